Background: an optimization exercise with open tools, aiming at small area, a short achievable clock period and few clock cycles. Do not read the settings as production practice. In this exercise RTL edits were held to simulation tests only and were not proved equivalent to the original. Runs are listed by start time; runs that overlapped did not see each other's results, and the first one shown may already differ from the original design. The series may have gaps, and a smaller design here may also do less where the tests do not look. Power is estimated from default activity; no workload was simulated.

[flow/run.sh]
#!/bin/bash
# synth_recipe.tcl (not shown) runs the flow's synth.tcl, then flattens the netlist and writes it again
# the make line also repeats each setting of config.mk as NAME=value (left out here)
make -C /OpenROAD-flow-scripts/flow DESIGN_CONFIG=/design/flow/config.mk WORK_HOME=/design/flow/orfs CLKGATE_MAP_FILE= SYNTH_SCRIPT=/design/flow/synth_recipe.tcl finish
[flow/config.mk]
export PLATFORM = sky130hd
export DESIGN_NAME = Processor
export DESIGN_NICKNAME = Processor
export VERILOG_FILES = /design/flow/design.v
export SDC_FILE = /design/flow/constraint.sdc
export NUM_CORES = 4
export LEC_CHECK = 0
export CAP_MARGIN = 20
export CORE_MARGIN = 2
export CORE_UTILIZATION = 40
export SLEW_MARGIN = 20
[flow/constraint.sdc]
create_clock -name core_clock -period 17.0 [get_ports {CLK}]
set_input_delay 3.4000 -clock core_clock [delete_from_list [all_inputs] [get_ports {CLK}]]
set_output_delay 3.4000 -clock core_clock [all_outputs]
set_load 0.01 [all_outputs]
[flow/design.v]
`default_nettype none
module fadd_pipe
   ( input wire [31:0] x1,
     input wire [31:0] x2,
     output wire [31:0] y,
     input wire clk);
   wire s1, s2;
   wire [7:0] e1, e2;
   wire [22:0] m1, m2;
   assign {s1, e1, m1} = x1;
   assign {s2, e2, m2} = x2;
   wire [24:0] m1a, m2a;
   assign m1a = (e1 == 8'd0) ? {2'b0, m1} : {2'b1, m1};
   assign m2a = (e2 == 8'd0) ? {2'b0, m2} : {2'b1, m2};
   wire [7:0] e1a, e2a;
   assign e1a = (e1 == 8'd0) ? 8'd1 : e1;
   assign e2a = (e2 == 8'd0) ? 8'd1 : e2;
   wire [7:0] e2ai;
   assign e2ai = ~e2a;
   wire [8:0] te;
   assign te = {1'b0, e1a} + {1'b0, e2ai};
   wire ce;
   wire [7:0] tde;
   assign ce = (te[8] == 1'b1) ? 1'b0 : 1'b1;
   wire [8:0] tmp1;
   wire [7:0] tmp2;
   assign tmp1 = te + 9'd1;
   assign tmp2 = ~te[7:0];
   assign tde = (te[8] == 1'b1) ? tmp1[7:0] : tmp2[7:0];
   wire [4:0] de;
   assign de = (|(tde[7:5])) ? 5'd31 : tde[4:0];
   wire sel;
   assign sel = (de == 5'b0) ? ((m1a > m2a) ? 1'b0 : 1'b1) : ce;
   wire [24:0] ms, mi;
   wire [7:0] es;
   wire ss;
   assign ms = (sel == 1'b0) ? m1a : m2a;
   assign mi = (sel == 1'b0) ? m2a : m1a;
   assign es = (sel == 1'b0) ? e1a : e2a;
   assign ss = (sel == 1'b0) ? s1 : s2;
   wire [55:0] mie;
   assign mie = {mi, 31'b0};
   wire [55:0] mia;
   assign mia = mie >> de;
   wire tstck;
   assign tstck = |(mia[28:0]);
   reg [24:0] ms_1;
   reg [26:0] mia_1;
   reg tstck_1;
   reg [7:0] es_1;
   reg ss_1;
   wire [26:0] mye;
   assign mye = (s1 == s2) ? {ms_1, 2'b0} + mia_1 : {ms_1, 2'b0} - mia_1;
   wire [7:0] esi;
   assign esi = es_1 + 8'd1;
   wire [7:0] eyd;
   wire [26:0] myd;
   wire stck;
   assign eyd = (mye[26] == 1'b1) ? ((esi == 8'd255) ? 8'd255 : esi) : es_1;
   assign myd = (mye[26] == 1'b1) ? ((esi == 8'd255) ? {2'b01, 25'b0} : mye >> 1) : mye;
   assign stck = (mye[26] == 1'b1) ? tstck_1 || mye[0] : tstck_1;
   wire [4:0] se;
   assign se = (myd[25] == 1) ? 5'b00000 :
               (myd[24] == 1) ? 5'b00001 :
               (myd[23] == 1) ? 5'b00010 :
               (myd[22] == 1) ? 5'b00011 :
               (myd[21] == 1) ? 5'b00100 :
               (myd[20] == 1) ? 5'b00101 :
               (myd[19] == 1) ? 5'b00110 :
               (myd[18] == 1) ? 5'b00111 :
               (myd[17] == 1) ? 5'b01000 :
               (myd[16] == 1) ? 5'b01001 :
               (myd[15] == 1) ? 5'b01010 :
               (myd[14] == 1) ? 5'b01011 :
               (myd[13] == 1) ? 5'b01100 :
               (myd[12] == 1) ? 5'b01101 :
               (myd[11] == 1) ? 5'b01110 :
               (myd[10] == 1) ? 5'b01111 :
               (myd[9] == 1) ? 5'b10000 :
               (myd[8] == 1) ? 5'b10001 :
               (myd[7] == 1) ? 5'b10010 :
               (myd[6] == 1) ? 5'b10011 :
               (myd[5] == 1) ? 5'b10100 :
               (myd[4] == 1) ? 5'b10101 :
               (myd[3] == 1) ? 5'b10110 :
               (myd[2] == 1) ? 5'b10111 :
               (myd[1] == 1) ? 5'b11000 :
               (myd[0] == 1) ? 5'b11001 : 5'b11010;
   reg [7:0] eyd_2;
   reg [26:0] myd_2;
   reg stck_2;
   reg [4:0] se_2;
   reg ss_2;
   wire signed [8:0] eyf;
   assign eyf = $signed({1'b0,eyd_2}) - $signed({4'b0,se_2});
   wire [7:0] eyr;
   wire [26:0] myf;
   assign myf = ($signed(eyf) > $signed(8'b0)) ? myd_2 << se_2 : myd_2 << (eyd_2[4:0]-1);
   assign eyr = ($signed(eyf) > $signed(8'b0)) ? eyf[7:0] : 8'b0;
   reg [26:0] myf_3;
   reg [7:0] eyr_3;
   reg stck_3;
   reg ss_3;
   wire [24:0] myr;
   assign myr = ((myf_3[1] == 1 && myf_3[0] == 0 & stck_3 == 0 && myf_3[2] == 1) || (myf_3[1] == 1 && myf_3[0] == 0 && s1 == s2 && stck_3 == 1) || myf_3[1] == 1 && myf_3[0] == 1) ? myf_3[26:2] + 25'b1 : myf_3[26:2];
   wire [7:0] eyri;
   assign eyri = eyr_3 + 8'b1;
   wire [7:0] ey;
   wire [22:0] my;
   assign ey = (myr[24] == 1) ? eyri : ((myr[23:0] == 24'b0) ? 8'd0 : eyr_3);
   assign my = (myr[24] == 1) ? 23'b0 : ((myr[23:0] == 24'b0) ? 23'b0 : myr[22:0]);
   wire sy;
   assign sy = (ey == 0 && my == 0) ? s1 && s2 : ss_3;
   wire nzm1, nzm2;
   assign nzm1 = |(m1[22:0]);
   assign nzm2 = |(m2[22:0]);
   assign y = (e1 == 255 && e2 != 255) ? {s1,8'd255,nzm1,m1[21:0]} : ((e2 == 255 && e1 != 255) ? {s2,8'd255,nzm2,m2[21:0]} : ((e1 == 255 && e2 == 255 && nzm2) ? {s2,8'd255,1'b1,m2[21:0]} : ((e1 == 255 && e2 == 255 && nzm1) ? {s1,8'd255,1'b1,m1[21:0]} : ((e1 == 255 && e2 == 255 && s1==s2) ? {s1,8'd255,23'b0} : ((e1 == 255 && e2 == 255) ? {1'b1,8'd255,1'b1,22'b0} : {sy,ey,my})))));
   always @(posedge clk) begin
      ms_1 <= ms;
      mia_1 <= mia[55:29];
      tstck_1 <= tstck;
      es_1 <= es;
      ss_1 <= ss;
      eyd_2 <= eyd;
      myd_2 <= myd;
      stck_2 <= stck;
      se_2 <= se;
      ss_2 <= ss_1;
      myf_3 <= myf;
      eyr_3 <= eyr;
      stck_3 <= stck_2;
      ss_3 <= ss_2;
   end
endmodule
`default_nettype wire
`default_nettype none
module fmul_pipe
   ( input wire [31:0] x1,
     input wire [31:0] x2,
     output wire [31:0] y,
     input wire clk);
   wire s1, s2;
   wire [7:0] e1, e2;
   wire [22:0] m1, m2;
   assign {s1, e1, m1} = x1;
   assign {s2, e2, m2} = x2;
   wire [23:0] ma, mb;
   assign ma = {1'b1, m1};
   assign mb = {1'b1, m2};
   reg [35:0] p_lo, p_hi;
   always @(posedge clk) begin
     p_lo <= ma * mb[11:0];
     p_hi <= ma * mb[23:12];
   end
   wire s;
   assign s = s1 ^ s2;
   wire [47:0] tmp_m;
   assign tmp_m = {p_hi, 12'd0} + {12'd0, p_lo};
   wire [22:0] m;
   assign m = (tmp_m[47] == 1'b0) ? tmp_m[45:23] : tmp_m[46:24];
   wire [8:0] tmp_e;
   assign tmp_e = (tmp_m[47] == 1'b0) ? {1'b0, e1} + {1'b0, e2} : {1'b0, e1} + {1'b0, e2} + 9'd1;
   wire [8:0] tmp_tmp_e;
   wire [7:0] e;
   assign tmp_tmp_e = tmp_e - 9'd127;
   assign e = tmp_tmp_e[7:0];
   wire unf, ovf;
   assign unf = (tmp_e <= 9'd127) || (e1 == 8'd0 || e2 == 8'd0);
   assign ovf = (tmp_e >= 9'd382);
   assign y = (unf) ? 32'd0 :
              (ovf) ? {s, 31'b1111111100000000000000000000000} : {s, e, m};
endmodule
`default_nettype wire
`default_nettype none
module itof
   ( input wire [31:0] x,
     output wire [31:0] y);
   wire s;
   wire [30:0] i;
   assign {s, i} = x;
   wire [30:0] i_abs;
   assign i_abs = (s == 1'b0) ? i : ~(i - 31'b1);
   wire [4:0] l;
   function [4:0] SE (
     input [30:0] M
   );
     begin
     casex(M)
       31'b1xxxxxxxxxxxxxxxxxxxxxxxxxxxxxx: SE = 5'd0;
       31'b01xxxxxxxxxxxxxxxxxxxxxxxxxxxxx: SE = 5'd1;
       31'b001xxxxxxxxxxxxxxxxxxxxxxxxxxxx: SE = 5'd2;
       31'b0001xxxxxxxxxxxxxxxxxxxxxxxxxxx: SE = 5'd3;
       31'b00001xxxxxxxxxxxxxxxxxxxxxxxxxx: SE = 5'd4;
       31'b000001xxxxxxxxxxxxxxxxxxxxxxxxx: SE = 5'd5;
       31'b0000001xxxxxxxxxxxxxxxxxxxxxxxx: SE = 5'd6;
       31'b00000001xxxxxxxxxxxxxxxxxxxxxxx: SE = 5'd7;
       31'b000000001xxxxxxxxxxxxxxxxxxxxxx: SE = 5'd8;
       31'b0000000001xxxxxxxxxxxxxxxxxxxxx: SE = 5'd9;
       31'b00000000001xxxxxxxxxxxxxxxxxxxx: SE = 5'd10;
       31'b000000000001xxxxxxxxxxxxxxxxxxx: SE = 5'd11;
       31'b0000000000001xxxxxxxxxxxxxxxxxx: SE = 5'd12;
       31'b00000000000001xxxxxxxxxxxxxxxxx: SE = 5'd13;
       31'b000000000000001xxxxxxxxxxxxxxxx: SE = 5'd14;
       31'b0000000000000001xxxxxxxxxxxxxxx: SE = 5'd15;
       31'b00000000000000001xxxxxxxxxxxxxx: SE = 5'd16;
       31'b000000000000000001xxxxxxxxxxxxx: SE = 5'd17;
       31'b0000000000000000001xxxxxxxxxxxx: SE = 5'd18;
       31'b00000000000000000001xxxxxxxxxxx: SE = 5'd19;
       31'b000000000000000000001xxxxxxxxxx: SE = 5'd20;
       31'b0000000000000000000001xxxxxxxxx: SE = 5'd21;
       31'b00000000000000000000001xxxxxxxx: SE = 5'd22;
       31'b000000000000000000000001xxxxxxx: SE = 5'd23;
       31'b0000000000000000000000001xxxxxx: SE = 5'd24;
       31'b00000000000000000000000001xxxxx: SE = 5'd25;
       31'b000000000000000000000000001xxxx: SE = 5'd26;
       31'b0000000000000000000000000001xxx: SE = 5'd27;
       31'b00000000000000000000000000001xx: SE = 5'd28;
       31'b000000000000000000000000000001x: SE = 5'd29;
       31'b0000000000000000000000000000001: SE = 5'd30;
       31'b0000000000000000000000000000000: SE = 5'd31;
     endcase
     end
   endfunction
   assign l = SE(i_abs);
   wire [7:0] e;
   wire [22:0] m;
   wire [30:0] tmp_i;
   assign tmp_i = i_abs << (l + 5'd1);
   assign m = tmp_i[30:8];
   assign e = 8'd157 - {3'd0, l};
   assign y = (i == 0) ? 32'd0 :
              (x == 32'd4294967295) ? {1'b1, 8'd0, 23'd158} : {s, e, m};
endmodule
`default_nettype wire
`default_nettype none
module ftoi
   ( input wire [31:0] x,
     output wire [31:0] y,
     output wire ovf);
   wire s;
   wire [7:0] e;
   wire [22:0] m;
   assign {s, e, m} = x;
   wire [23:0] m1;
   assign m1 = {1'b1, m};
   wire [53:0] shift_m1;
   assign shift_m1 = m1 << (e - 8'd127);
   wire [30:0] i;
   assign i = (e == 8'd126) ? 31'd1 :
              (e <= 8'd125) ? 31'd0 :
              (e >= 8'd150) ? shift_m1[53:23] : shift_m1[53:23] + {30'b0, shift_m1[22]};
   assign ovf = (e >= 8'd158);
   assign y = (s == 0) ? {s, i} : {1'b1, ~i} + 32'd1;
endmodule
`default_nettype wire
module RegisterFile (
    input  wire        CLK,
    input  wire [4:0]  ra1,
    input  wire [4:0]  ra2,
    output wire [31:0] rd1,
    output wire [31:0] rd2,
    input  wire        we,
    input  wire [4:0]  wa,
    input  wire [31:0] wd);
    reg [31:0] RF [1:31];
    assign rd1 = (ra1 == 5'd0) ? 32'd0 : RF[ra1];
    assign rd2 = (ra2 == 5'd0) ? 32'd0 : RF[ra2];
    always @(posedge CLK) begin
        if (we && wa != 5'd0) RF[wa] <= wd;
    end
endmodule
module Processor(
  output wire [31:0] inst_addr,
  output wire [31:0] inst_wdata,
  input wire [31:0]  inst_rdata,
  output wire [3:0]  inst_we,
  output wire        inst_en,
  input wire [31:0] mem_rdata,
  output wire [31:0] mem_wdata,
  output wire [31:0] mem_addr,
  output wire [3:0] mem_wenable,
  output wire mem_enable,
  output wire io_read_req,
  output wire io_write_req,
  input wire io_ready,
  input wire io_done,
  output wire [7:0] io_wdata,
  input wire [7:0] io_rdata,
  output wire boot_ready,
  output wire [7:0] err,
  input wire CLK,
  input wire RSTN
);
  reg        booted;
  reg        b_start;
  reg        b_req;
  reg [16:0] b_nacc;      
  reg [16:0] b_nrec;      
  reg [15:0] b_len;
  reg [31:0] b_buf;
  reg [3:0]  b_mask;
  reg        b_wr;
  reg        b_last;
  reg [31:0] b_waddr;
  reg [31:0] b_wdata;
  reg [3:0]  b_we;
  wire [16:0] b_j = b_nrec - 17'd2;             
  wire        b_islast = (b_nrec == {1'b0, b_len} + 17'd1);
  reg  [31:0] b_bufn;
  reg  [3:0]  b_lane;
  always @(*) begin
    b_bufn = b_buf;
    case (b_j[1:0])
      2'd0: begin b_bufn[31:24] = io_rdata; b_lane = 4'b1000; end
      2'd1: begin b_bufn[23:16] = io_rdata; b_lane = 4'b0100; end
      2'd2: begin b_bufn[15:8]  = io_rdata; b_lane = 4'b0010; end
      default: begin b_bufn[7:0] = io_rdata; b_lane = 4'b0001; end
    endcase
  end
  always @(posedge CLK) begin
    if (~RSTN) begin
      booted <= 1'b0;
      b_start <= 1'b0;
      b_req <= 1'b0;
      b_nacc <= 17'd0;
      b_nrec <= 17'd0;
      b_len <= 16'd0;
      b_mask <= 4'd0;
      b_wr <= 1'b0;
      b_last <= 1'b0;
      b_we <= 4'd0;
    end else if (!booted) begin
      if (!b_start) begin
        b_start <= 1'b1;
        b_req <= 1'b1;
      end
      if (b_req & io_ready) begin
        b_nacc <= b_nacc + 17'd1;
        if (b_nacc >= 17'd2 && b_nacc == {1'b0, b_len} + 17'd1) b_req <= 1'b0;
      end
      b_wr <= 1'b0;
      b_we <= 4'd0;
      if (io_done) begin
        b_nrec <= b_nrec + 17'd1;
        if (b_nrec == 17'd0) b_len[15:8] <= io_rdata;
        else if (b_nrec == 17'd1) b_len[7:0] <= io_rdata;
        else begin
          b_buf <= b_bufn;
          if (b_j[1:0] == 2'd3 || b_islast) begin
            b_wr <= 1'b1;
            b_we <= b_mask | b_lane;
            b_wdata <= b_bufn;
            b_waddr <= {13'd0, b_j[16:2], 2'b00};
            b_mask <= 4'd0;
            b_last <= b_islast;
          end else begin
            b_mask <= b_mask | b_lane;
          end
        end
      end
      if (b_wr && b_last) booted <= 1'b1;
    end
  end
  reg [31:0] fpc;         
  reg [31:0] dpc;         
  reg        d_valid;
  reg        e_valid;
  reg        ebusy;
  reg [1:0]  ecnt;
  reg        e_fix;       
  reg [4:0]  erd;
  reg [31:0] opA, opB, e_imm, e_lr1;
  reg        e_useimm;
  reg        e_wi, e_wf, e_win;
  reg        k_add, k_sub, k_shl, k_shr, k_li, k_mr, k_mflr, k_ld, k_st, k_cvt, k_itof;
  reg        k_fadd, k_fflip, k_fmul, k_in, k_out, k_halt, k_ba, k_lrw, k_mtlr, k_cmp, k_fcmp;
  reg [31:0] linkreg;
  reg        c_lt, c_eq;
  reg        c_rreq, c_wreq, c_rdout;
  reg [7:0]  c_wdata;
  reg        halted;
  reg [31:0] cvt_q;
  wire [31:0] inst = inst_rdata;
  wire [5:0]  op = inst[31:26];
  wire [4:0]  f_rd = inst[25:21];
  wire [4:0]  f_ra = inst[20:16];
  wire [4:0]  f_rb = inst[15:11];
  wire o_li = op == 6'd0, o_mr = op == 6'd1, o_addi = op == 6'd2, o_add = op == 6'd3;
  wire o_sub = op == 6'd4, o_slwi = op == 6'd5, o_srwi = op == 6'd6, o_fadd = op == 6'd7;
  wire o_fsub = op == 6'd8, o_fmul = op == 6'd10, o_fmr = op == 6'd13, o_b = op == 6'd14;
  wire o_beq = op == 6'd15, o_bne = op == 6'd16, o_blt = op == 6'd17, o_bl = op == 6'd18;
  wire o_blr = op == 6'd19, o_mflr = op == 6'd20, o_mtlr = op == 6'd21, o_cmpwi = op == 6'd22;
  wire o_cmpw = op == 6'd23, o_fcmpw = op == 6'd24, o_ld = op == 6'd25, o_st = op == 6'd26;
  wire o_fld = op == 6'd27, o_fst = op == 6'd28, o_slw = op == 6'd29, o_srw = op == 6'd30;
  wire o_itof = op == 6'd32, o_ftoi = op == 6'd33, o_ba = op == 6'd34, o_bal = op == 6'd35;
  wire o_in = op == 6'd62, o_out = op == 6'd63;
  wire o_halt = (op == 6'd9) | (op == 6'd11) | (op == 6'd12) | (op == 6'd31) |
                ((op >= 6'd36) & (op <= 6'd61));
  wire a_f  = o_fadd | o_fsub | o_fmul | o_fcmpw | o_ftoi;      
  wire b_f  = o_fadd | o_fsub | o_fmul | o_fcmpw | o_fst;       
  wire b_di = o_st | o_mtlr | o_ba | o_bal | o_out;             
  wire [4:0] ia2 = b_di ? f_rd : f_rb;
  wire [4:0] fa2 = o_fst ? f_rd : f_rb;
  wire [31:0] ip1, ip2, fp1, fp2;
  wire [31:0] eres;
  wire        iw_en, fw_en;
  RegisterFile iregs(.CLK(CLK), .ra1(f_ra), .ra2(ia2), .rd1(ip1), .rd2(ip2),
                     .we(iw_en), .wa(erd), .wd(eres));
  RegisterFile fregs(.CLK(CLK), .ra1(f_ra), .ra2(fa2), .rd1(fp1), .rd2(fp2),
                     .we(fw_en), .wa(erd), .wd(eres));
  wire fw_i = e_valid & e_wi;
  wire fw_f = e_valid & e_wf;
  wire a_fwd = a_f ? (fw_f & (erd == f_ra)) : (fw_i & (erd == f_ra));
  wire b_fwd = b_f ? (fw_f & (erd == fa2)) : (fw_i & (erd == ia2));
  wire [31:0] opA_n = a_fwd ? eres : (a_f ? fp1 : ip1);
  wire [31:0] opB_n = b_fwd ? eres : (b_f ? fp2 : ip2);
  wire [31:0] b2 = e_useimm ? e_imm : opB;
  wire [31:0] addsub = k_sub ? (opA - b2) : (opA + b2);
  wire        shbig = |b2[31:5];
  wire [31:0] shl = shbig ? 32'd0 : (opA << b2[4:0]);
  wire [31:0] shr = shbig ? 32'd0 : (opA >> b2[4:0]);
  wire [31:0] fx2 = {opB[31] ^ k_fflip, opB[30:0]};
  wire [31:0] fadd_y, fmul_y, itof_y, ftoi_y;
  wire        ftoi_ovf;
  fadd_pipe u_fadd(.x1(opA), .x2(fx2), .y(fadd_y), .clk(CLK));
  fmul_pipe u_fmul(.x1(opA), .x2(opB), .y(fmul_y), .clk(CLK));
  itof u_itof(opA, itof_y);
  ftoi u_ftoi(opA, ftoi_y, ftoi_ovf);
  always @(posedge CLK) cvt_q <= k_itof ? itof_y : ftoi_y;
  assign eres = ({32{k_add | k_sub}} & addsub) |
                ({32{k_shl}} & shl) |
                ({32{k_shr}} & shr) |
                ({32{k_li}} & e_imm) |
                ({32{k_mr}} & opA) |
                ({32{k_mflr}} & linkreg) |
                ({32{k_ld}} & mem_rdata) |
                ({32{k_cvt}} & cvt_q) |
                ({32{k_fadd}} & fadd_y) |
                ({32{k_fmul}} & fmul_y) |
                ({32{k_in}} & {24'd0, io_rdata});
  wire in_done = k_in & c_rdout & io_done;
  assign iw_en = e_valid & ((e_wi & ~ebusy) | (e_win & in_done));
  assign fw_en = e_valid & e_wf & ~ebusy;
  wire e_ccw = e_valid & (k_cmp | k_fcmp);
  wire e_lt = k_fcmp ? fadd_y[31] : addsub[31];
  wire e_eq = k_fcmp ? (fadd_y[30:23] != 8'd0) : (addsub == 32'd0);
  wire cc_lt = e_ccw ? e_lt : c_lt;
  wire cc_eq = e_ccw ? e_eq : c_eq;
  wire e_lrw = e_valid & k_lrw;
  wire [31:0] e_lrv = k_mtlr ? opB : e_lr1;
  wire [31:0] lr_f = e_lrw ? e_lrv : linkreg;
  wire e_redir = e_valid & k_ba;
  wire [31:0] d_rel = dpc + {{6{inst[25]}}, inst[25:0]};
  wire d_taken = o_b | o_bl | o_blr | (o_beq & cc_eq) | (o_bne & ~cc_eq) | (o_blt & cc_lt);
  wire [31:0] d_tgt = o_blr ? lr_f : d_rel;
  wire d_ok = d_valid & ~e_redir;
  wire go = booted & ~ebusy;
  assign inst_addr  = booted ? {fpc[29:0], 2'b00} : b_waddr;
  assign inst_en    = booted ? ~ebusy : b_wr;
  assign inst_we    = b_we;
  assign inst_wdata = b_wdata;
  assign mem_addr    = opA + e_imm;
  assign mem_wdata   = opB;
  assign mem_enable  = e_valid & ((k_ld & ebusy) | k_st);
  assign mem_wenable = {4{e_valid & k_st}};
  assign io_read_req  = booted ? c_rreq : b_req;
  assign io_write_req = c_wreq;
  assign io_wdata     = c_wdata;
  assign boot_ready = booted;
  assign err = {3'b000, halted, 4'b0000};
  always @(posedge CLK) begin
    if (~RSTN) begin
      fpc <= 32'd0;
      dpc <= 32'd0;
      d_valid <= 1'b0;
      e_valid <= 1'b0;
      ebusy <= 1'b0;
      ecnt <= 2'd0;
      e_fix <= 1'b0;
      c_rreq <= 1'b0;
      c_wreq <= 1'b0;
      c_rdout <= 1'b0;
      c_wdata <= 8'd0;
      halted <= 1'b0;
      c_lt <= 1'b0;
      c_eq <= 1'b0;
      linkreg <= 32'd0;
    end else begin
      if (c_wreq & io_ready) c_wreq <= 1'b0;
      if (c_rreq & io_ready) begin
        c_rreq <= 1'b0;
        c_rdout <= 1'b1;
      end
      if (ebusy) begin
        if (e_fix) begin
          if (ecnt == 2'd0) ebusy <= 1'b0;
          else ecnt <= ecnt - 2'd1;
        end
        if (k_in) begin
          if (~c_rreq & ~c_rdout & ~c_wreq) c_rreq <= 1'b1;
          if (c_rdout & io_done) begin
            c_rdout <= 1'b0;
            ebusy <= 1'b0;
          end
        end
        if (k_out) begin
          if (~c_wreq & ~c_rreq & ~c_rdout) begin
            c_wreq <= 1'b1;
            c_wdata <= opB[7:0];
            ebusy <= 1'b0;
          end
        end
        if (k_halt) begin
          if (~c_wreq & ~c_rreq & ~c_rdout) halted <= 1'b1;
        end
      end else if (booted) begin
        if (e_valid & (k_cmp | k_fcmp)) begin
          c_lt <= e_lt;
          c_eq <= e_eq;
        end
        if (e_lrw) linkreg <= e_lrv;
        dpc <= fpc;
        if (e_redir) begin
          fpc <= opB;
          d_valid <= 1'b0;
        end else if (d_ok & d_taken) begin
          fpc <= d_tgt;
          d_valid <= 1'b0;
        end else begin
          fpc <= fpc + 32'd1;
          d_valid <= 1'b1;
        end
        e_valid <= d_ok;
        if (d_ok) begin
          ebusy <= o_ld | o_fld | o_itof | o_ftoi | o_fmul | o_fadd | o_fsub | o_fcmpw |
                   o_in | o_out | o_halt;
          e_fix <= o_ld | o_fld | o_itof | o_ftoi | o_fmul | o_fadd | o_fsub | o_fcmpw;
          ecnt <= (o_fadd | o_fsub | o_fcmpw) ? 2'd2 : 2'd0;
        end
      end
    end
  end
  always @(posedge CLK) begin
    if (go & d_ok) begin
      opA <= opA_n;
      opB <= opB_n;
      e_imm <= (o_slwi | o_srwi) ? {27'd0, f_rb} : {{16{inst[15]}}, inst[15:0]};
      e_lr1 <= dpc + 32'd1;
      erd <= f_rd;
      e_useimm <= o_addi | o_cmpwi | o_slwi | o_srwi;
      e_wi <= (o_li | o_mr | o_addi | o_add | o_sub | o_slwi | o_srwi | o_slw | o_srw |
               o_mflr | o_ld | o_ftoi) & (f_rd != 5'd0);
      e_wf <= (o_fadd | o_fsub | o_fmul | o_fmr | o_fld | o_itof) & (f_rd != 5'd0);
      e_win <= o_in & (f_rd != 5'd0);
      k_add <= o_add | o_addi;
      k_sub <= o_sub | o_cmpw | o_cmpwi;
      k_shl <= o_slwi | o_slw;
      k_shr <= o_srwi | o_srw;
      k_li <= o_li;
      k_mr <= o_mr | o_fmr;
      k_mflr <= o_mflr;
      k_ld <= o_ld | o_fld;
      k_st <= o_st | o_fst;
      k_cvt <= o_itof | o_ftoi;
      k_itof <= o_itof;
      k_fadd <= o_fadd | o_fsub | o_fcmpw;
      k_fflip <= o_fsub | o_fcmpw;
      k_fmul <= o_fmul;
      k_in <= o_in;
      k_out <= o_out;
      k_halt <= o_halt;
      k_ba <= o_ba | o_bal;
      k_lrw <= o_bl | o_bal | o_mtlr;
      k_mtlr <= o_mtlr;
      k_cmp <= o_cmpw | o_cmpwi;
      k_fcmp <= o_fcmpw;
    end
  end
endmodule
==> results.ini, run 1 <==
[setup_path]
crit_arrival_ns=6.34
reg2regPathDepth=26
startpoint=opA[1]$_DFFE_PP_
cp-endpoint=mem_addr[31]
r2r-end=fpc[24]$_SDFFE_PN0P_
cp-end-kind=primary output
cpPeakStageDelay_ns=0.62
crit_fanout=21
required_ns=13.60
path_cells=buf_4 > buf_4 > ha_1 > a21oi_1 > nor2_1 > o2111ai_1 > nand3_1 > a211oi_1 > o31ai_1 > a41o_1 > a31oi_1 > nor2b_1 > o21a_1 > o41a_1 > and2_1 > o21ai_0 > o21ai_0 > xnor2_1 > clkdlybuf4s50_1
start_kind=flop
r2r_start=e_useimm$_DFFE_PP_
cp_slowest_cell=clkdlybuf4s50_1
crit_type=flop to primary output
rrSetupSlack_ns=8.10

[global_routing]
grt_pass1_vias=121000
grt.total_usage_pct=27.7
grt_start_max_net_pins=164
grt_overflow_total=0
antenna_found_initial=37
grt_pass1_wl_microns=853000

[synth]
yosysUniqueCellTypes=111
ys_seq_area_share_pct=45.3
syn-cell-area_sq_um=164000
synthArstFlopShare_pct=0
synth_cells=14700
synth-edff-count=2206
ys.flop_type=edfxtp_1
ys_ff_latch=2615
ys_warn_count=5
syn_area_per_cell_sq_um=11.2

[power_and_ir_drop]
p_int_mw=11.1
switchingPower_mw=3.41
switching_share_pct=23.6
p_seq_share_pct=47.6
p_leak_nw=64.4
peakVddDrop_v=0.0000935
power_density_nw_per_um2=79.2
p_clk_share_pct=45.4
p_total_mw=14.5
power_frac_comb_pct=7.1

[floorplan]
rows=235
dieArea_sq_um=416000
core_sq_um=409000
die_w_microns=645
io_pins=233
initial_core_util_pct=40.1
fp.dieH_microns=645

[timing]
finalCriticalPeriod_ns=9.74
slew_headroom_pct=18.3
rsz0062_at_grt=false
slew_violations=0
fin_crit_sh_pct=57.3
worst_pin_slew_ns=1.21
setup_ws_ns=7.26
hold_violations=0
timing.setup.tns_ns=0
skew_ns=0.0770
setup_viol=0
maxClockFrequency_ghz=0.103

[clock_network]
cts_hold_buf=0
cts_tree=yes
clock_sinks=2615
cts_resized=0
cts_setup_buffers=0
clockBufferDepth=4
cts_buffers=293
root_buffer=clkbuf_16
clk_pin_slew_worst_paths_ns=0.06
h-tree-depth=5
clock_latency_ns=0.96

[placed_design]
io_buffers=223
dp_slack_ns=6.70
placed_cells=19700
finalWeightedCongestion=0.997
hpwl_microns=385000

[layout]
syn_to_final_growth_pct=11.4
layout_common_cells=edfxtp_1, nand2_1, mux4_2
instances_no_fill=20200
nNetsFinal=15500
drive_above_1_share_pct=13.8
final_common_cell=edfxtp_1
final_core_util_pct=44.7

[route]
drt-pass1-iter-count=8
ant_nets=0
drc_errors=0
num_vias=126000
vias_per_cell=6.25
wl_per_cell_microns=29.2
drt_iter0_drc=16800
wl_microns=590000

[run_status]
status=finished clean

[min_path]
hold_path.class=flop to flop

[run]
drv_cap=0

-- cells by family after synthesis --
logic type | count (synthesis) | share of synthesized area (%)
buffers and inverters | 1809 | 4.23
adder cells (fa/ha/maj) | 860 | 8.59
AND/OR/NAND/NOR | 4829 | 13.3
flip-flops | 2615 | 45.3
XOR/XNOR | 521 | 2.80
multiplexers | 1394 | 15.2
AO/OA/AOI/OAI | 2681 | 10.6
other | 1 | 0.00228
-- critical path: cells and delay by family (launching register included) --
kind | cells | cell delay [ns]
compound gates | 10 | 2.41
buf+inv | 3 | 1.44
simple gates | 4 | 0.53
xor+xnor | 1 | 0.39
flops | 1 | 0.34
fa+ha+maj | 1 | 0.28
-- how the worst min path moves through the flow --
stage / start / end / slack [ns] / depth (start not counted)
after floorplan: u_fadd.ss_1$_DFF_P_ / u_fadd.ss_2$_DFF_P_ / 0.31 / 0
after global placement: u_fadd.ss_2$_DFF_P_ / u_fadd.ss_3$_DFF_P_ / 0.31 / 0
after detailed placement: u_fadd.ss_2$_DFF_P_ / u_fadd.ss_3$_DFF_P_ / 0.31 / 0
after CTS: u_fadd.ss_2$_DFF_P_ / u_fadd.ss_3$_DFF_P_ / 0.33 / 0
after global routing: u_fadd.ss_2$_DFF_P_ / u_fadd.ss_3$_DFF_P_ / 0.34 / 0
final: u_fadd.ss_2$_DFF_P_ / u_fadd.ss_3$_DFF_P_ / 0.33 / 0
-- sequential cells by signal, indices dropped and copies added, names as in the netlist, 24 cells and up --
signal,cells
u_fadd.myd_2,26
iregs.RF,992
fregs.RF,992
b_buf,32
u_fadd.myf_3,27
opA,32
cvt_q,32
u_fadd.ms_1,24
b_wdata,32
u_fmul.p_lo,24
opB,32
u_fmul.p_hi,36
e_lr1,32
linkreg,32
u_fadd.mia_1,26
fpc,32
dpc,32
-- power by group through the flow --
stage	Sequential [mW]	Combinational, mW	Clock [mW]
global route	6.89	1.09	6.90
CTS	6.89	1.01	6.65
global placement	7.03	1.00	0
detailed placement	7.03	1.01	0
finish	6.89	1.02	6.58
floorplan	7.03	0.677	0
-- synthesized netlist by cell type (all sizes together), types with 58 or more instances --
cell type,instances,area [sq um]
nand2b,96,601
nor4,63,415
buf,224,992
a311oi,236,2070
mux2i,404,4040
mux2,129,1450
fa,446,8930
o21a,65,488
inv,704,2640
o22ai,71,444
edfxtp,2206,66200
dfxtp,409,8190
nand4,92,591
a21o,58,435
or3,63,394
nor3,185,936
xnor2,330,2900
nor2b,69,432
a31oi,133,845
o211ai,91,688
a22oi,98,736
nand2,2174,8160
mux4,861,19400
o21ai,546,2730
clkbuf,871,3270
nor2,895,3360
and2,262,1640
xor2,191,1690
a21oi,802,4030
ha,414,5180
a211oi,119,893
nand3,638,3200
and3,142,893
-- stage by stage --
stage               hold WS (ns)  instance area [sq um]
finish                     0.327                 183000
CTS                        0.328                 183000
global placement           0.311                 173000
floorplan                  0.310                 164000
detailed placement         0.314                 173000
global route               0.338                 183000
-- cell type report --
class,count,area [sq um]
flip-flops and latches,2615,74400
multi-input cells,10300,83800
inverters,714,2690
fillers,37600,226000
well taps,5451,6820
diodes,13,32.5
clock buffers,349,7640
repair buffers,597,5280
clock inverters,183,2230
-- metal layers --
layer	vias to the layer above	part of all wire, %	track usage (%)
li1	54100	-	-
met1	63800	40	37.7
met2	7137	45	42.8
met3	1362	11	6.02
met4	20	4.9	11.9
met5	-	0.021	0
Testbench counts, summed over its fixed seeds: cycles 269,459.
==> inputs of run 2 (changes only) <==
--- a/flow/design.v
+++ b/flow/design.v
@@ -42,13 +42,21 @@
    assign mie = {mi, 31'b0};
    wire [55:0] mia;
    assign mia = mie >> de;
-   wire tstck;
-   assign tstck = |(mia[28:0]);
    reg [24:0] ms_1;
    reg [26:0] mia_1;
-   reg tstck_1;
+   reg [24:0] mi_1;
+   reg [4:0] de_1;
    reg [7:0] es_1;
    reg ss_1;
+   wire [24:0] tmask;
+   genvar j;
+   generate
+     for (j = 0; j < 25; j = j + 1) begin : g_tm
+       assign tmask[j] = ({1'b0, de_1} >= j + 3);
+     end
+   endgenerate
+   wire tstck_1;
+   assign tstck_1 = |(mi_1 & tmask);
    wire [26:0] mye;
    assign mye = (s1 == s2) ? {ms_1, 2'b0} + mia_1 : {ms_1, 2'b0} - mia_1;
    wire [7:0] esi;
@@ -118,7 +126,8 @@
    always @(posedge clk) begin
       ms_1 <= ms;
       mia_1 <= mia[55:29];
-      tstck_1 <= tstck;
+      mi_1 <= mi;
+      de_1 <= de;
       es_1 <= es;
       ss_1 <= ss;
       eyd_2 <= eyd;
@@ -147,15 +156,36 @@
    wire [23:0] ma, mb;
    assign ma = {1'b1, m1};
    assign mb = {1'b1, m2};
-   reg [35:0] p_lo, p_hi;
+   wire [24*48-1:0] pp;
+   genvar i;
+   generate
+     for (i = 0; i < 24; i = i + 1) begin : g_pp
+       assign pp[i*48 +: 48] = {24'd0, ma & {24{mb[i]}}} << i;
+     end
+   endgenerate
+   wire [16*48-1:0] r1;
+   wire [11*48-1:0] r2;
+   wire [8*48-1:0]  r3;
+   wire [6*48-1:0]  r4;
+   wire [4*48-1:0]  r5;
+   wire [3*48-1:0]  r6;
+   wire [2*48-1:0]  r7;
+   csa_level #(.N(24)) l1 (.in(pp), .out(r1));
+   csa_level #(.N(16)) l2 (.in(r1), .out(r2));
+   csa_level #(.N(11)) l3 (.in(r2), .out(r3));
+   csa_level #(.N(8))  l4 (.in(r3), .out(r4));
+   csa_level #(.N(6))  l5 (.in(r4), .out(r5));
+   csa_level #(.N(4))  l6 (.in(r5), .out(r6));
+   csa_level #(.N(3))  l7 (.in(r6), .out(r7));
+   reg [47:0] row_s, row_c;
+   reg [47:0] tmp_m;
    always @(posedge clk) begin
-     p_lo <= ma * mb[11:0];
-     p_hi <= ma * mb[23:12];
+     row_s <= r7[47:0];
+     row_c <= r7[95:48];
+     tmp_m <= row_s + row_c;
    end
    wire s;
    assign s = s1 ^ s2;
-   wire [47:0] tmp_m;
-   assign tmp_m = {p_hi, 12'd0} + {12'd0, p_lo};
    wire [22:0] m;
    assign m = (tmp_m[47] == 1'b0) ? tmp_m[45:23] : tmp_m[46:24];
    wire [8:0] tmp_e;
@@ -170,6 +200,23 @@
    assign y = (unf) ? 32'd0 :
               (ovf) ? {s, 31'b1111111100000000000000000000000} : {s, e, m};
 endmodule
+module csa_level #(parameter N = 3)
+   ( input wire [N*48-1:0] in,
+     output wire [(2*(N/3)+(N%3))*48-1:0] out);
+   genvar g;
+   generate
+     for (g = 0; g < N/3; g = g + 1) begin : g_fa
+       wire [47:0] a = in[(3*g)*48 +: 48];
+       wire [47:0] b = in[(3*g+1)*48 +: 48];
+       wire [47:0] c = in[(3*g+2)*48 +: 48];
+       assign out[(2*g)*48 +: 48] = a ^ b ^ c;
+       assign out[(2*g+1)*48 +: 48] = ((a & b) | (a & c) | (b & c)) << 1;
+     end
+     for (g = 0; g < N%3; g = g + 1) begin : g_pass
+       assign out[(2*(N/3)+g)*48 +: 48] = in[(3*(N/3)+g)*48 +: 48];
+     end
+   endgenerate
+endmodule
 `default_nettype wire
 `default_nettype none
 module itof
@@ -269,6 +316,113 @@
         if (we && wa != 5'd0) RF[wa] <= wd;
     end
 endmodule
+module KSAdd32 (
+    input  wire [31:0] a,
+    input  wire [31:0] b,
+    input  wire        cin,
+    output wire [31:0] s);
+    wire [31:0] p0 = a ^ b;
+    wire [31:0] g0 = (a & b) | {31'd0, p0[0] & cin};
+    wire [31:0] g1, p1, g2, p2, g3, p3, g4, p4, g5;
+    genvar i;
+    generate
+      for (i = 0; i < 32; i = i + 1) begin : g_pref
+        if (i >= 1) begin : l1
+          assign g1[i] = g0[i] | (p0[i] & g0[i-1]);
+          assign p1[i] = p0[i] & p0[i-1];
+        end else begin : l1n
+          assign g1[i] = g0[i];
+          assign p1[i] = p0[i];
+        end
+        if (i >= 2) begin : l2
+          assign g2[i] = g1[i] | (p1[i] & g1[i-2]);
+          assign p2[i] = p1[i] & p1[i-2];
+        end else begin : l2n
+          assign g2[i] = g1[i];
+          assign p2[i] = p1[i];
+        end
+        if (i >= 4) begin : l3
+          assign g3[i] = g2[i] | (p2[i] & g2[i-4]);
+          assign p3[i] = p2[i] & p2[i-4];
+        end else begin : l3n
+          assign g3[i] = g2[i];
+          assign p3[i] = p2[i];
+        end
+        if (i >= 8) begin : l4
+          assign g4[i] = g3[i] | (p3[i] & g3[i-8]);
+          assign p4[i] = p3[i] & p3[i-8];
+        end else begin : l4n
+          assign g4[i] = g3[i];
+          assign p4[i] = p3[i];
+        end
+        if (i >= 16) begin : l5
+          assign g5[i] = g4[i] | (p4[i] & g4[i-16]);
+        end else begin : l5n
+          assign g5[i] = g4[i];
+        end
+      end
+    endgenerate
+    assign s = p0 ^ {g5[30:0], cin};
+endmodule
+module KSAdd10 (
+    input  wire [9:0]  a,
+    input  wire [9:0]  b,
+    output wire [10:0] s);
+    wire [9:0] p0 = a ^ b;
+    wire [9:0] g0 = a & b;
+    wire [9:0] g1, p1, g2, p2, g3, p3, g4;
+    genvar i;
+    generate
+      for (i = 0; i < 10; i = i + 1) begin : g_pref
+        if (i >= 1) begin : l1
+          assign g1[i] = g0[i] | (p0[i] & g0[i-1]);
+          assign p1[i] = p0[i] & p0[i-1];
+        end else begin : l1n
+          assign g1[i] = g0[i];
+          assign p1[i] = p0[i];
+        end
+        if (i >= 2) begin : l2
+          assign g2[i] = g1[i] | (p1[i] & g1[i-2]);
+          assign p2[i] = p1[i] & p1[i-2];
+        end else begin : l2n
+          assign g2[i] = g1[i];
+          assign p2[i] = p1[i];
+        end
+        if (i >= 4) begin : l3
+          assign g3[i] = g2[i] | (p2[i] & g2[i-4]);
+          assign p3[i] = p2[i] & p2[i-4];
+        end else begin : l3n
+          assign g3[i] = g2[i];
+          assign p3[i] = p2[i];
+        end
+        if (i >= 8) begin : l4
+          assign g4[i] = g3[i] | (p3[i] & g3[i-8]);
+        end else begin : l4n
+          assign g4[i] = g3[i];
+        end
+      end
+    endgenerate
+    assign s = {g4[9], p0 ^ {g4[8:0], 1'b0}};
+endmodule
+module RegisterFile3 (
+    input  wire        CLK,
+    input  wire [4:0]  ra1,
+    input  wire [4:0]  ra2,
+    input  wire [4:0]  ra3,
+    output wire [31:0] rd1,
+    output wire [31:0] rd2,
+    output wire [31:0] rd3,
+    input  wire        we,
+    input  wire [4:0]  wa,
+    input  wire [31:0] wd);
+    reg [31:0] RF [1:31];
+    assign rd1 = (ra1 == 5'd0) ? 32'd0 : RF[ra1];
+    assign rd2 = (ra2 == 5'd0) ? 32'd0 : RF[ra2];
+    assign rd3 = (ra3 == 5'd0) ? 32'd0 : RF[ra3];
+    always @(posedge CLK) begin
+        if (we && wa != 5'd0) RF[wa] <= wd;
+    end
+endmodule
 module Processor(
   output wire [31:0] inst_addr,
   output wire [31:0] inst_wdata,
@@ -293,93 +447,56 @@
 );
   reg        booted;
   reg        b_start;
-  reg        b_req;
   reg [16:0] b_nacc;      
   reg [16:0] b_nrec;      
   reg [15:0] b_len;
   reg [31:0] b_buf;
   reg [3:0]  b_mask;
-  reg        b_wr;
   reg        b_last;
-  reg [31:0] b_waddr;
   reg [31:0] b_wdata;
   reg [3:0]  b_we;
-  wire [16:0] b_j = b_nrec - 17'd2;             
-  wire        b_islast = (b_nrec == {1'b0, b_len} + 17'd1);
-  reg  [31:0] b_bufn;
-  reg  [3:0]  b_lane;
-  always @(*) begin
-    b_bufn = b_buf;
-    case (b_j[1:0])
-      2'd0: begin b_bufn[31:24] = io_rdata; b_lane = 4'b1000; end
-      2'd1: begin b_bufn[23:16] = io_rdata; b_lane = 4'b0100; end
-      2'd2: begin b_bufn[15:8]  = io_rdata; b_lane = 4'b0010; end
-      default: begin b_bufn[7:0] = io_rdata; b_lane = 4'b0001; end
-    endcase
-  end
-  always @(posedge CLK) begin
-    if (~RSTN) begin
-      booted <= 1'b0;
-      b_start <= 1'b0;
-      b_req <= 1'b0;
-      b_nacc <= 17'd0;
-      b_nrec <= 17'd0;
-      b_len <= 16'd0;
-      b_mask <= 4'd0;
-      b_wr <= 1'b0;
-      b_last <= 1'b0;
-      b_we <= 4'd0;
-    end else if (!booted) begin
-      if (!b_start) begin
-        b_start <= 1'b1;
-        b_req <= 1'b1;
-      end
-      if (b_req & io_ready) begin
-        b_nacc <= b_nacc + 17'd1;
-        if (b_nacc >= 17'd2 && b_nacc == {1'b0, b_len} + 17'd1) b_req <= 1'b0;
-      end
-      b_wr <= 1'b0;
-      b_we <= 4'd0;
-      if (io_done) begin
-        b_nrec <= b_nrec + 17'd1;
-        if (b_nrec == 17'd0) b_len[15:8] <= io_rdata;
-        else if (b_nrec == 17'd1) b_len[7:0] <= io_rdata;
-        else begin
-          b_buf <= b_bufn;
-          if (b_j[1:0] == 2'd3 || b_islast) begin
-            b_wr <= 1'b1;
-            b_we <= b_mask | b_lane;
-            b_wdata <= b_bufn;
-            b_waddr <= {13'd0, b_j[16:2], 2'b00};
-            b_mask <= 4'd0;
-            b_last <= b_islast;
-          end else begin
-            b_mask <= b_mask | b_lane;
-          end
-        end
-      end
-      if (b_wr && b_last) booted <= 1'b1;
-    end
-  end
   reg [31:0] fpc;         
   reg [31:0] dpc;         
+  reg [21:0] dhp1, dhm1;   
   reg        d_valid;
   reg        e_valid;
-  reg        ebusy;
-  reg [1:0]  ecnt;
-  reg        e_fix;       
+  reg        ebusy;       
+  reg        e_long;      
+  reg        pbusy;       
   reg [4:0]  erd;
-  reg [31:0] opA, opB, e_imm, e_lr1;
+  reg [31:0] opA, opB, e_imm, e_pc;
+  reg [31:0] xA, xB;      
   reg        e_useimm;
   reg        e_wi, e_wf, e_win;
   reg        k_add, k_sub, k_shl, k_shr, k_li, k_mr, k_mflr, k_ld, k_st, k_cvt, k_itof;
   reg        k_fadd, k_fflip, k_fmul, k_in, k_out, k_halt, k_ba, k_lrw, k_mtlr, k_cmp, k_fcmp;
+  reg        k_lbr;       
+  reg        e_outpost;   
+  reg        lu_valid;
+  reg [1:0]  lu_cnt;      
+  reg [4:0]  lu_rd;
+  reg        lu_wi, lu_wf, lu_ld, lu_fadd, lu_fmul, lu_cvt, lu_fcmp;
   reg [31:0] linkreg;
   reg        c_lt, c_eq;
   reg        c_rreq, c_wreq, c_rdout;
   reg [7:0]  c_wdata;
   reg        halted;
   reg [31:0] cvt_q;
+  reg [31:0] m_addr, m_wdata;
+  reg        m_en, m_we;
+  wire [16:0] b_j = b_nrec - 17'd2;             
+  wire        b_islast = (b_nrec == {1'b0, b_len} + 17'd1);
+  reg  [31:0] b_bufn;
+  reg  [3:0]  b_lane;
+  always @(*) begin
+    b_bufn = b_buf;
+    case (b_j[1:0])
+      2'd0: begin b_bufn[31:24] = io_rdata; b_lane = 4'b1000; end
+      2'd1: begin b_bufn[23:16] = io_rdata; b_lane = 4'b0100; end
+      2'd2: begin b_bufn[15:8]  = io_rdata; b_lane = 4'b0010; end
+      default: begin b_bufn[7:0] = io_rdata; b_lane = 4'b0001; end
+    endcase
+  end
   wire [31:0] inst = inst_rdata;
   wire [5:0]  op = inst[31:26];
   wire [4:0]  f_rd = inst[25:21];
@@ -399,84 +516,155 @@
   wire a_f  = o_fadd | o_fsub | o_fmul | o_fcmpw | o_ftoi;      
   wire b_f  = o_fadd | o_fsub | o_fmul | o_fcmpw | o_fst;       
   wire b_di = o_st | o_mtlr | o_ba | o_bal | o_out;             
-  wire [4:0] ia2 = b_di ? f_rd : f_rb;
   wire [4:0] fa2 = o_fst ? f_rd : f_rb;
-  wire [31:0] ip1, ip2, fp1, fp2;
-  wire [31:0] eres;
-  wire        iw_en, fw_en;
-  RegisterFile iregs(.CLK(CLK), .ra1(f_ra), .ra2(ia2), .rd1(ip1), .rd2(ip2),
-                     .we(iw_en), .wa(erd), .wd(eres));
+  wire x_fp   = o_fadd | o_fsub | o_fmul | o_fcmpw | o_itof | o_ftoi;
+  wire x_long = o_ld | o_fld | x_fp;
+  wire x_wi   = o_li | o_mr | o_addi | o_add | o_sub | o_slwi | o_srwi | o_slw | o_srw |
+                o_mflr | o_ld | o_ftoi;
+  wire x_wf   = o_fadd | o_fsub | o_fmul | o_fmr | o_fld | o_itof;
+  wire a_used = o_mr | o_addi | o_add | o_sub | o_slwi | o_srwi | o_slw | o_srw | o_fmr |
+                o_cmpwi | o_cmpw | o_ld | o_st | o_fld | o_fst | x_fp;
+  wire b_used = o_add | o_sub | o_slw | o_srw | o_cmpw | o_st | o_fst | o_mtlr | o_ba |
+                o_bal | o_out | o_fadd | o_fsub | o_fmul | o_fcmpw;
+  wire x_shadow = ~x_long & ~o_in & ~o_out & ~o_halt & ~o_ba & ~o_bal;
+  wire [31:0] ip1, ip2, ip3, fp1, fp2;
+  wire [31:0] eres, lu_res;
+  wire lu_fin = lu_valid & (lu_cnt == 2'd0);    
+  wire in_done = k_in & c_rdout & io_done;
+  wire e_wr_i = e_valid & ~e_long & e_wi & ~ebusy;
+  wire e_wr_f = e_valid & ~e_long & e_wf;
+  wire l_wr_i = lu_fin & lu_wi;
+  wire l_wr_f = lu_fin & lu_wf;
+  wire iw_en = e_wr_i | l_wr_i | (e_valid & e_win & in_done);
+  wire fw_en = e_wr_f | l_wr_f;
+  wire [4:0]  iw_a = l_wr_i ? lu_rd : erd;
+  wire [4:0]  fw_a = l_wr_f ? lu_rd : erd;
+  wire [31:0] iw_d = l_wr_i ? lu_res : eres;
+  wire [31:0] fw_d = l_wr_f ? lu_res : eres;
+  RegisterFile3 iregs(.CLK(CLK), .ra1(f_ra), .ra2(f_rb), .ra3(f_rd),
+                      .rd1(ip1), .rd2(ip2), .rd3(ip3),
+                      .we(iw_en), .wa(iw_a), .wd(iw_d));
   RegisterFile fregs(.CLK(CLK), .ra1(f_ra), .ra2(fa2), .rd1(fp1), .rd2(fp2),
-                     .we(fw_en), .wa(erd), .wd(eres));
-  wire fw_i = e_valid & e_wi;
-  wire fw_f = e_valid & e_wf;
-  wire a_fwd = a_f ? (fw_f & (erd == f_ra)) : (fw_i & (erd == f_ra));
-  wire b_fwd = b_f ? (fw_f & (erd == fa2)) : (fw_i & (erd == ia2));
-  wire [31:0] opA_n = a_fwd ? eres : (a_f ? fp1 : ip1);
-  wire [31:0] opB_n = b_fwd ? eres : (b_f ? fp2 : ip2);
+                     .we(fw_en), .wa(fw_a), .wd(fw_d));
+  wire fwi = e_wr_i | l_wr_i;
+  wire fwf = e_wr_f | l_wr_f;
+  wire a_fwd = a_f ? (fwf & (fw_a == f_ra)) : (fwi & (iw_a == f_ra));
+  wire bi_rb = fwi & (iw_a == f_rb);
+  wire bi_rd = fwi & (iw_a == f_rd);
+  wire bf_rb = fwf & (fw_a == f_rb);
+  wire bf_rd = fwf & (fw_a == f_rd);
+  wire b_fwd = b_f ? (o_fst ? bf_rd : bf_rb) : (b_di ? bi_rd : bi_rb);
+  wire [31:0] opA_n = a_fwd ? (a_f ? fw_d : iw_d) : (a_f ? fp1 : ip1);
+  wire [31:0] opB_n = b_fwd ? (b_f ? fw_d : iw_d) : (b_f ? fp2 : (b_di ? ip3 : ip2));
   wire [31:0] b2 = e_useimm ? e_imm : opB;
-  wire [31:0] addsub = k_sub ? (opA - b2) : (opA + b2);
+  wire [31:0] addsub;
+  KSAdd32 u_alu_add(.a(opA), .b(k_sub ? ~b2 : b2), .cin(k_sub), .s(addsub));
   wire        shbig = |b2[31:5];
   wire [31:0] shl = shbig ? 32'd0 : (opA << b2[4:0]);
   wire [31:0] shr = shbig ? 32'd0 : (opA >> b2[4:0]);
-  wire [31:0] fx2 = {opB[31] ^ k_fflip, opB[30:0]};
-  wire [31:0] fadd_y, fmul_y, itof_y, ftoi_y;
-  wire        ftoi_ovf;
-  fadd_pipe u_fadd(.x1(opA), .x2(fx2), .y(fadd_y), .clk(CLK));
-  fmul_pipe u_fmul(.x1(opA), .x2(opB), .y(fmul_y), .clk(CLK));
-  itof u_itof(opA, itof_y);
-  ftoi u_ftoi(opA, ftoi_y, ftoi_ovf);
-  always @(posedge CLK) cvt_q <= k_itof ? itof_y : ftoi_y;
   assign eres = ({32{k_add | k_sub}} & addsub) |
                 ({32{k_shl}} & shl) |
                 ({32{k_shr}} & shr) |
                 ({32{k_li}} & e_imm) |
                 ({32{k_mr}} & opA) |
                 ({32{k_mflr}} & linkreg) |
-                ({32{k_ld}} & mem_rdata) |
-                ({32{k_cvt}} & cvt_q) |
-                ({32{k_fadd}} & fadd_y) |
-                ({32{k_fmul}} & fmul_y) |
                 ({32{k_in}} & {24'd0, io_rdata});
-  wire in_done = k_in & c_rdout & io_done;
-  assign iw_en = e_valid & ((e_wi & ~ebusy) | (e_win & in_done));
-  assign fw_en = e_valid & e_wf & ~ebusy;
-  wire e_ccw = e_valid & (k_cmp | k_fcmp);
-  wire e_lt = k_fcmp ? fadd_y[31] : addsub[31];
-  wire e_eq = k_fcmp ? (fadd_y[30:23] != 8'd0) : (addsub == 32'd0);
-  wire cc_lt = e_ccw ? e_lt : c_lt;
-  wire cc_eq = e_ccw ? e_eq : c_eq;
+  wire [31:0] fx2 = {xB[31] ^ k_fflip, xB[30:0]};
+  reg         fflip_q;
+  wire [31:0] fadd_y, fmul_y, itof_y, ftoi_y;
+  wire        ftoi_ovf;
+  fadd_pipe u_fadd(.x1(xA), .x2({xB[31] ^ fflip_q, xB[30:0]}), .y(fadd_y), .clk(CLK));
+  fmul_pipe u_fmul(.x1(xA), .x2(xB), .y(fmul_y), .clk(CLK));
+  itof u_itof(xA, itof_y);
+  ftoi u_ftoi(xA, ftoi_y, ftoi_ovf);
+  reg         itof_q;
+  always @(posedge CLK) cvt_q <= itof_q ? itof_y : ftoi_y;
+  assign lu_res = ({32{lu_ld}} & mem_rdata) |
+                  ({32{lu_cvt}} & cvt_q) |
+                  ({32{lu_fadd}} & fadd_y) |
+                  ({32{lu_fmul}} & fmul_y);
+  wire [31:0] maddr;
+  KSAdd32 u_maddr(.a(opA), .b(e_imm), .cin(1'b0), .s(maddr));
+  wire m_go_st = e_valid & k_st;
+  wire m_go_ld = e_valid & k_ld;
+  wire m_go = m_go_st | m_go_ld;
+  wire e_ccw = e_valid & k_cmp;
+  wire l_ccw = lu_fin & lu_fcmp;
+  wire e_lt = addsub[31];
+  wire e_eq = (addsub == 32'd0);
+  wire l_lt = fadd_y[31];
+  wire l_eq = (fadd_y[30:23] != 8'd0);
+  wire cc_lt = e_ccw ? e_lt : (l_ccw ? l_lt : c_lt);
+  wire cc_eq = e_ccw ? e_eq : (l_ccw ? l_eq : c_eq);
   wire e_lrw = e_valid & k_lrw;
+  wire [31:0] e_lr1 = e_pc + 32'd1;
   wire [31:0] e_lrv = k_mtlr ? opB : e_lr1;
   wire [31:0] lr_f = e_lrw ? e_lrv : linkreg;
-  wire e_redir = e_valid & k_ba;
-  wire [31:0] d_rel = dpc + {{6{inst[25]}}, inst[25:0]};
-  wire d_taken = o_b | o_bl | o_blr | (o_beq & cc_eq) | (o_bne & ~cc_eq) | (o_blt & cc_lt);
+  wire e_redir = e_valid & (k_ba | k_lbr);
+  wire [31:0] e_btgt;
+  KSAdd32 u_ebr(.a(e_pc), .b(e_imm), .cin(1'b0), .s(e_btgt));
+  wire [31:0] e_rtgt = k_ba ? opB : e_btgt;
+  wire e_lp = e_valid & e_long;
+  wire [4:0] p_rd = e_lp ? erd : lu_rd;
+  wire p_wi = e_lp ? e_wi : lu_wi;
+  wire p_wf = e_lp ? e_wf : lu_wf;
+  wire p_fcmp = e_lp ? k_fcmp : lu_fcmp;
+  wire p_rem1 = e_lp ? k_cvt : (lu_cnt == 2'd1);    
+  wire hz_raw_a = a_used & (a_f ? p_wf : p_wi) & (p_rd == f_ra);
+  wire p_hit_rb = (p_rd == f_rb);
+  wire p_hit_rd = (p_rd == f_rd);
+  wire hz_raw_b = b_used & (b_f ? (p_wf & (o_fst ? p_hit_rd : p_hit_rb))
+                               : (p_wi & (b_di ? p_hit_rd : p_hit_rb)));
+  wire hz_waw = ((x_wi & p_wi) | (x_wf & p_wf)) & p_hit_rd;
+  wire hz_port = p_rem1 & ((x_wi & p_wi) | (x_wf & p_wf));
+  wire hz_flag = p_fcmp & (o_beq | o_bne | o_blt | o_cmpw | o_cmpwi);
+  wire hz = pbusy & (~x_shadow | hz_raw_a | hz_raw_b | hz_waw | hz_port | hz_flag);
+  wire [10:0] d_lo;
+  KSAdd10 u_dlo(.a(dpc[9:0]), .b(inst[9:0]), .s(d_lo));
+  wire        d_short = (inst[25:10] == 16'h0000) | (inst[25:10] == 16'hffff);
+  wire [21:0] d_hi = (inst[25] == d_lo[10]) ? dpc[31:10] : (d_lo[10] ? dhp1 : dhm1);
+  wire [31:0] d_rel = {d_hi, d_lo[9:0]};
+  wire d_rtaken = o_b | o_bl | (o_beq & cc_eq) | (o_bne & ~cc_eq) | (o_blt & cc_lt);
+  wire d_taken = (d_rtaken & d_short) | o_blr;
   wire [31:0] d_tgt = o_blr ? lr_f : d_rel;
-  wire d_ok = d_valid & ~e_redir;
-  wire go = booted & ~ebusy;
-  assign inst_addr  = booted ? {fpc[29:0], 2'b00} : b_waddr;
-  assign inst_en    = booted ? ~ebusy : b_wr;
+  wire fetch = ~d_valid | (~ebusy & ~pbusy);
+  wire d_adv = booted & d_valid & ~ebusy & ~e_redir & ~hz;
+  wire d_redir = booted & d_valid & ~ebusy & ~e_redir & d_taken &
+                 ~(pbusy & p_fcmp & (o_beq | o_bne | o_blt));
+  wire io_idle = ~(c_wreq & ~io_ready) & ~(e_valid & k_out & e_outpost) &
+                 ~c_rreq & ~c_rdout;
+  assign inst_addr  = {fpc[29:0], 2'b00};
+  assign inst_en    = fetch;
   assign inst_we    = b_we;
   assign inst_wdata = b_wdata;
-  assign mem_addr    = opA + e_imm;
-  assign mem_wdata   = opB;
-  assign mem_enable  = e_valid & ((k_ld & ebusy) | k_st);
-  assign mem_wenable = {4{e_valid & k_st}};
-  assign io_read_req  = booted ? c_rreq : b_req;
+  assign mem_addr    = m_addr;
+  assign mem_wdata   = m_wdata;
+  assign mem_enable  = m_en;
+  assign mem_wenable = {4{m_we}};
+  assign io_read_req  = c_rreq;
   assign io_write_req = c_wreq;
   assign io_wdata     = c_wdata;
   assign boot_ready = booted;
   assign err = {3'b000, halted, 4'b0000};
   always @(posedge CLK) begin
     if (~RSTN) begin
+      booted <= 1'b0;
+      b_start <= 1'b0;
+      b_nacc <= 17'd0;
+      b_nrec <= 17'd0;
+      b_len <= 16'd0;
+      b_mask <= 4'd0;
+      b_last <= 1'b0;
+      b_we <= 4'd0;
       fpc <= 32'd0;
       dpc <= 32'd0;
       d_valid <= 1'b0;
       e_valid <= 1'b0;
       ebusy <= 1'b0;
-      ecnt <= 2'd0;
-      e_fix <= 1'b0;
+      e_long <= 1'b0;
+      pbusy <= 1'b0;
+      lu_valid <= 1'b0;
+      lu_cnt <= 2'd0;
       c_rreq <= 1'b0;
       c_wreq <= 1'b0;
       c_rdout <= 1'b0;
@@ -485,17 +673,72 @@
       c_lt <= 1'b0;
       c_eq <= 1'b0;
       linkreg <= 32'd0;
+      m_en <= 1'b0;
+      m_we <= 1'b0;
+    end else if (!booted) begin
+      if (!b_start) begin
+        b_start <= 1'b1;
+        c_rreq <= 1'b1;
+      end
+      if (c_rreq & io_ready) begin
+        b_nacc <= b_nacc + 17'd1;
+        if (b_nacc >= 17'd2 && b_nacc == {1'b0, b_len} + 17'd1) c_rreq <= 1'b0;
+      end
+      b_we <= 4'd0;
+      if (io_done) begin
+        b_nrec <= b_nrec + 17'd1;
+        if (b_nrec == 17'd0) b_len[15:8] <= io_rdata;
+        else if (b_nrec == 17'd1) b_len[7:0] <= io_rdata;
+        else begin
+          b_buf <= b_bufn;
+          if (b_j[1:0] == 2'd3 || b_islast) begin
+            b_we <= b_mask | b_lane;
+            b_wdata <= b_bufn;
+            fpc <= {17'd0, b_j[16:2]};
+            b_mask <= 4'd0;
+            b_last <= b_islast;
+          end else begin
+            b_mask <= b_mask | b_lane;
+          end
+        end
+      end
+      if (b_we != 4'd0 && b_last) begin
+        booted <= 1'b1;
+        fpc <= 32'd0;
+      end
     end else begin
       if (c_wreq & io_ready) c_wreq <= 1'b0;
       if (c_rreq & io_ready) begin
         c_rreq <= 1'b0;
         c_rdout <= 1'b1;
       end
+      m_en <= m_go;
+      m_we <= m_go_st;
+      if (m_go) begin
+        m_addr <= maddr;
+        m_wdata <= opB;
+      end
+      if (e_lp) begin
+        lu_valid <= 1'b1;
+        lu_cnt <= k_cvt ? 2'd0 : (k_fadd ? 2'd2 : 2'd1);
+        lu_rd <= erd;
+        lu_wi <= e_wi;
+        lu_wf <= e_wf;
+        lu_ld <= k_ld;
+        lu_fadd <= k_fadd;
+        lu_fmul <= k_fmul;
+        lu_cvt <= k_cvt;
+        lu_fcmp <= k_fcmp;
+      end else if (lu_valid) begin
+        if (lu_cnt == 2'd0) lu_valid <= 1'b0;
+        else lu_cnt <= lu_cnt - 2'd1;
+      end
+      pbusy <= (d_adv & x_long) | (e_lp & ~k_cvt) | (lu_valid & lu_cnt[1]);
+      if (l_ccw) begin
+        c_lt <= l_lt;
+        c_eq <= l_eq;
+      end
       if (ebusy) begin
-        if (e_fix) begin
-          if (ecnt == 2'd0) ebusy <= 1'b0;
-          else ecnt <= ecnt - 2'd1;
-        end
         if (k_in) begin
           if (~c_rreq & ~c_rdout & ~c_wreq) c_rreq <= 1'b1;
           if (c_rdout & io_done) begin
@@ -513,44 +756,55 @@
         if (k_halt) begin
           if (~c_wreq & ~c_rreq & ~c_rdout) halted <= 1'b1;
         end
-      end else if (booted) begin
-        if (e_valid & (k_cmp | k_fcmp)) begin
+      end else begin
+        if (e_ccw) begin
           c_lt <= e_lt;
           c_eq <= e_eq;
         end
         if (e_lrw) linkreg <= e_lrv;
-        dpc <= fpc;
-        if (e_redir) begin
-          fpc <= opB;
-          d_valid <= 1'b0;
-        end else if (d_ok & d_taken) begin
-          fpc <= d_tgt;
-          d_valid <= 1'b0;
-        end else begin
-          fpc <= fpc + 32'd1;
-          d_valid <= 1'b1;
-        end
-        e_valid <= d_ok;
-        if (d_ok) begin
-          ebusy <= o_ld | o_fld | o_itof | o_ftoi | o_fmul | o_fadd | o_fsub | o_fcmpw |
-                   o_in | o_out | o_halt;
-          e_fix <= o_ld | o_fld | o_itof | o_ftoi | o_fmul | o_fadd | o_fsub | o_fcmpw;
-          ecnt <= (o_fadd | o_fsub | o_fcmpw) ? 2'd2 : 2'd0;
+        if (e_valid & k_out & e_outpost) begin
+          c_wreq <= 1'b1;
+          c_wdata <= opB[7:0];
         end
+        e_valid <= d_adv;
+        e_long <= d_adv & x_long;
+        if (d_adv) begin
+          ebusy <= o_in | (o_out & ~io_idle) | o_halt;
+          e_outpost <= o_out & io_idle;
+          if (o_in & io_idle) c_rreq <= 1'b1;
+        end
+      end
+      if (fetch) begin
+        dpc <= fpc;
+        dhp1 <= fpc[31:10] + 22'd1;
+        dhm1 <= fpc[31:10] - 22'd1;
       end
+      if (e_redir) fpc <= e_rtgt;
+      else if (d_redir) fpc <= d_tgt;
+      else if (fetch) fpc <= fpc + 32'd1;
+      d_valid <= fetch ? ~(e_redir | d_redir) : (d_valid & ~d_adv & ~e_redir);
     end
   end
+  wire e_take = booted & ~ebusy;
+  wire fp_hold = (e_lp & (k_fadd | k_fmul)) | (lu_valid & (lu_fadd | lu_fmul) & (lu_cnt != 2'd0));
   always @(posedge CLK) begin
-    if (go & d_ok) begin
+    if (e_take & x_fp & ~fp_hold) begin
+      xA <= opA_n;
+      xB <= opB_n;
+      fflip_q <= o_fsub | o_fcmpw;
+      itof_q <= o_itof;
+    end
+    if (e_take) begin
       opA <= opA_n;
       opB <= opB_n;
-      e_imm <= (o_slwi | o_srwi) ? {27'd0, f_rb} : {{16{inst[15]}}, inst[15:0]};
-      e_lr1 <= dpc + 32'd1;
+      e_imm <= (o_slwi | o_srwi) ? {27'd0, f_rb} :
+               (o_b | o_bl | o_beq | o_bne | o_blt) ? {{6{inst[25]}}, inst[25:0]} :
+               {{16{inst[15]}}, inst[15:0]};
+      e_pc <= dpc;
       erd <= f_rd;
       e_useimm <= o_addi | o_cmpwi | o_slwi | o_srwi;
-      e_wi <= (o_li | o_mr | o_addi | o_add | o_sub | o_slwi | o_srwi | o_slw | o_srw |
-               o_mflr | o_ld | o_ftoi) & (f_rd != 5'd0);
-      e_wf <= (o_fadd | o_fsub | o_fmul | o_fmr | o_fld | o_itof) & (f_rd != 5'd0);
+      e_wi <= x_wi & (f_rd != 5'd0);
+      e_wf <= x_wf & (f_rd != 5'd0);
       e_win <= o_in & (f_rd != 5'd0);
       k_add <= o_add | o_addi;
       k_sub <= o_sub | o_cmpw | o_cmpwi;
@@ -574,6 +828,7 @@
       k_mtlr <= o_mtlr;
       k_cmp <= o_cmpw | o_cmpwi;
       k_fcmp <= o_fcmpw;
+      k_lbr <= d_rtaken & ~d_short;
     end
   end
 endmodule
==> flow/flow/run.sh (new file) <==
#!/bin/bash
# Standard synthesis, then the standard layout with repair_timing asked for a
# larger setup margin, so that it sizes and buffers the design's real critical
# paths (the design's clock and constraints are unchanged). Only the worst
# fifth of the failing endpoints are repaired, to keep the added area down.
set -euo pipefail
bash standard.sh synth > synth.log 2>&1
bash standard.sh SETUP_SLACK_MARGIN=11.5 TNS_END_PERCENT=20 finish > layout.log 2>&1
==> flow/standard.sh (new file) <==
#!/bin/bash
# synth_recipe.tcl (not shown) runs the flow's synth.tcl, then flattens the netlist and writes it again
# the make line also repeats each setting of config.mk as NAME=value (left out here)
make -C /OpenROAD-flow-scripts/flow DESIGN_CONFIG=/design/flow/config.mk WORK_HOME=/design/flow/orfs CLKGATE_MAP_FILE= SYNTH_SCRIPT=/design/flow/synth_recipe.tcl "${@:-finish}"
removed: flow/run.sh
==> results.ini, run 2 <==
[global_routing]
grt_pass1_wl_microns=1070000  ; was 853000 microns
grt_start_max_net_pins=81  ; was 164
grt_pass1_vias=139000  ; was 121000
grt.total_usage_pct=32.2  ; was 27.7%
grt_overflow_total=0  ; unchanged
antenna_found_initial=63  ; was 37

[power_and_ir_drop]
p_total_mw=16.2  ; was 14.5 mW
power_density_nw_per_um2=74.9  ; was 79.2 nW/um^2
p_leak_nw=77.7  ; was 64.4 nW
peakVddDrop_v=0.0000762  ; was 0.0000935 V

[setup_path]
crit_arrival_ns=6.81  ; was 6.34 ns
start_kind=flop  ; unchanged
cp-end-kind=flop  ; was primary output
required_ns=17.81  ; was 13.60 ns
crit_type=flop to flop  ; was flop to primary output
crit_fanout=19  ; was 21

[layout]
layout_common_cells=edfxtp_1, nand2_1, nor2_1  ; was edfxtp_1, nand2_1, mux4_2
instances_no_fill=22500  ; was 20200
final_core_util_pct=47.8  ; was 44.7%
final_common_cell=edfxtp_1  ; unchanged
reg.largest.list=fregs.RF: 992 flops, iregs.RF: 992 flops  ; was fregs.RF: 992 flops, iregs.RF: 992 flops, u_fmul.p_hi: 36 flops
drive_above_1_share_pct=22.0  ; was 13.8%
nNetsFinal=17200  ; was 15500
final_area_sq_um=216000  ; was 183000 sq um
syn_to_final_growth_pct=19.0  ; was 11.4%

[placed_design]
placed_area_sq_um=192000  ; was 173000 sq um
io_buffers=223  ; unchanged
finalWeightedCongestion=0.981  ; was 0.997
dp_slack_ns=7.91  ; was 6.70 ns
placed_cells=21200  ; was 19700
hpwl_microns=471000  ; was 385000 microns

[synth]
synth_top_area_share_pct=39.4  ; was 40.3%
ys.flop_type=edfxtp_1  ; unchanged
syn-cell-area_sq_um=182000  ; was 164000 sq um
ys_seq_area_share_pct=44.8  ; was 45.3%
yosysUniqueCellTypes=119  ; was 111
synthArstFlopShare_pct=0  ; unchanged
synth_cells=15800  ; was 14700
synthTopCellsByArea=edfxtp_1, mux4_2, fa_1  ; unchanged
yosysTopAreaCell=edfxtp_1  ; unchanged
synth_common_cells=edfxtp_1, nand2_1, nor2_1  ; unchanged
synth-edff-count=2386  ; was 2206
post-synth-top-count-cell=edfxtp_1  ; unchanged
ys_warn_count=6  ; was 5
syn_area_per_cell_sq_um=11.5  ; was 11.2 sq um
ys_ff_latch=2870  ; was 2615

[clock_network]
clk_pin_slew_worst_paths_ns=0.06  ; about the same
clockBufferDepth=4  ; unchanged
cts_buffers=320  ; was 293
clock_latency_ns=1.02  ; was 0.96 ns
root_buffer=clkbuf_16  ; unchanged
cts_tree=yes  ; unchanged
clock_sinks=2870  ; was 2615
h-tree-depth=5  ; unchanged
cts_hold_buf=0  ; unchanged

[timing]
hold_violations=0  ; unchanged
slew_headroom_pct=12.3  ; was 18.3%
timing.setup.tns_ns=0  ; unchanged
rsz0062_at_grt=true  ; was false
skew_ns=0.106  ; was 0.0770 ns
slew_violations=0  ; unchanged
finalCriticalPeriod_ns=6.00  ; was 9.74 ns
setup_ws_ns=11.00  ; was 7.26 ns
setup_viol=0  ; unchanged
fin_crit_sh_pct=35.3  ; was 57.3%
worst_pin_slew_ns=1.31  ; was 1.21 ns
maxClockFrequency_ghz=0.167  ; was 0.103 GHz
whs_ns=0.331  ; was 0.327 ns

[min_path]
hold_path.class=flop to flop  ; unchanged

[floorplan]
rows=247  ; was 235
core_sq_um=452000  ; was 409000 sq um
die_w_microns=678  ; was 645 microns
fp.dieH_microns=678  ; was 645 microns
dieArea_sq_um=460000  ; was 416000 sq um
initial_core_util_pct=40.2  ; was 40.1%
io_pins=233  ; unchanged

[route]
ant_nets=0  ; unchanged
wl_per_cell_microns=34.2  ; was 29.2 microns
drt_iter0_drc=21600  ; was 16800
num_vias=148000  ; was 126000
vias_per_cell=6.60  ; was 6.25
wl_microns=769000  ; was 590000 microns
drc_errors=0  ; unchanged
drt-pass1-iter-count=12  ; was 8

[run]
drv_cap=0  ; unchanged

[run_status]
status=finished clean  ; unchanged

run 2: final cells by class:
| type | count | area, sq um |
|---|---|---|
| Antenna cell | 36 | 90.1 |
| Clock buffer | 392 | 8590 |
| Clock inverter | 194 | 1820 |
| Fill cell | 39900 | 236000 |
| Inverter | 773 | 3080 |
| Multi-Input combinational cell | 11000 | 98100 |
| Sequential cell | 2870 | 81300 |
| Tap cell | 5976 | 7480 |
| Timing Repair Buffer | 1236 | 15600 |
| Timing Repair inverter | 23 | 168 |
run 2: final timing paths:
path	end	slack (ns)	start	depth (start not counted)
max	u_fadd.mia_1[4]$_DFF_P_	11.00	xA[30]$_DFFE_PP_	24
min	u_fadd.stck_3$_DFF_P_	0.33	u_fadd.stck_2$_DFF_P_	0
max reg2reg	u_fadd.mia_1[4]$_DFF_P_	11.00	xA[30]$_DFFE_PP_	24
min reg2reg	u_fadd.stck_3$_DFF_P_	0.33	u_fadd.stck_2$_DFF_P_	0
run 2: logic make-up after synthesis:
| group | Yosys count | share of synthesized area, % |
|---|---|---|
| AO/OA/AOI/OAI | 2899 | 10.7 |
| XOR/XNOR | 533 | 2.59 |
| adder cells (fa/ha/maj) | 887 | 8.16 |
| buffers and inverters | 2004 | 4.29 |
| flip-flops | 2870 | 44.8 |
| multiplexers | 1925 | 18.1 |
| other | 1 | 0.00206 |
| AND/OR/NAND/NOR | 4692 | 11.4 |
run 2: metal layers:
| metal | track usage (%) | vias to the layer above | part of all wire (%) |
|---|---|---|---|
| li1 | - | 60300 | - |
| met1 | 42.0 | 74300 | 36 |
| met2 | 46.3 | 11100 | 42 |
| met3 | 10.6 | 2450 | 14 |
| met4 | 19.9 | 50 | 7.7 |
| met5 | 1.37 | - | 0.24 |
run 2: what timing repair did:
action | 4_1_cts | 5_1_grt
buffers inserted | 301 | 154
gates resized for setup | 868 | 402
pin swaps | 167 | 133
endpoints found under the hold margin | 0 | 0
endpoints found under the setup margin | 3448 | 2398
cloned | 141 | 15
run 2: worst max-delay path, stage by stage, from the launching register on:
cell,delay [ns]
edfxtp_1,0.34
buf_4,0.39
nor3_4,0.10
buf_12,0.16
nand2_4,0.13
nand2_2,0.11
ha_4,0.18
fa_2,0.37
a21o_1,0.21
a21oi_2,0.19
xnor2_2,0.09
and3_1,0.16
buf_4,0.13
mux2_4,0.26
or4_4,0.45
a21o_4,0.23
or4b_4,0.48
a22oi_2,0.16
buf_6,0.16
buf_12,0.12
mux4_2,0.51
mux2i_2,0.19
mux2i_1,0.11
a222oi_1,0.48
inv_1,0.12
run 2: where the power goes:
| part | total (mW) | internal [mW] | switching (mW) |
|---|---|---|---|
| clock network | 7.07 | 3.99 | 3.08 |
| logic | 1.58 | 0.640 | 0.936 |
| registers | 7.56 | 7.55 | 0.0146 |
Testbench counts for the RTL of run 2, summed over its fixed seeds: cycles 266,342.
==> inputs of run 3 (changes only) <==
--- a/flow/design.v
+++ b/flow/design.v
@@ -15,18 +15,15 @@
    wire [7:0] e1a, e2a;
    assign e1a = (e1 == 8'd0) ? 8'd1 : e1;
    assign e2a = (e2 == 8'd0) ? 8'd1 : e2;
-   wire [7:0] e2ai;
-   assign e2ai = ~e2a;
-   wire [8:0] te;
-   assign te = {1'b0, e1a} + {1'b0, e2ai};
+   wire gt;
+   assign gt = (e1a > e2a);
+   wire [7:0] d12, d21;
+   assign d12 = e1a - e2a;
+   assign d21 = e2a - e1a;
    wire ce;
    wire [7:0] tde;
-   assign ce = (te[8] == 1'b1) ? 1'b0 : 1'b1;
-   wire [8:0] tmp1;
-   wire [7:0] tmp2;
-   assign tmp1 = te + 9'd1;
-   assign tmp2 = ~te[7:0];
-   assign tde = (te[8] == 1'b1) ? tmp1[7:0] : tmp2[7:0];
+   assign ce = ~gt;
+   assign tde = gt ? d12 : d21;
    wire [4:0] de;
    assign de = (|(tde[7:5])) ? 5'd31 : tde[4:0];
    wire sel;
@@ -219,14 +216,23 @@
 endmodule
 `default_nettype wire
 `default_nettype none
-module itof
+module itof_pipe
    ( input wire [31:0] x,
-     output wire [31:0] y);
+     output wire [31:0] y,
+     input wire clk);
    wire s;
    wire [30:0] i;
    assign {s, i} = x;
    wire [30:0] i_abs;
    assign i_abs = (s == 1'b0) ? i : ~(i - 31'b1);
+   reg [30:0] i_abs_r;
+   reg s_r, iz_r, xm_r;
+   always @(posedge clk) begin
+     i_abs_r <= i_abs;
+     s_r <= s;
+     iz_r <= (i == 0);
+     xm_r <= (x == 32'd4294967295);
+   end
    wire [4:0] l;
    function [4:0] SE (
      input [30:0] M
@@ -268,22 +274,22 @@
      endcase
      end
    endfunction
-   assign l = SE(i_abs);
+   assign l = SE(i_abs_r);
    wire [7:0] e;
    wire [22:0] m;
    wire [30:0] tmp_i;
-   assign tmp_i = i_abs << (l + 5'd1);
+   assign tmp_i = i_abs_r << (l + 5'd1);
    assign m = tmp_i[30:8];
    assign e = 8'd157 - {3'd0, l};
-   assign y = (i == 0) ? 32'd0 :
-              (x == 32'd4294967295) ? {1'b1, 8'd0, 23'd158} : {s, e, m};
+   assign y = iz_r ? 32'd0 :
+              xm_r ? {1'b1, 8'd0, 23'd158} : {s_r, e, m};
 endmodule
 `default_nettype wire
 `default_nettype none
-module ftoi
+module ftoi_pipe
    ( input wire [31:0] x,
      output wire [31:0] y,
-     output wire ovf);
+     input wire clk);
    wire s;
    wire [7:0] e;
    wire [22:0] m;
@@ -296,8 +302,13 @@
    assign i = (e == 8'd126) ? 31'd1 :
               (e <= 8'd125) ? 31'd0 :
               (e >= 8'd150) ? shift_m1[53:23] : shift_m1[53:23] + {30'b0, shift_m1[22]};
-   assign ovf = (e >= 8'd158);
-   assign y = (s == 0) ? {s, i} : {1'b1, ~i} + 32'd1;
+   reg [30:0] i_r;
+   reg s_r;
+   always @(posedge clk) begin
+     i_r <= i;
+     s_r <= s;
+   end
+   assign y = (s_r == 0) ? {s_r, i_r} : {1'b1, ~i_r} + 32'd1;
 endmodule
 `default_nettype wire
 module RegisterFile (
@@ -481,7 +492,6 @@
   reg        c_rreq, c_wreq, c_rdout;
   reg [7:0]  c_wdata;
   reg        halted;
-  reg [31:0] cvt_q;
   reg [31:0] m_addr, m_wdata;
   reg        m_en, m_we;
   wire [16:0] b_j = b_nrec - 17'd2;             
@@ -569,18 +579,17 @@
                 ({32{k_mr}} & opA) |
                 ({32{k_mflr}} & linkreg) |
                 ({32{k_in}} & {24'd0, io_rdata});
-  wire [31:0] fx2 = {xB[31] ^ k_fflip, xB[30:0]};
   reg         fflip_q;
   wire [31:0] fadd_y, fmul_y, itof_y, ftoi_y;
-  wire        ftoi_ovf;
   fadd_pipe u_fadd(.x1(xA), .x2({xB[31] ^ fflip_q, xB[30:0]}), .y(fadd_y), .clk(CLK));
   fmul_pipe u_fmul(.x1(xA), .x2(xB), .y(fmul_y), .clk(CLK));
-  itof u_itof(xA, itof_y);
-  ftoi u_ftoi(xA, ftoi_y, ftoi_ovf);
-  reg         itof_q;
-  always @(posedge CLK) cvt_q <= itof_q ? itof_y : ftoi_y;
+  itof_pipe u_itof(.x(xA), .y(itof_y), .clk(CLK));
+  ftoi_pipe u_ftoi(.x(xA), .y(ftoi_y), .clk(CLK));
+  reg         itof_q, itof_q2;
+  always @(posedge CLK) itof_q2 <= itof_q;
+  wire [31:0] cvt_y = itof_q2 ? itof_y : ftoi_y;
   assign lu_res = ({32{lu_ld}} & mem_rdata) |
-                  ({32{lu_cvt}} & cvt_q) |
+                  ({32{lu_cvt}} & cvt_y) |
                   ({32{lu_fadd}} & fadd_y) |
                   ({32{lu_fmul}} & fmul_y);
   wire [31:0] maddr;
@@ -591,7 +600,7 @@
   wire e_ccw = e_valid & k_cmp;
   wire l_ccw = lu_fin & lu_fcmp;
   wire e_lt = addsub[31];
-  wire e_eq = (addsub == 32'd0);
+  wire e_eq = (opA == b2);              
   wire l_lt = fadd_y[31];
   wire l_eq = (fadd_y[30:23] != 8'd0);
   wire cc_lt = e_ccw ? e_lt : (l_ccw ? l_lt : c_lt);
==> results.ini, run 3 <==
[synth]
ys_ff_latch=2904  ; was 2870
yosysUniqueCellTypes=96  ; was 119
ys_warn_count=7  ; was 6
synthArstFlopShare_pct=0  ; unchanged
synth_common_cells=edfxtp_1, nor2_1, mux4_2  ; was edfxtp_1, nand2_1, nor2_1
synthTopCellsByArea=edfxtp_1, mux4_2, dfxtp_1  ; was edfxtp_1, mux4_2, fa_1
syn_area_per_cell_sq_um=12.3  ; was 11.5 sq um
synth_cells=14600  ; was 15800
ys.flop_type=edfxtp_1  ; unchanged
synth-edff-count=2386  ; unchanged
yosysTopAreaCell=edfxtp_1  ; unchanged
ys_seq_area_share_pct=45.6  ; was 44.8%
syn-cell-area_sq_um=180000  ; was 182000 sq um
synth_top_area_share_pct=39.9  ; was 39.4%
post-synth-top-count-cell=edfxtp_1  ; unchanged

[floorplan]
dieArea_sq_um=455000  ; was 460000 sq um
initial_core_util_pct=40.1  ; was 40.2%
core_sq_um=448000  ; was 452000 sq um
die_w_microns=674  ; was 678 microns
io_pins=233  ; unchanged
fp.dieH_microns=674  ; was 678 microns
rows=246  ; was 247

[power_and_ir_drop]
p_leak_nw=75.5  ; was 77.7 nW
peakVddDrop_v=0.0000835  ; was 0.0000762 V
power_density_nw_per_um2=77.1  ; was 74.9 nW/um^2

[clock_network]
root_buffer=clkbuf_16  ; unchanged
clock_latency_ns=1.01  ; was 1.02 ns
cts_hold_buf=0  ; unchanged
clock_sinks=2904  ; was 2870
cts_tree=yes  ; unchanged
cts_buffers=328  ; was 320
h-tree-depth=5  ; unchanged
clockBufferDepth=4  ; unchanged
clk_pin_slew_worst_paths_ns=0.06  ; about the same

[layout]
final_core_util_pct=47.5  ; was 47.8%
final_area_sq_um=213000  ; was 216000 sq um
multi_input_area_sq_um=94700  ; was 98100 sq um
nNetsFinal=16100  ; was 17200
drive_above_1_share_pct=23.3  ; was 22.0%
regArea_sq_um=82000  ; was 81300 sq um
syn_to_final_growth_pct=18.5  ; was 19.0%
reg.largest.list=fregs.RF: 992 flops, iregs.RF: 992 flops  ; unchanged
fill_cells=39500  ; was 39900
final_common_cell=edfxtp_1  ; unchanged
layout_common_cells=edfxtp_1, mux4_2, nor2_1  ; was edfxtp_1, nand2_1, nor2_1

[route]
dr_wl_met2_microns=317000  ; was 321000 microns
routedLengthMet1_microns=255000  ; was 276000 microns
wl_per_cell_microns=33.8  ; was 34.2 microns
num_vias=138000  ; was 148000
drc_errors=0  ; unchanged
wl_microns=721000  ; was 769000 microns
met3WireLength_microns=94200  ; was 111000 microns
highest_layer=met5  ; unchanged
vias_per_cell=6.49  ; was 6.60
drt_iter0_drc=19200  ; was 21600
drt-pass1-iter-count=9  ; was 12
ant_nets=0  ; unchanged

[global_routing]
grt_pass1_wl_microns=1000000  ; was 1070000 microns
grt_start_max_net_pins=121  ; was 81
antenna_found_initial=43  ; was 63
grt_overflow_total=0  ; unchanged
grt_pass1_vias=132000  ; was 139000
grt.total_usage_pct=30.8  ; was 32.2%

[setup_path]
path_cells=buf_8 > buf_12 > and3_4 > o211ai_1 > o31ai_4 > a21o_4 > bufbuf_16 > o31ai_4 > buf_6 > buf_8 > o32ai_2 > a21oi_1 > a311oi_2 > or3_4  ; was buf_4 > nor3_4 > buf_12 > nand2_4 > nand2_2 > ha_4 > fa_2 > a21o_1 > a21oi_2 > xnor2_2 > and3_1 > buf_4 > mux2_4 > or4_4 > a21o_4 > or4b_4 > a22oi_2 > buf_6 > buf_12 > mux4_2 > mux2i_2 > mux2i_1 > a222oi_1 > inv_1
rrSetupSlack_ns=11.36  ; was 11.00 ns
start_kind=primary input  ; was flop
crit_arrival_ns=6.61  ; was 6.81 ns
crit_fanout=17  ; was 19
cpPeakStageDelay_ns=0.42  ; was 0.51 ns
r2r_start=xA[29]$_DFFE_PP_  ; was xA[30]$_DFFE_PP_
required_ns=17.70  ; was 17.81 ns
cp_slowest_cell=or3_4  ; was mux4_2
cp-end-kind=flop  ; unchanged
r2r-end=u_fadd.mia_1[5]$_DFF_P_  ; was u_fadd.mia_1[4]$_DFF_P_
crit_type=primary input to flop  ; was flop to flop
reg2regPathDepth=27  ; was 24

[timing]
timing.setup.tns_ns=0  ; unchanged
slew_violations=0  ; unchanged
setup_viol=0  ; unchanged
hold_violations=0  ; unchanged
finalCriticalPeriod_ns=5.90  ; was 6.00 ns
slew_headroom_pct=11.3  ; was 12.3%
setup_ws_ns=11.10  ; was 11.00 ns
worst_pin_slew_ns=1.33  ; was 1.31 ns
maxClockFrequency_ghz=0.169  ; was 0.167 GHz
fin_crit_sh_pct=34.7  ; was 35.3%
skew_ns=0.0620  ; was 0.106 ns
rsz0062_at_grt=true  ; unchanged

[min_path]
min-delay-start=u_fadd.ss_2$_DFF_P_  ; was u_fadd.stck_2$_DFF_P_
hold_path.class=flop to flop  ; unchanged
hold_end=u_fadd.ss_3$_DFF_P_  ; was u_fadd.stck_3$_DFF_P_
holdPathStages=0  ; unchanged

[placed_design]
finalWeightedCongestion=0.979  ; was 0.981
dp_slack_ns=7.91  ; about the same
hpwl_microns=445000  ; was 471000 microns
io_buffers=223  ; unchanged
placed_area_sq_um=190000  ; was 192000 sq um

[run_status]
status=finished clean  ; unchanged

[run]
drv_cap=0  ; unchanged

-- run 3: changes by cell type after synthesis, moves of 126 or more --
cell | before | now
o21ai_0 | 548 | 708
clkbuf_1 | 931 | 799
mux4_2 | 1074 | 1302
nand3_1 | 631 | 269
a311oi_1 | 215 | 89
nand2_1 | 1884 | 1231
-- run 3: repair_timing --
item	4_1_cts	5_1_grt
endpoints found under the setup margin	3388	2366
gates cloned	133	28
pin swaps	133	96
setup buffers	252	110
gates resized for setup	846	297
-- run 3: cell type report --
class	count	area share [%]
timing repair buffer	1168	6.97
inverter	758	1.40
multi-input combinational	9904	44.4
clock buffer	410	4.17
clock inverter	183	0.911
tap	5952	3.50
timing repair inverter	17	0.0576
sequential	2904	38.5
antenna	39	0.0458
-- run 3: metrics by stage --
stage | hold slack [ns] | std cells | power, mW
2_1_floorplan | 0.310 | 14600 | 8.62
6_report | 0.328 | 21300 | 16.4
3_5_place_dp | 0.315 | 20200 | 9.00
5_1_grt | 0.329 | 21300 | 16.8
3_3_place_gp | 0.313 | 20200 | 8.99
4_1_cts | 0.330 | 21200 | 16.4
-- run 3: how the worst max path moves through the flow --
stage,startpoint,to,slack [ns],cells past startpoint
3_5_place_dp,inst_rdata[30],opB[15]$_DFFE_PP_,7.91,15
2_1_floorplan,inst_rdata[29],opB[9]$_DFFE_PP_,10.82,15
3_3_place_gp,inst_rdata[30],opB[15]$_DFFE_PP_,7.84,15
6_report,inst_rdata[31],xB[13]$_DFFE_PP_,11.10,14
4_1_cts,inst_rdata[27],opB[13]$_DFFE_PP_,11.30,17
5_1_grt,inst_rdata[31],opB[16]$_DFFE_PP_,11.07,18
-- run 3: where the power goes --
part           leakage [nW]  internal (mW)  switching, mW
logic                  44.6          0.648          0.828
clock network          5.26           4.21           3.11
registers              25.6           7.63         0.0149
-- run 3: worst max-delay path, delay by kind of cell --
family                 cells  cell delay [ns]
and+or+nand+nor            2             0.59
buffers and inverters      5             1.24
AOI/OAI and AO/OA          7             1.29
-- run 3: logic make-up (layout without fill, tap and decap cells) --
group,after synthesis,count (layout),synth area share [%]
AND/OR/NAND/NOR,3660,3663,8.95
flip-flops,2904,2904,45.6
multiplexers,2105,2120,20.9
other,1,48,0.00209
adder cells (fa/ha/maj),896,896,8.31
buffers and inverters,1863,2536,4.03
XOR/XNOR,569,569,2.77
AO/OA/AOI/OAI,2641,2647,9.44
-- run 3: per-layer routing --
metal,vias up,GRT usage [%]
met2,9630,46.9
met5,-,0.500
met1,69800,38.4
li1,56500,-
met4,30,18.5
met3,2360,9.47
Testbench counts for the RTL of run 3, summed over its fixed seeds: cycles 266,342.
==> inputs of run 4 (changes only) <==
==> flow/flow/run.sh (replaced) <==
#!/bin/bash
# Standard synthesis, then the standard layout with repair_timing asked for a
# larger setup margin, so that it sizes and buffers the design's real critical
# paths (the design's clock and constraints are unchanged). Only the worst
# 8% of the failing endpoints are repaired, to keep the added area down.
set -euo pipefail
bash standard.sh synth > synth.log 2>&1
bash standard.sh SETUP_SLACK_MARGIN=11.5 TNS_END_PERCENT=8 finish > layout.log 2>&1
==> results.ini, run 4 <==
[run_status]
status=finished clean  ; unchanged

[clock_network]
root_buffer=clkbuf_16  ; unchanged
cts_buffers=327  ; was 328
clockBufferDepth=4  ; unchanged
h-tree-depth=5  ; unchanged
clk_pin_slew_worst_paths_ns=0.07  ; was 0.06 ns
clock_latency_ns=1.01  ; about the same
cts_tree=yes  ; unchanged
clock_sinks=2904  ; unchanged

[global_routing]
grt_start_max_net_pins=108  ; was 121
grt_pass1_vias=133000  ; was 132000
antenna_found_initial=61  ; was 43
grt_overflow_total=0  ; unchanged
gr-max-usage-layer=met2  ; unchanged
grtUsageMet2_pct=46.9  ; about the same
grt_pass1_wl_microns=1010000  ; was 1000000 microns
use_met3_pct=9.44  ; was 9.47%
grt.total_usage_pct=31.1  ; was 30.8%
grt_use_met1_pct=39.2  ; was 38.4%

[route]
drt-pass1-iter-count=10  ; was 9
wl_microns=726000  ; was 721000 microns
ant_nets=0  ; unchanged
wl_per_cell_microns=34.1  ; was 33.8 microns
drt_iter0_drc=21000  ; was 19200
num_vias=139000  ; was 138000
vias_per_cell=6.52  ; was 6.49
drc_errors=0  ; unchanged

[timing]
rsz0062_at_grt=true  ; unchanged
slew_violations=0  ; unchanged
maxClockFrequency_ghz=0.169  ; about the same
worst_pin_slew_ns=1.19  ; was 1.33 ns
skew_ns=0.0717  ; was 0.0620 ns
setup_viol=0  ; unchanged
fin_crit_sh_pct=34.9  ; was 34.7%
timing.setup.tns_ns=0  ; unchanged
slew_headroom_pct=20.0  ; was 11.3%
finalCriticalPeriod_ns=5.93  ; was 5.90 ns
hold_violations=0  ; unchanged

[min_path]
hold_end=u_fadd.stck_3$_DFF_P_  ; was u_fadd.ss_3$_DFF_P_
holdPathStages=0  ; unchanged
hold_path.class=flop to flop  ; unchanged
min-delay-start=u_fadd.stck_2$_DFF_P_  ; was u_fadd.ss_2$_DFF_P_

[layout]
drive_above_1_share_pct=22.9  ; was 23.3%
final_area_sq_um=212000  ; was 213000 sq um
reg.largest.list=fregs.RF: 992 flops, iregs.RF: 992 flops  ; unchanged
instances_no_fill=21300  ; about the same
nNetsFinal=16000  ; was 16100
layout_common_cells=edfxtp_1, mux4_2, nand2_1  ; was edfxtp_1, mux4_2, nor2_1
final_common_cell=edfxtp_1  ; unchanged
syn_to_final_growth_pct=18.0  ; was 18.5%

[placed_design]
finalWeightedCongestion=0.999  ; was 0.979
io_buffers=223  ; unchanged
placed_area_sq_um=190000  ; about the same
hpwl_microns=445000  ; about the same
placed_cells=20200  ; about the same

[power_and_ir_drop]
power_density_nw_per_um2=77.5  ; was 77.1 nW/um^2
p_leak_nw=75.1  ; was 75.5 nW
peakVddDrop_v=0.0000857  ; was 0.0000835 V

[floorplan]
rows=246  ; unchanged
initial_core_util_pct=40.1  ; unchanged
dieArea_sq_um=455000  ; unchanged
die_w_microns=674  ; unchanged
fp.dieH_microns=674  ; unchanged
io_pins=233  ; unchanged
core_sq_um=448000  ; unchanged

[run]
drv_cap=0  ; unchanged

[synth]
synthArstFlopShare_pct=0  ; unchanged
synth_cells=14600  ; unchanged
synth_top_area_share_pct=39.9  ; unchanged
synth-edff-count=2386  ; unchanged
ys_ff_latch=2904  ; unchanged
ys_warn_count=7  ; unchanged
syn_area_per_cell_sq_um=12.3  ; unchanged
synthTopCellsByArea=edfxtp_1, mux4_2, dfxtp_1  ; unchanged
yosysUniqueCellTypes=96  ; unchanged
syn-cell-area_sq_um=180000  ; unchanged
ys.flop_type=edfxtp_1  ; unchanged
ys_seq_area_share_pct=45.6  ; unchanged
synth_common_cells=edfxtp_1, nor2_1, mux4_2  ; unchanged
yosysTopAreaCell=edfxtp_1  ; unchanged
post-synth-top-count-cell=edfxtp_1  ; unchanged

[setup_path]
startpoint=inst_rdata[29]  ; was inst_rdata[31]
required_ns=17.76  ; was 17.70 ns
start_kind=primary input  ; unchanged
path_buf_inv=6  ; was 5
crit_family=compound AO/OA/AOI/OAI gates  ; unchanged
r2r_start=xA[30]$_DFFE_PP_  ; was xA[29]$_DFFE_PP_
r2r-end=u_fadd.mia_1[8]$_DFF_P_  ; was u_fadd.mia_1[5]$_DFF_P_
crit_arrival_ns=6.68  ; was 6.61 ns
cp_slowest_cell=o32ai_2  ; was or3_4
crit_fanout=32  ; was 17
path_cells=buf_2 > buf_12 > clkinv_2 > nand2_2 > o31ai_4 > a21o_4 > buf_4 > buf_4 > o31ai_4 > buf_12 > o32ai_2 > a21oi_4 > nor2_1 > o21ai_1 > o311ai_2  ; was buf_8 > buf_12 > and3_4 > o211ai_1 > o31ai_4 > a21o_4 > bufbuf_16 > o31ai_4 > buf_6 > buf_8 > o32ai_2 > a21oi_1 > a311oi_2 > or3_4
cpPeakStageDelay_ns=1.06  ; was 0.42 ns
crit_type=primary input to flop  ; unchanged
rrSetupSlack_ns=11.24  ; was 11.36 ns
cp-end-kind=flop  ; unchanged
reg2regPathDepth=26  ; was 27

-- run 4: cell count changes in the layout (fill, tap and decap cells not counted), sizes merged, moves of 2 or more --
cell,delta
buf,-29
clkinvlp,-16
bufbuf,-13
a21o,+5
bufinv,+4
clkbuf,-4
clkinv,+4
diode,+3
mux2,+3
a31o,-2
-- run 4: power by group --
part / switching, mW / total (mW) / internal (mW)
Clock: 3.07 / 7.32 / 4.25
Sequential: 0.0143 / 7.65 / 7.63
Combinational: 0.842 / 1.48 / 0.640
-- run 4: worst reg2reg max path: cells and delay by family, from the launching register on --
family                     cells  cell delay [ns]
AOI/OAI and AO/OA              5             1.01
adders and majority gates      1             0.26
buffers and inverters          8             1.14
DFF                            1             0.43
muxes                          5             1.30
and+or+nand+nor                7             1.53
-- run 4: worst max-delay path by stage --
stage / to / slack, ns / depth (start not counted)
after floorplan: opB[9]$_DFFE_PP_ / 10.82 / 15
after global placement: opB[15]$_DFFE_PP_ / 7.75 / 15
after detailed placement: xB[15]$_DFFE_PP_ / 7.70 / 15
after CTS: inst_addr[29] / 11.25 / 1
after global routing: opB[16]$_DFFE_PP_ / 11.01 / 20
final: xB[16]$_DFFE_PP_ / 11.07 / 15
-- run 4: cell type report --
class,count,area (sq um)
Tap cell,5952,7450
Antenna cell,42,105
Inverter,758,2980
Timing Repair Buffer,1121,13900
Clock buffer,412,8870
Clock inverter,180,1930
Multi-Input combinational cell,9907,94800
Fill cell,39400,236000
Timing Repair inverter,11,77.6
Sequential cell,2904,82000
-- run 4: through the flow --
step,hold slack [ns],total power [mW],utilization [%],worst slack (ns)
CTS,0.338,16.4,46.9,11.25
global placement,0.319,8.99,42.4,7.75
detailed placement,0.314,9.00,42.4,7.70
floorplan,0.310,8.62,-,10.82
global route,0.350,16.8,47.3,11.01
finish,0.337,16.4,47.3,11.07
-- run 4: layer usage --
layer  vias to the layer above  part of all wire, %
met2                     10100                   44
met1                     69900                   35
met4                        34                  7.5
li1                      56400                    -
met3                      2442                   13
met5                         -                0.044
-- run 4: kinds of logic (layout without fill, tap and decap cells) --
logic type,Yosys count,after routing,share of synthesized area (%)
AND/OR/NAND/NOR,3660,3662,8.95
flip-flops,2904,2904,45.6
AO/OA/AOI/OAI,2641,2649,9.44
multiplexers,2105,2122,20.9
buffers and inverters,1863,2482,4.03
adder cells (fa/ha/maj),896,896,8.31
XOR/XNOR,569,569,2.77
other,1,51,0.00209
-- run 4: what timing repair did --
action	in CTS	in global routing
hold buffers	0	0
cloned	130	14
endpoints found under the setup margin	3381	2404
buffers inserted	262	87
gates resized for setup	937	155
endpoints found under the hold margin	0	0
pin swaps	187	67

[static timing again, ports no longer ideal]
The flow's constraints put no driver on any port. The routed layouts listed below were extracted and timed again, unchanged, in two steps.
Step 1 sets driving cells, clkbuf_16 on the clock port and buf_2 on the other inputs (assumed; they add their load-dependent delay and slew).
Step 2 also shifts input and output timing later by t, the mid clock arrival at the registers, as if the neighbouring blocks saw the same clock.
Slacks: ideal ports / drivers / drivers and shift; pairs: ideal ports / drivers.
| run | t, ns | setup WS [ns] | cell pins on the clock port's net |
|---|---|---|---|
| run 1 | 1.031 | 7.256 / 7.152 / 6.657 | 1 |
| run 2 | 1.080 | 11.001 / 10.973 / 9.945 | 1 |
| run 3 | 1.097 | 11.096 / 11.108 / 10.011 | 1 |
| run 4 | 1.079 | 11.075 / 11.008 / 9.929 | 1 |
After both steps every run listed still meets setup and hold. For run 4, which loses most, drivers alone change the setup slack by -0.067 ns; drivers and shift together by -1.146 ns.
